Source: an optimization exercise on an open RTL-to-GDS flow (aim: small area and a short achievable clock period). Production flows keep margins and buffers that such runs may drop.
At most, simulation tests tie the RTL to the original design; equivalence was not proved.
The runs stand in the order in which they began. Some may have run side by side, so a run need not build on the results above it, and the first need not be the original design.
The series may have gaps, and a smaller design here may also do less where the tests do not look.
No functional check of the RTL was part of runs 1 to 3.
Power is estimated from default activity; no workload was simulated.

**design/flow/design.v**
```verilog
parameter NBITS = 32;          
parameter BYTE = 8;
parameter WORDS = 1 << (NBITS-13);
parameter S_CONTROL = 2;       
parameter ALU_CONTROL = 6;     
parameter B = 4;
parameter C = 9;
parameter MEM = 3;
parameter DP_CTRL = S_CONTROL + ALU_CONTROL + B + C + MEM;
parameter CS_ADDR = 9;
parameter MICROINSTS = 1 << CS_ADDR;
parameter CS_CTRL = DP_CTRL + CS_ADDR;
module datapath (
   input logic clk,
   input logic reset,
   input logic [DP_CTRL-1:0] microinst,
   output logic n,
   output logic z,
   input logic [BYTE-1:0] mem_in,
   output logic [NBITS-1:0] mem_addr,
   output logic [BYTE-1:0] mem_out,
   output logic we);
   logic [1:0] sh;
   logic [5:0] alu;
   logic [8:0] wc;
   logic [2:0] mem;
   logic [3:0] bs;
   assign {sh, alu, wc, mem, bs} = microinst;
   logic [1:0] f;
   logic ena, enb, inva, inc;
   assign {f, ena, enb, inva, inc} = alu;
   logic fetch, rd, wr;
   assign {wr, rd, fetch} = mem;
   logic [31:0] mar, mdr, pc, sp, lv, cpp, tos, opc, h;
   logic [7:0]  mbr;
   logic s_mdr, s_pc, s_mbru, s_mbrs, s_sp, s_lv, s_cpp, s_tos, s_opc;
   assign s_mdr  = enb & (bs == 4'd0);
   assign s_pc   = enb & (bs == 4'd1);
   assign s_mbru = enb & (bs == 4'd2);
   assign s_mbrs = enb & (bs == 4'd3);
   assign s_sp   = enb & (bs == 4'd4);
   assign s_lv   = enb & (bs == 4'd5);
   assign s_cpp  = enb & (bs == 4'd6);
   assign s_tos  = enb & (bs == 4'd7);
   assign s_opc  = enb & (bs == 4'd8);
   logic [31:0] bb, aa;
   assign bb = ({32{s_mdr}} & mdr) | ({32{s_pc}} & pc) | ({32{s_sp}} & sp) |
               ({32{s_lv}} & lv) | ({32{s_cpp}} & cpp) | ({32{s_tos}} & tos) |
               ({32{s_opc}} & opc) |
               {{24{s_mbrs & mbr[7]}}, {8{s_mbru | s_mbrs}} & mbr};
   assign aa = ({32{ena}} & h) ^ {32{inva}};
   logic [31:0] g, p, sum, y;
   assign g = aa & bb;
   assign p = aa ^ bb;
   assign sum = aa + bb + {31'd0, inc};
   always_comb
      case (f)
         2'b00: y = g;
         2'b01: y = aa | bb;
         2'b10: y = ~bb;
         default: y = sum;
      endcase
   assign n = y[31];
   logic [31:0] kin;
   assign kin = {aa[30:0] | bb[30:0], inc};
   logic z_sum, z_log;
   assign z_sum = &(~(p ^ kin));
   assign z_log = ~|y;
   assign z = (f == 2'b11) ? z_sum : z_log;
   logic [31:0] cb;
   assign cb = (sh == 2'b10) ? {y[23:0], 8'd0} :
               (sh == 2'b01) ? {y[31], y[31:1]} : y;
   logic [31:0] cz;
   logic [7:0] mz;
   assign cz = cb & {32{~reset}};
   assign mz = mem_in & {8{~reset}};
   always_ff @(posedge clk) begin
      if (wc[0] | reset) h   <= cz;
      if (wc[1] | reset) opc <= cz;
      if (wc[2] | reset) tos <= cz;
      if (wc[3] | reset) cpp <= cz;
      if (wc[4] | reset) lv  <= cz;
      if (wc[5] | reset) sp  <= cz;
      if (wc[6] | reset) pc  <= cz;
      if (wc[8] | reset) mar <= cz;
      if (fetch | reset) mbr <= mz;
      if ((wc[7] & ~rd) | reset) mdr[31:8] <= cz[31:8];
      if ((wc[7] & ~rd) | reset) mdr[7:0] <= cz[7:0];
      else if (~wc[7] & rd) mdr[7:0] <= mz;
   end
   assign mem_addr = {mar[29:0], 2'b00};
   assign mem_out = mdr[7:0];
   assign we = wr & ~rd;
endmodule
```
**design/flow/run.sh**
```bash
#!/bin/bash
# synth_recipe.tcl (not shown) runs the flow's synth.tcl, then flattens the netlist and writes it again
# the make line also repeats each setting of config.mk as NAME=value (left out here)
make -C /OpenROAD-flow-scripts/flow DESIGN_CONFIG=/design/flow/config.mk WORK_HOME=/design/flow/orfs CLKGATE_MAP_FILE= SYNTH_SCRIPT=/design/flow/synth_recipe.tcl finish
```
**design/flow/config.mk**
```make
export PLATFORM = sky130hd
export DESIGN_NAME = datapath
export DESIGN_NICKNAME = datapath
export VERILOG_FILES = /design/flow/design.v
export SDC_FILE = /design/flow/constraint.sdc
export NUM_CORES = 4
export LEC_CHECK = 0
export CAP_MARGIN = 20
export CORE_MARGIN = 2
export CORE_UTILIZATION = 40
export SLEW_MARGIN = 20
```
**design/flow/constraint.sdc**
```tcl
create_clock -name core_clock -period 9.0 [get_ports {clk}]
set_input_delay 1.8000 -clock core_clock [delete_from_list [all_inputs] [get_ports {clk}]]
set_output_delay 1.8000 -clock core_clock [all_outputs]
set_load 0.01 [all_outputs]
```
==> impl_metrics.py, run 1 <==
metrics = {
    "outcome": {
        "status": "finished clean",
    },
    "setup_path": {
        "cpMostUsedCell": "buf_4",
        "arrival_ns": 7.02,
        "r2r_start": "mbr[7]",
        "ff2ff_setup_slack_ns": 3.90,
        "rr_worst_depth": 21,
        "endpoint_kind": "primary output",
        "critPathBufInv": 6,
        "startpoint_type": "input port",
        "reg2reg_to": "cpp[29]",
        "cp_slowest_cell": "mux4_2",
        "crit_family": "simple AND/OR/NAND/NOR gates",
        "crit_fanout": 13,
        "slowest_delay_ns": 0.51,
        "cp_cell_sequence": "dlygate4sd2_1 -> or3b_4 -> nor3_4 -> buf_12 -> buf_8 -> a22oi_1 -> nand3_1 -> ha_1 -> a21oi_1 -> buf_4 -> o221ai_2 -> buf_4 -> nor2_1 -> a21oi_2 -> xor2_1 -> mux4_2 -> nand4bb_1 -> or4_4 -> nor4b_2 -> or4b_4 -> nand2_2 -> clkdlybuf4s15_2",
        "worstSetupPathType": "input port to primary output",
        "crit_required_ns": 7.20,
    },
    "worst_hold_path": {
        "hold_path.class": "flop to flop",
        "min_from": "cpp[3]",
        "hold_depth": 6,
        "whs_endpoint": "mdr[2]",
    },
    "logic_synthesis": {
        "synth_area_leaders": "edfxtp_1 55%, ha_1 4.9%, nand2_1 2.8%",
        "yosys_most_used_dff": "edfxtp_1",
        "syn_avg_cell_area_um2": 11.30,
        "ys_seq_area_share_pct": 55.20,
        "synth_top_area_share_pct": 55.20,
        "ys_types": 79,
        "syn_area_mm2": 0.01599,
        "yosysTopAreaCell": "edfxtp_1",
        "synth-edff-count": 294,
        "synth.most_common_cell": "edfxtp_1",
        "yosysWarnings": 1,
        "synth_common_cells": "294 x edfxtp_1, 121 x nand2_1, 97 x nor2_1, 84 x inv_1, 76 x a21oi_1",
        "syn-instance-count": 1415,
        "ys_async_sr_fraction_pct": 0,
        "synth-seq-cells": 294,
    },
    "sta": {
        "fmax_ghz": 0.1134,
        "period_needed_ns": 8.815,
        "drv_slew": 0,
        "setup_viol_count_final": 0,
        "hold_ws_ns": 1.506,
        "skew_ns": 0.01242,
        "fin_crit_sh_pct": 97.95,
        "max-slew-margin-rel_pct": 29.02,
        "tightestPinTransition_ns": 1.065,
        "finalHoldViolCount": 0,
    },
    "placement": {
        "gp_congestion": 0.9378,
        "placed_area_mm2": 0.01902,
        "place_hpwl_um": 37420,
        "portBuffers": 74,
    },
    "pwr": {
        "power.density_mw_per_mm2": 185.3,
        "ir_drop_v": 0.0001369,
        "leakage_uw": 0.008333,
    },
    "detailed_routing": {
        "drcViolationCount": 0,
        "viasPerCell": 5.698,
        "wl_per_cell_um": 23.06,
        "vias": 12746,
        "ant_nets": 0,
        "routed_wl_um": 51590,
        "first_pass_iters": 5,
        "first_iter_violations": 1107,
    },
    "global_routing": {
        "first_global_vias": 12448,
        "antenna_found_initial": 0,
        "grt_overflow": 0,
        "grt_pass1_wl_um": 77070,
        "grt_max_degree": 57,
        "grt_usage_pct": 24.60,
    },
    "final_layout": {
        "area_growth_pct": 28.25,
        "fin_nets": 1794,
        "drive_gt1_share_pct": 25.76,
        "antenna_cells": 0,
        "stdcell_area_mm2": 0.02051,
    },
    "cts": {
        "clockBufferDepth": 3,
        "clk_pin_slew_ns": 0.06,
        "clock-sinks": 294,
        "htreeDepth": 1,
        "cts_buffers": 27,
        "clk_latency_ns": 0.54,
        "cts_tree": "yes",
        "cts_root_buffer": "clkbuf_16",
    },
    "floorplan": {
        "ioPinCount": 77,
        "start_util_pct": 40.34,
        "dieArea_mm2": 0.04160,
        "die_w_um": 204.0,
        "num_rows": 73,
        "core_mm2": 0.03964,
        "die_y_um": 204.0,
    },
    "job": {
        "cap_viol_max_count": 0,
    },
}
-- worst register-to-register path, cell delays in order (launching register included) --
cell	delay [ns]
edfxtp_1	0.41
nand3_1	0.15
nor2_4	0.08
buf_6	0.16
buf_6	0.18
a2111oi_1	0.43
buf_4	0.24
inv_1	0.06
ha_2	0.39
nand4_1	0.12
or2_2	0.33
o22ai_1	0.18
a21oi_2	0.08
nand2_1	0.11
buf_4	0.13
mux2i_1	0.17
a2bb2oi_1	0.45
buf_4	0.20
nand2_1	0.06
nor2_1	0.11
a221oi_1	0.06
nor2_1	0.68
-- metrics by stage --
| stage | setup WS (ns) | total power [uW] | util (%) | std cells | setup TNS [ns] |
|---|---|---|---|---|---|
| detailed placement | -0.7867 | 2686 | 47.99 | 2181 | -0.9115 |
| global placement | -0.7785 | 2676 | 47.95 | 2180 | -0.9163 |
| CTS | 0.0008225 | 3789 | 50.86 | 2233 | 0 |
| finish | 0.1848 | 3800 | 51.74 | 2237 | 0 |
| global route | -0.04044 | 3958 | 51.74 | 2237 | -0.04044 |
| floorplan | 0.3837 | 2234 | - | 1416 | 0 |
-- layer usage --
layer | global-route usage, % | share of wire (%) | vias to the layer above
li1 | - | - | 5878
met1 | 35.05 | 45 | 6314
met2 | 40.04 | 47 | 479
met3 | 2.599 | 6.0 | 75
met4 | 6.781 | 2.6 | 0
met5 | 0 | 0 | -
-- power breakdown --
group          total (uW)  internal, uW  switching (uW)
Sequential           1760          1710            52.4
Combinational         961           412             548
Clock                1080           606             474
Total                3800          2720            1080
-- registers in the layout (all words and copies together) (netlist names) --
signal,count
cpp,32
mbr,8
tos,32
sp,32
mdr,32
h,32
opc,32
mar,30
pc,32
lv,32
-- how the worst max path moves through the flow --
stage,from,to,cells past startpoint
5_1_grt,microinst[3],z,23
4_1_cts,microinst[2],z,24
3_3_place_gp,microinst[1],z,23
3_5_place_dp,microinst[3],z,22
2_1_floorplan,microinst[3],z,23
6_report,microinst[1],z,22
-- area by class of cell --
| cell class | count | area [um2] |
|---|---|---|
| clock buffers | 32 | 694.4 |
| well taps | 525 | 656.9 |
| inverters | 85 | 319.1 |
| clock inverters | 13 | 125.1 |
| multi-input cells | 930 | 6930 |
| repair buffers | 358 | 2957 |
| fillers | 3484 | 19130 |
| flip-flops and latches | 294 | 8828 |
-- layout by cell type (no fill, tap or decap), drive strengths merged, types with 10 or more instances in the layout --
cell           netlist  routed
edfxtp             294     294
buf                 38     286
nand2              121     121
nor2                97      97
inv                 84      84
a21oi               76      76
clkdlybuf4s50        0      65
ha                  63      63
a22oi               59      59
xnor2               49      49
a211oi              34      34
o21ai               33      33
clkbuf              69      32
nand3               29      29
a22o                28      28
a221oi              28      28
nand4               26      26
xor2                26      26
nor3                24      24
a2111oi             21      21
and3                20      20
nor2b               16      16
a21o                14      14
and2                13      13
clkinv               1      11
or2                 10      10
o31ai               10      10
-- timing repair --
item                                    in CTS  in global routing
endpoints found under the setup margin       2                  2
hold buffers                                 0                  0
gates resized for setup                     66                 67
setup buffers                                7                  4
pin swaps                                   14                 20
-- kinds of logic after synthesis --
group	synth area share (%)
mux	1.698
simple gates	12.67
other cells	0.02345
compound gates	16.27
fa+ha+maj	5.054
flops	55.20
xor+xnor	4.107
buf+inv	4.968
==> run 2, diff against run 1 <==
--- a/design/flow/design.v
+++ b/design/flow/design.v
@@ -54,11 +54,7 @@
    assign p = aa ^ bb;
    assign sum = aa + bb + {31'd0, inc};
-   always_comb
-      case (f)
-         2'b00: y = g;
-         2'b01: y = aa | bb;
-         2'b10: y = ~bb;
-         default: y = sum;
-      endcase
+   logic [31:0] ylog;
+   assign ylog = f[1] ? ~bb : (f[0] ? (aa | bb) : g);
+   assign y = (f == 2'b11) ? sum : ylog;
    assign n = y[31];
    logic [31:0] kin;
@@ -66,5 +62,5 @@
    logic z_sum, z_log;
    assign z_sum = &(~(p ^ kin));
-   assign z_log = ~|y;
+   assign z_log = ~|ylog;
    assign z = (f == 2'b11) ? z_sum : z_log;
    logic [31:0] cb;
--- a/design/flow/config.mk
+++ b/design/flow/config.mk
@@ -9,3 +9,5 @@
 export CORE_MARGIN = 2
 export CORE_UTILIZATION = 40
+export CTS_BUF_LIST = sky130_fd_sc_hd__clkbuf_4 sky130_fd_sc_hd__clkbuf_8
+export GPL_TIMING_DRIVEN = 0
 export SLEW_MARGIN = 20
==> run 2 against run 1 <==
- cell area down 7.8%
- clock power grew 8%
- global-route usage increased by 1.7 points
- critical endpoint is now n
- largest cell class unchanged
==> impl_metrics.py, run 2 <==
metrics = {
    "outcome": {
        "status": "finished clean",
    },
    "detailed_routing": {
        "ant_nets": 0,
        "vias": 12217,
        "viasPerCell": 5.910,
        "first_pass_iters": 6,
        "first_iter_violations": 1418,
        "wl_per_cell_um": 26.71,
        "drcViolationCount": 0,
        "top_layer_used": "met4",
        "wl_met2_um": 24440,
        "met3_length_um": 4067,
        "wl_met1_um": 24880,
        "routed_wl_um": 55200,
    },
    "logic_synthesis": {
        "yosys_most_used_dff": "edfxtp_1",
        "ys_types": 86,
        "synth_area_leaders": "edfxtp_1 55%, ha_1 4.9%, a22oi_1 3.2%",
        "synth-seq-cells": 294,
        "synth.area.mux_share_pct": 1.911,
        "synth_xor_area_share_pct": 4.969,
        "synth_compound_area_share_pct": 17.35,
        "synth_common_cells": "294 x edfxtp_1, 124 x nand2_1, 77 x inv_1, 76 x nor2_1, 68 x a22oi_1",
        "yosysTopAreaCell": "edfxtp_1",
        "synth-edff-count": 294,
        "synth_top_area_share_pct": 55.04,
        "ys_seq_area_share_pct": 55.04,
        "ys_async_sr_fraction_pct": 0,
        "synth-simple-area-share_pct": 10.70,
        "syn_avg_cell_area_um2": 11.53,
        "synth_top_family_by_area": "compound AO/OA/AOI/OAI gates",
        "yosysWarnings": 1,
        "syn_area_mm2": 0.01604,
        "synth_adder_area_share_pct": 5.039,
        "synth.most_common_cell": "edfxtp_1",
        "syn-instance-count": 1391,
    },
    "cts": {
        "cts_tree": "yes",
        "htreeDepth": 2,
        "cts_buffers": 44,
        "clk_pin_slew_ns": 0.07,
        "clock-sinks": 294,
        "postCtsHoldBufs": 0,
        "clockBufferDepth": 3,
        "clk_latency_ns": 0.60,
        "cts_root_buffer": "clkbuf_8",
    },
    "worst_hold_path": {
        "hold_depth": 6,
        "hold_path.class": "flop to flop",
    },
    "global_routing": {
        "antenna_found_initial": 0,
        "grt_pass1_wl_um": 79430,
        "grt_usage_pct": 26.29,
        "grt_overflow": 0,
        "grt_max_degree": 33,
        "first_global_vias": 11527,
    },
    "setup_path": {
        "worstSetupPathType": "input port to primary output",
        "arrival_ns": 7.04,
        "slowest_delay_ns": 0.67,
        "crit_fanout": 10,
        "startpoint_type": "input port",
        "crit_family": "buffers and inverters",
        "crit_required_ns": 7.20,
        "critPathBufInv": 6,
        "cp_cell_sequence": "clkdlybuf4s50_1 -> nand3b_1 -> nor3b_4 -> buf_4 -> buf_4 -> a22oi_1 -> and3_1 -> inv_1 -> ha_1 -> buf_2 -> a21oi_2 -> o21ai_0 -> a21oi_1 -> o21ba_2 -> o21a_1 -> nand2_2 -> a21oi_2 -> xor2_1 -> mux2i_2 -> clkdlybuf4s50_1",
        "cp_slowest_cell": "clkdlybuf4s50_1",
        "worst-path-stages": 20,
        "rr_worst_depth": 17,
        "endpoint_kind": "primary output",
    },
    "placement": {
        "placed_area_mm2": 0.01751,
        "gp_congestion": 0.9867,
        "portBuffers": 66,
        "place_hpwl_um": 40190,
    },
    "pwr": {
        "clkPwrFrac_pct": 31.1,
        "switchingPower_uw": 1138,
        "seqPwrFrac_pct": 46.8,
        "power.density_mw_per_mm2": 199.1,
        "switching_share_pct": 30.22,
        "intPower_uw": 2628,
        "leakage_uw": 0.007454,
        "combPwrFrac_pct": 22.1,
        "ir_drop_v": 0.0001330,
    },
    "sta": {
        "hold_ws_ns": 1.405,
        "fmax_ghz": 0.1131,
        "skew_ns": 0.03140,
        "setup_viol_count_final": 0,
        "tns_ns": 0,
        "max-slew-margin-rel_pct": 25.58,
        "fin_crit_sh_pct": 98.23,
        "period_needed_ns": 8.841,
        "drv_slew": 0,
        "tightestPinTransition_ns": 1.108,
        "finalHoldViolCount": 0,
    },
    "floorplan": {
        "dieArea_mm2": 0.04172,
        "start_util_pct": 40.46,
        "num_rows": 73,
        "ioPinCount": 77,
        "core_mm2": 0.03964,
        "die_y_um": 204.2,
        "die_w_um": 204.2,
    },
    "final_layout": {
        "layout_commonest_cell": "edfxtp_1",
        "antenna_cells": 0,
        "stdcell_area_mm2": 0.01891,
        "area_growth_pct": 17.91,
        "drive_gt1_share_pct": 14.33,
        "final_cell_mix": "294 x edfxtp_1, 122 x nand2_1, 76 x inv_1, 74 x nor2_1, 68 x a22oi_1",
        "fin_nets": 1604,
    },
    "job": {
        "cap_viol_max_count": 0,
    },
}
[run 2: changes by cell type after synthesis, sizes merged, moves of 11 or more]
cell	delta
xor2	+11
o21ai	+17
nand3	-16
nor2	-20
a221oi	-23
a21o	+15
a21oi	-17
[run 2: metal layers]
layer / vias to the layer above / track usage [%]
met5: - / 0
met4: 0 / 9.032
met3: 94 / 3.970
met2: 546 / 39.87
met1: 6117 / 38.36
li1: 5460 / -
[run 2: worst reg2reg max path, stage by stage, from the launching register on]
cell and delay (ns):
edfxtp_1 0.46, nand2_1 0.11, nor3_2 0.06, buf_4 0.21, clkbuf_2 0.37, a2111oi_4 0.64
inv_1 0.10, ha_2 0.45, nand4_1 0.22, or3_1 0.45, nor2_2 0.19, o2111ai_1 0.21
nand2_2 0.16, nand3_1 0.10, mux2i_1 0.26, nor4_1 0.48, nor2_1 0.10, nor3_1 0.89
[run 2: power groups by stage]
stage | Clock [uW] | Sequential (uW) | Combinational, uW
floorplan | 0 | 1780 | 465
global placement | 0 | 1780 | 778
detailed placement | 0 | 1790 | 784
CTS | 1180 | 1760 | 804
global route | 1240 | 1780 | 884
finish | 1170 | 1760 | 832
[run 2: final timing paths]
kind	startpoint	end	slack, ns
setup / recovery	microinst[2]	n	0.16
hold / removal	opc[18]	opc[17]	1.40
setup reg to reg	mbr[7]	lv[26]	3.16
hold reg to reg	opc[18]	opc[17]	1.40
[run 2: area by class of cell]
| type | instances | area (um2) |
|---|---|---|
| fillers | 3659 | 20730 |
| flip-flops and latches | 294 | 8828 |
| multi-input cells | 910 | 6894 |
| repair buffers | 81 | 785.8 |
| well taps | 525 | 656.9 |
| clock buffers | 49 | 643.1 |
| plain buffers | 97 | 506.7 |
| clock inverters | 33 | 304.0 |
| inverters | 78 | 292.8 |
[run 2: cell families (layout without fill, tap and decap cells)]
| kind of cell | count (synthesis) | in the layout |
|---|---|---|
| other cells | 1 | 2 |
| mux | 25 | 25 |
| compound gates | 378 | 378 |
| flops | 294 | 294 |
| xor+xnor | 91 | 91 |
| fa+ha+maj | 64 | 64 |
| simple gates | 350 | 350 |
| buf+inv | 188 | 338 |
[run 2: what timing repair did]
item                       in CTS  in global routing
setup buffers                   5                  6
gates resized for setup        56                 19
setup endpoints to repair       1                  1
cloned                          0                  0
pin swaps                       6                  4
[run 2: per-stage QoR]
step / power (uW) / setup WS [ns] / utilization [%] / instances
after global placement: 2560 / -1.260 / 43.79 / 1983
after global routing: 3901 / -0.02888 / 47.71 / 2067
after detailed placement: 2572 / -0.8188 / 44.18 / 1987
after floorplan: 2243 / 1.854 / - / 1392
after CTS: 3753 / 0.007654 / 47.38 / 2063
final: 3766 / 0.1591 / 47.71 / 2067
==> run 3, diff against run 2 <==
--- a/design/flow/config.mk
+++ b/design/flow/config.mk
@@ -6,8 +6,10 @@
 export NUM_CORES = 4
 export LEC_CHECK = 0
+export ABC_AREA = 1
 export CAP_MARGIN = 20
 export CORE_MARGIN = 2
-export CORE_UTILIZATION = 40
+export CORE_UTILIZATION = 60
 export CTS_BUF_LIST = sky130_fd_sc_hd__clkbuf_4 sky130_fd_sc_hd__clkbuf_8
 export GPL_TIMING_DRIVEN = 0
+export SETUP_SLACK_MARGIN = 3
 export SLEW_MARGIN = 20
==> run 3 against run 2 <==
- global-route usage rose by 8.5 points
- die area fell by 31%
- sequential share of layout area fell by 2.0 points
- non-clock buffer count rose by 29
- core utilization rose by 26 points
- clock power fell by 16%
- sequential cell count did not move
- still clean on timing, DRC and antenna
- clock skew fell by 0.0057 ns
- synthesized cell count rose by 18%
- largest cell class unchanged
- sequential power barely moved
- highest routed layer unchanged
- critical path depth fell by 3
- critical path type unchanged
==> impl_metrics.py, run 3 <==
metrics = {
    "outcome": {
        "status": "finished clean",
    },
    "floorplan": {
        "start_util_pct": 61.08,
        "die_w_um": 169.4,
        "ioPinCount": 77,
        "die_y_um": 169.4,
        "num_rows": 60,
        "core_mm2": 0.02688,
        "dieArea_mm2": 0.02870,
    },
    "cts": {
        "clock-sinks": 294,
        "cts_tree": "yes",
        "cts_root_buffer": "clkbuf_8",
        "cts_buffers": 42,
        "htreeDepth": 2,
        "clockBufferDepth": 3,
        "clk_pin_slew_ns": 0.06,
        "clk_latency_ns": 0.54,
    },
    "setup_path": {
        "arrival_ns": 4.56,
        "cp_slowest_cell": "o311ai_1",
        "slowest_delay_ns": 0.45,
        "crit_family": "compound AO/OA/AOI/OAI gates",
        "startpoint_type": "input port",
        "critPathBufInv": 5,
        "cp_cell_sequence": "buf_8 -> nand3_4 -> nor2_4 -> buf_12 -> buf_12 -> a22o_1 -> a221oi_2 -> nand4_1 -> buf_6 -> ha_4 -> a21oi_1 -> o311ai_1 -> a21oi_2 -> nand3_1 -> nand3_2 -> nand2_4 -> buf_6",
        "crit_fanout": 10,
        "endpoint_kind": "primary output",
        "worstSetupPathType": "input port to primary output",
        "crit_required_ns": 7.20,
    },
    "logic_synthesis": {
        "yosys_most_used_dff": "edfxtp_1",
        "yosysTopAreaCell": "edfxtp_1",
        "syn_avg_cell_area_um2": 9.997,
        "synth.most_common_cell": "nand2_1",
        "ys_types": 62,
        "ys_async_sr_fraction_pct": 0,
        "synth-seq-cells": 294,
        "yosysWarnings": 1,
        "syn-instance-count": 1642,
        "synth_top_area_share_pct": 53.78,
        "synth_area_leaders": "edfxtp_1 54%, nand2_1 8.9%, ha_1 4.8%",
        "ys_seq_area_share_pct": 53.78,
        "synth-edff-count": 294,
        "syn_area_mm2": 0.01642,
        "synth_common_cells": "388 x nand2_1, 294 x edfxtp_1, 141 x inv_1, 101 x nor2_1, 93 x nand3_1",
    },
    "detailed_routing": {
        "drcViolationCount": 0,
        "first_iter_violations": 1358,
        "vias": 13173,
        "routed_wl_um": 50440,
        "viasPerCell": 6.012,
        "wl_per_cell_um": 23.02,
        "first_pass_iters": 5,
        "ant_nets": 0,
    },
    "sta": {
        "max-slew-margin-rel_pct": 26.72,
        "rsz0062_at_grt": "true",
        "setup_viol_count_final": 0,
        "tns_ns": 0,
        "drv_slew": 0,
        "period_needed_ns": 6.356,
        "fmax_ghz": 0.1573,
        "fin_crit_sh_pct": 70.62,
        "finalHoldViolCount": 0,
        "tightestPinTransition_ns": 1.099,
        "skew_ns": 0.02574,
    },
    "final_layout": {
        "multi_input_area_mm2": 0.007249,
        "final_cell_mix": "372 x nand2_1, 294 x edfxtp_1, 132 x inv_1, 93 x nor2_1, 88 x nand3_1",
        "area_growth_pct": 20.38,
        "layout_commonest_cell": "nand2_1",
        "drive_gt1_share_pct": 21.14,
        "fin_nets": 1924,
        "fin_cells": 2191,
        "antenna_cells": 0,
        "seq_area_mm2": 0.008828,
        "n_fill_cell": 1934,
    },
    "global_routing": {
        "grt_usage_pct": 34.75,
        "grt_pass1_wl_um": 73270,
        "first_global_vias": 12437,
        "grt_max_degree": 34,
        "antenna_found_initial": 1,
        "grt_overflow": 0,
    },
    "pwr": {
        "ir_drop_v": 0.0001904,
        "power.density_mw_per_mm2": 182.3,
        "leakage_uw": 0.008124,
    },
    "worst_hold_path": {
        "hold_path.class": "flop to flop",
    },
    "placement": {
        "gp_congestion": 0.9751,
        "portBuffers": 71,
        "post-place-cells": 2055,
        "place_hpwl_um": 35250,
    },
    "job": {
        "cap_viol_max_count": 0,
    },
}
==> run 3: timing repair <==
action	CTS	global route
resized for setup	152	86
cloned	0	2
endpoints found under the setup margin	56	2
pin swaps	39	45
setup buffers	50	16
hold buffers	0	0
==> run 3: cell type report <==
class                           count  area share, %
Clock buffer                       54          3.381
Inverter                          156          3.039
Clock inverter                     14         0.4622
Multi-Input combinational cell   1125          36.68
Sequential cell                   294          44.68
Timing Repair Buffer              139          6.635
Buffer                             68          2.963
Tap cell                          341          2.159
==> run 3: power breakdown <==
group | total, uW | switching, uW | internal [uW]
combinational | 855 | 536 | 319
sequential | 1770 | 50.9 | 1720
clock | 980 | 469 | 511
total | 3600 | 1060 | 2550
==> run 3: path summary, 6_finish.rpt <==
path	slack (ns)	end	cells past startpoint	start
setup / recovery	2.64	n	17	microinst[2]
hold / removal	1.23	sp[13]	7	pc[13]
setup reg to reg	4.65	h[27]	18	mbr[7]
hold reg to reg	1.23	sp[13]	7	pc[13]
==> run 3: logic make-up (layout without fill, tap and decap cells) <==
family / count (synthesis) / count (layout) / synth area share (%)
and+or+nand+nor: 738 / 738 / 21.33
DFF: 294 / 294 / 53.78
AOI/OAI and AO/OA: 251 / 251 / 9.886
buffers and inverters: 224 / 431 / 6.319
xor gates and xnor gates: 70 / 70 / 3.735
adders and majority gates: 64 / 64 / 4.924
other: 1 / 2 / 0.02284
==> run 3: worst reg2reg max path, stage by stage, from the launching register on <==
cell	delay (ns)
edfxtp_1	0.42
nand2_4	0.13
nor2_8	0.06
inv_4	0.13
buf_8	0.18
nand4_1	0.25
ha_4	0.31
buf_4	0.14
buf_4	0.14
a21oi_1	0.24
o21ai_0	0.19
a21oi_1	0.40
o221a_2	0.29
nand2_1	0.05
nand2_1	0.05
nand3_1	0.17
nand3_1	0.13
o21ai_1	0.07
nor2_1	0.70
==> run 3: through the flow <==
step / total power, uW / area, um2 / hold slack, ns / util [%] / worst slack, ns
final: 3603 / 19760 / 1.227 / 73.53 / 2.644
after global routing: 3737 / 19760 / 1.285 / 73.53 / 2.566
after CTS: 3532 / 19240 / 1.169 / 71.60 / 2.600
after detailed placement: 2502 / 17560 / 1.166 / 65.33 / 1.122
after global placement: 2486 / 17560 / 1.125 / 65.33 / 1.104
after floorplan: 2242 / 16420 / 0.9620 / - / 3.018
==> run 3: routing by layer <==
layer	vias up	routed length (um)	track usage [%]	part of all wire (%)
met4	0	1892	12.97	3.8
met2	698	24270	58.67	48
met1	6306	19940	46.51	40
met3	127	4324	4.314	8.6
met5	-	0	0	0
li1	6042	-	-	-
==> run 4, diff against run 3 <==
--- a/design/flow/design.v
+++ b/design/flow/design.v
@@ -53,5 +53,32 @@
    assign g = aa & bb;
    assign p = aa ^ bb;
-   assign sum = aa + bb + {31'd0, inc};
+   logic [31:0] G [0:5];
+   logic [31:0] P [0:5];
+   logic [31:0] D [0:4];
+   assign G[0] = {g[30:0], inc};
+   assign P[0] = {p[30:0], 1'b0};
+   genvar l, i;
+   generate for (l = 1; l <= 5; l++) begin : up
+      for (i = 0; i < 32; i++) begin : b
+         if ((i % (1 << l)) == (1 << l) - 1) begin : node
+            assign G[l][i] = G[l-1][i] | (P[l-1][i] & G[l-1][i - (1 << (l-1))]);
+            assign P[l][i] = P[l-1][i] & P[l-1][i - (1 << (l-1))];
+         end else begin : pass
+            assign G[l][i] = G[l-1][i];
+            assign P[l][i] = P[l-1][i];
+         end
+      end
+   end endgenerate
+   assign D[4] = G[5];
+   generate for (l = 4; l >= 1; l--) begin : dn
+      for (i = 0; i < 32; i++) begin : b
+         if (((i % (1 << l)) == (1 << (l-1)) - 1) && i >= (1 << l)) begin : node
+            assign D[l-1][i] = G[l-1][i] | (P[l-1][i] & D[l][i - (1 << (l-1))]);
+         end else begin : pass
+            assign D[l-1][i] = D[l][i];
+         end
+      end
+   end endgenerate
+   assign sum = p ^ D[0];
    logic [31:0] ylog;
    assign ylog = f[1] ? ~bb : (f[0] ? (aa | bb) : g);
==> design/flow/flow/run.sh (new file) <==
#!/bin/bash
# Layout flow: the standard ORFS flow with a synthesis script that maps the
# logic with its own ABC script (same flip-flops and names as the standard
# synthesis) and small port buffers. Each tool's output goes to a log here.
set -euo pipefail
here=$(pwd)
{
  echo 'proc synth {args} { yosys synth -nofsm -noshare {*}$args }'
  echo "proc abc {args} {"
  echo '  set i [lsearch -exact $args -script]'
  echo "  if {\$i >= 0} { set args [lreplace \$args \$i [expr {\$i+1}] -script $here/flow/abc.script] }"
  echo '  yosys abc {*}$args'
  echo '}'
  tail -n +2 synth_recipe.tcl
} > flow_synth.tcl
sed "s#SYNTH_SCRIPT=[^ ]*#SYNTH_SCRIPT=$here/flow_synth.tcl#" standard.sh > flow_standard.sh
export BUFFER_PORTS_ARGS="-buffer_cell sky130_fd_sc_hd__buf_1"
bash flow_standard.sh > flow_make.log 2>&1
==> design/flow/flow/abc.script (new file) <==
strash
dch
map -a
topo
buffer -c
upsize -c
dnsize -c
stime -c
==> design/flow/standard.sh (new file) <==
#!/bin/bash
# synth_recipe.tcl (not shown) runs the flow's synth.tcl, then flattens the netlist and writes it again
# the make line also repeats each setting of config.mk as NAME=value (left out here)
make -C /OpenROAD-flow-scripts/flow DESIGN_CONFIG=/design/flow/config.mk WORK_HOME=/design/flow/orfs CLKGATE_MAP_FILE= SYNTH_SCRIPT=/design/flow/synth_recipe.tcl "${@:-finish}"
--- a/design/flow/config.mk
+++ b/design/flow/config.mk
@@ -6,9 +6,9 @@
 export NUM_CORES = 4
 export LEC_CHECK = 0
-export ABC_AREA = 1
 export CAP_MARGIN = 20
 export CORE_MARGIN = 2
 export CORE_UTILIZATION = 60
-export CTS_BUF_LIST = sky130_fd_sc_hd__clkbuf_4 sky130_fd_sc_hd__clkbuf_8
+export CTS_BUF_LIST = sky130_fd_sc_hd__clkbuf_8
+export CTS_CLUSTER_SIZE = 30
 export GPL_TIMING_DRIVEN = 0
 export SETUP_SLACK_MARGIN = 3
removed: design/flow/run.sh
==> run 4 against run 3 <==
- global-route usage is 2.1 points lower
- hold slack improved by 0.11 ns
- non-clock buffer count grew 25
- sequential power barely moved
==> impl_metrics.py, run 4 <==
metrics = {
    "outcome": {
        "status": "finished clean",
    },
    "setup_path": {
        "arrival_ns": 5.15,
        "r2r_start": "mbr[7]",
        "crit_end": "n",
        "crit_required_ns": 7.20,
        "rr_worst_depth": 24,
        "endpoint_kind": "primary output",
        "crit_fanout": 5,
        "startpoint_type": "input port",
        "worstSetupPathType": "input port to primary output",
        "startpoint": "microinst[0]",
        "reg2reg_to": "pc[22]",
        "ff2ff_setup_slack_ns": 4.11,
    },
    "cts": {
        "clk_pin_slew_ns": 0.06,
        "clk_latency_ns": 0.56,
        "cts_root_buffer": "clkbuf_8",
        "clockBufferDepth": 3,
        "htreeDepth": 2,
        "cts_tree": "yes",
        "postCtsHoldBufs": 0,
        "cts_buffers": 43,
        "clock-sinks": 294,
    },
    "detailed_routing": {
        "routed_wl_um": 43860,
        "wl_per_cell_um": 23.02,
        "first_iter_violations": 1112,
        "first_pass_iters": 7,
        "drcViolationCount": 0,
        "ant_nets": 0,
        "vias": 11363,
        "viasPerCell": 5.965,
    },
    "floorplan": {
        "ioPinCount": 77,
        "die_w_um": 162.5,
        "core_mm2": 0.02489,
        "start_util_pct": 60.56,
        "dieArea_mm2": 0.02641,
        "die_y_um": 162.5,
        "num_rows": 58,
    },
    "final_layout": {
        "fin_nets": 1658,
        "area_growth_pct": 23.77,
        "antenna_cells": 0,
        "final_cell_mix": "294 x edfxtp_1, 212 x nand2_1, 124 x inv_1, 80 x buf_4, 69 x buf_1",
        "drive_gt1_share_pct": 24.38,
        "layout_commonest_cell": "edfxtp_1",
    },
    "pwr": {
        "leakage_uw": 0.007646,
        "ir_drop_v": 0.0001905,
        "power.density_mw_per_mm2": 189.2,
    },
    "logic_synthesis": {
        "yosysWarnings": 4,
        "synth.most_common_cell": "edfxtp_1",
        "ys_seq_area_share_pct": 58.57,
        "syn_area_mm2": 0.01507,
        "ys_async_sr_fraction_pct": 0,
        "synth_common_cells": "294 x edfxtp_1, 220 x nand2_1, 118 x inv_1, 81 x nor2_1, 76 x a22oi_1",
        "synth_top_area_share_pct": 58.57,
        "ys_types": 51,
        "yosysTopAreaCell": "edfxtp_1",
        "synth-edff-count": 294,
        "yosys_most_used_dff": "edfxtp_1",
        "syn_avg_cell_area_um2": 11.31,
        "synth_area_leaders": "edfxtp_1 59%, nand2_1 5.5%, ha_1 5.3%",
        "synth-seq-cells": 294,
        "syn-instance-count": 1333,
    },
    "placement": {
        "gp_congestion": 0.9065,
        "place_hpwl_um": 28610,
        "portBuffers": 71,
    },
    "sta": {
        "drv_slew": 0,
        "fmax_ghz": 0.1440,
        "finalHoldViolCount": 0,
        "hold_ws_ns": 1.335,
        "skew_ns": 0.02600,
        "period_needed_ns": 6.945,
        "setup_viol_count_final": 0,
        "rsz0062_at_grt": "true",
        "tns_ns": 0,
        "fin_crit_sh_pct": 77.17,
        "tightestPinTransition_ns": 1.029,
        "max-slew-margin-rel_pct": 30.89,
    },
    "global_routing": {
        "grt_overflow": 0,
        "grt_max_degree": 33,
        "first_global_vias": 10712,
        "antenna_found_initial": 0,
        "grt_usage_pct": 32.63,
        "grt_pass1_wl_um": 63340,
    },
    "worst_hold_path": {
        "hold_path.class": "flop to flop",
    },
    "job": {
        "cap_viol_max_count": 0,
    },
}
## run 4: how the worst min path moves through the flow
stage                     slack (ns)  cells after the start    start       to
after floorplan                 1.04                      7  opc[31]  cpp[31]
after global placement          1.18                      7  mdr[31]    h[31]
after detailed placement        1.19                      7  mdr[31]    h[30]
after CTS                       1.29                      8  mdr[31]  opc[31]
after global routing            1.41                      7   opc[6]    pc[5]
final                           1.34                      8  mdr[29]   lv[29]
## run 4: stage by stage
stage	total power [uW]	area [um2]	worst slack (ns)	util, %	std cells
6_report	3529	18660	2.055	74.96	1905
5_1_grt	3660	18660	1.961	74.96	1905
4_1_cts	3455	18020	2.097	72.38	1878
3_5_place_dp	2375	15880	1.267	63.79	1741
3_3_place_gp	2352	15790	1.090	63.42	1735
2_1_floorplan	2173	15110	2.661	-	1334
## run 4: kinds of logic (layout without fill, tap and decap cells)
group	after synthesis	in the layout	share of synthesized area [%]
DFF	294	294	58.57
xor gates and xnor gates	67	67	3.893
AOI/OAI and AO/OA	258	258	11.30
muxes	6	6	0.3984
adders and majority gates	80	80	7.437
buffers and inverters	203	442	5.652
and+or+nand+nor	424	426	12.72
other	1	2	0.02488
## run 4: layout make-up
cell class / count / area, um2
timing repair buffer: 163 / 1240
clock buffer: 44 / 605.6
clock inverter: 32 / 190.2
buffer: 69 / 479.2
inverter: 134 / 524.3
multi-input combinational: 839 / 6377
fill: 1636 / 6233
tap: 330 / 412.9
sequential: 294 / 8828
## run 4: repair_timing
action | 4_1_cts | 5_1_grt
resized for setup | 184 | 79
setup buffers | 60 | 23
hold endpoints to repair | 0 | 0
gates cloned | 1 | 3
endpoints found under the setup margin | 180 | 171
pin swaps | 56 | 46
## run 4: report_power, final
part           internal [uW]  leakage [uW]  switching [uW]
clock network            514      0.000458             491
registers               1720       0.00316            47.2
logic                    281       0.00403             478
total                   2510       0.00765            1020
## run 4: routing by layer
layer,up-vias,global-route usage [%],wire length (um)
met5,-,0,0
met1,5501,45.04,17500
li1,5149,-,-
met2,595,53.09,20600
met3,118,5.551,4100
met4,0,11.14,1659
## run 4: critical path, stage by stage
cell and delay, ns:
buf_2 0.17, inv_4 0.08, nor4_4 0.47, buf_6 0.20, a22oi_2 0.09, nand2_2 0.09
nor2_4 0.07, fa_2 0.40, o21a_1 0.20, o21a_1 0.21, o21ai_2 0.19, inv_2 0.08
nor2_4 0.12, nor3_4 0.05, a31oi_4 0.23, nand3_2 0.11, nand2_2 0.09, xor2_1 0.16
nand2_1 0.11, o21ai_4 0.11, buf_6 0.12
==> run 5, diff against run 4 <==
==> design/flow/flow/run.sh (replaced) <==
#!/bin/bash
# Layout flow: the standard ORFS flow, with a synthesis script that maps the
# logic with its own ABC script (flow/abc.script) and without Yosys's full-adder
# extraction (flow/synth_pre.tcl), keeping the standard flip-flops and names,
# and with small port buffers. Each tool's output goes to a log here.
set -euo pipefail
here=$(pwd)
{
  echo 'proc synth {args} { yosys synth -nofsm -noshare {*}$args }'
  echo 'proc abc {args} {'
  echo '  set i [lsearch -exact $args -script]'
  echo "  if {\$i >= 0} { set args [lreplace \$args \$i [expr {\$i+1}] -script $here/flow/abc.script] }"
  echo '  yosys abc {*}$args'
  echo '}'
  if [[ -f flow/synth_pre.tcl ]]; then echo "source $here/flow/synth_pre.tcl"; fi
  tail -n +2 synth_recipe.tcl
} > flow_synth.tcl
sed "s#SYNTH_SCRIPT=[^ ]*#SYNTH_SCRIPT=$here/flow_synth.tcl#" standard.sh > flow_standard.sh
export BUFFER_PORTS_ARGS="-buffer_cell sky130_fd_sc_hd__buf_1"
bash flow_standard.sh > flow_make.log 2>&1
==> design/flow/flow/abc.script (replaced) <==
strash
dch
map -a
topo
stime -c
==> design/flow/flow/synth_pre.tcl (new file) <==
set ::env(ADDER_MAP_FILE) {}
--- a/design/flow/config.mk
+++ b/design/flow/config.mk
@@ -8,5 +8,5 @@
 export CAP_MARGIN = 20
 export CORE_MARGIN = 2
-export CORE_UTILIZATION = 60
+export CORE_UTILIZATION = 50
 export CTS_BUF_LIST = sky130_fd_sc_hd__clkbuf_8
 export CTS_CLUSTER_SIZE = 30
==> run 5 against run 4 <==
- setup slack got worse by 0.29 ns
- register-to-register slack got worse by 0.40 ns
- power increased by 1.7%
- hold slack got worse by 0.12 ns
- highest routed layer unchanged
- largest cell class unchanged
- global-route usage about the same
- combinational power increased by 0.5%
==> impl_metrics.py, run 5 <==
metrics = {
    "outcome": {
        "status": "finished clean",
    },
    "placement": {
        "place_hpwl_um": 27550,
        "gp_congestion": 0.9736,
        "portBuffers": 74,
    },
    "setup_path": {
        "crit_required_ns": 7.20,
        "endpoint_kind": "primary output",
        "crit_fanout": 6,
        "ff2ff_setup_slack_ns": 3.71,
        "startpoint_type": "input port",
        "worstSetupPathType": "input port to primary output",
        "arrival_ns": 5.44,
    },
    "cts": {
        "clk_pin_slew_ns": 0.06,
        "cts_root_buffer": "clkbuf_8",
        "cts_buffers": 49,
        "clock-sinks": 294,
        "htreeDepth": 2,
        "cts_tree": "yes",
        "clockBufferDepth": 3,
        "clk_latency_ns": 0.57,
    },
    "detailed_routing": {
        "top_layer_used": "met4",
        "wl_met1_um": 20080,
        "first_iter_violations": 1339,
        "wl_per_cell_um": 24.22,
        "wl_met2_um": 23430,
        "drcViolationCount": 0,
        "first_pass_iters": 5,
        "routed_wl_um": 50100,
        "vias": 12137,
        "viasPerCell": 5.866,
        "met3_length_um": 4653,
        "ant_nets": 0,
    },
    "final_layout": {
        "antenna_cells": 0,
        "drive_gt1_share_pct": 31.70,
        "area_growth_pct": 36.01,
        "fin_nets": 1688,
        "final_cell_mix": "294 x edfxtp_1, 174 x nand2_1, 164 x buf_4, 128 x nor2_1, 114 x clkinv_1",
        "layout_commonest_cell": "edfxtp_1",
    },
    "sta": {
        "skew_ns": 0.02940,
        "setup_viol_count_final": 0,
        "drv_slew": 0,
        "fmax_ghz": 0.1381,
        "tns_ns": 0,
        "fin_crit_sh_pct": 80.44,
        "tightestPinTransition_ns": 1.337,
        "period_needed_ns": 7.240,
        "finalHoldViolCount": 0,
        "rsz0062_at_grt": "true",
        "hold_ws_ns": 1.218,
        "max-slew-margin-rel_pct": 10.75,
    },
    "worst_hold_path": {
        "hold_path.class": "flop to flop",
    },
    "floorplan": {
        "core_mm2": 0.02763,
        "die_w_um": 171.1,
        "dieArea_mm2": 0.02929,
        "start_util_pct": 50.56,
        "num_rows": 61,
        "die_y_um": 171.1,
        "ioPinCount": 77,
    },
    "logic_synthesis": {
        "yosys_most_used_dff": "edfxtp_1",
        "synth-seq-cells": 294,
        "syn_avg_cell_area_um2": 10.57,
        "ys_seq_area_share_pct": 63.20,
        "synth.most_common_cell": "edfxtp_1",
        "syn-instance-count": 1322,
        "synth-edff-count": 294,
        "synth_common_cells": "294 x edfxtp_1, 216 x nor2_1, 190 x nand2_1, 140 x clkinv_1, 103 x a22oi_1",
        "yosysTopAreaCell": "edfxtp_1",
        "yosysWarnings": 4,
        "synth_top_area_share_pct": 63.20,
        "ys_types": 32,
        "syn_area_mm2": 0.01397,
        "synth_area_leaders": "edfxtp_1 63%, nor2_1 5.8%, a22oi_1 5.5%",
        "ys_async_sr_fraction_pct": 0,
    },
    "global_routing": {
        "grt_pass1_wl_um": 69230,
        "first_global_vias": 11353,
        "grt_usage_pct": 32.67,
        "grt_overflow": 0,
        "grt_max_degree": 33,
        "antenna_found_initial": 0,
    },
    "pwr": {
        "leakage_uw": 0.007352,
        "p_total_uw": 3588,
        "ir_drop_v": 0.0001441,
        "power.density_mw_per_mm2": 188.9,
    },
    "job": {
        "cap_viol_max_count": 0,
    },
}
-- run 5: cell types whose count changed after synthesis, sizes merged, moves of 16 or more --
| cell | change |
|---|---|
| clkinv | +139 |
| a22oi | +27 |
| nor2 | +129 |
| xnor2 | -18 |
| nand2 | -33 |
| fa | -16 |
| buf | -29 |
| a21oi | +34 |
| inv | -133 |
| clkbuf | -30 |
| o211ai | -25 |
| nor3 | +21 |
| ha | -64 |
-- run 5: critical path, cell delays in order --
cell and delay, ns:
buf_12 0.12, clkinv_8 0.05, nor2_2 0.04, nand4_1 0.19, buf_6 0.19, clkinv_8 0.09
a22oi_1 0.19, nand3_1 0.19, nor2_4 0.21, nor2_4 0.08, nor2_2 0.14, clkinv_2 0.11
nor2_4 0.14, nand2_2 0.07, o211ai_1 0.21, nor2_2 0.11, clkinv_2 0.06, nand4_1 0.09
nand2_2 0.12, nand3_2 0.09, o2111ai_4 0.09, clkinv_2 0.11, nor3_4 0.21, a21oi_2 0.09
xor2_1 0.15, mux2i_2 0.28, buf_2 0.20
-- run 5: path summary, 6_finish.rpt --
kind,startpoint,endpoint,depth (start not counted)
hold reg to reg,pc[24],h[24],5
setup reg to reg,mdr[2],mdr[14],40
setup / recovery,microinst[18],n,27
hold / removal,pc[24],h[24],5
-- run 5: through the flow --
step           setup slack [ns]  utilization [%]  std cells  instance area [um2]
6_report                  1.760            68.76       2069                19000
5_1_grt                   1.619            68.76       2069                19000
3_5_place_dp           -0.04890            55.02       1789                15200
2_1_floorplan             2.067                -       1323                14150
4_1_cts                   1.935            65.92       2026                18210
3_3_place_gp             -1.182            53.94       1775                14900
-- run 5: metal layers --
layer / GRT usage (%) / up-vias
li1: - / 5497
met5: 0 / -
met1: 42.74 / 5895
met3: 7.217 / 147
met4: 13.15 / 0
met2: 53.09 / 598
-- run 5: repair_timing --
action,4_1_cts,5_1_grt
pin swaps,80,64
buffers inserted,142,38
endpoints found under the setup margin,270,160
hold buffers,0,0
gates cloned,7,3
resized for setup,239,113
-- run 5: cell type report --
cell class / instances / area [um2]
repair buffers: 272 / 2276
flip-flops and latches: 294 / 8828
multi-input cells: 885 / 5801
clock buffers: 49 / 674.4
inverters: 140 / 655.6
clock inverters: 39 / 187.7
fillers: 2070 / 8631
well taps: 378 / 473.0
repair inverters: 2 / 27.53
plain buffers: 10 / 75.07
-- run 5: cells by family (layout without fill, tap and decap cells) --
family                 count (synthesis)  after routing  share of synthesized area [%]
multiplexers                           1              1                        0.07166
AO/OA/AOI/OAI                        305            306                          13.95
AND/OR/NAND/NOR                      525            530                          15.57
buffers and inverters                150            512                          4.299
other                                  1              2                        0.02685
flip-flops                           294            294                          63.20
XOR/XNOR                              46             46                          2.884
-- run 5: power breakdown --
| group | internal (uW) | switching, uW | total (uW) |
|---|---|---|---|
| combinational | 271 | 491 | 763 |
| clock | 536 | 533 | 1070 |
| sequential | 1710 | 48.1 | 1760 |
| total | 2520 | 1070 | 3590 |
==> run 6, diff against run 5 <==
==> design/flow/flow/abc.script (replaced) <==
strash
dch
map -a
topo
buffer -c
upsize -c
dnsize -c
stime -c
==> run 6 against run 5 <==
- power shrank 1.5%
- register-to-register slack better by 0.92 ns
- via count is 6.8% lower
- first-iteration DRC count shrank 15%
- cell area shrank 7.3%
- die area grew 4.0%
- area after synthesis increased by 4.1%
- highest routed layer unchanged
- clock power is 6% higher
- sequential power hardly changed
- final cell count down 4.5%
- synthesized cell count rose by 4.3%
==> impl_metrics.py, run 6 <==
metrics = {
    "cts": {
        "clockBufferDepth": 3,
        "htreeDepth": 2,
        "cts_root_buffer": "clkbuf_8",
        "cts_tree": "yes",
        "postCtsHoldBufs": 0,
        "clk_pin_slew_ns": 0.06,
        "clk_latency_ns": 0.58,
        "clock-sinks": 294,
        "cts_buffers": 46,
    },
    "final_layout": {
        "antenna_cells": 0,
        "final_util_pct": 61.37,
        "fin_nets": 1587,
        "multi_input_area_mm2": 0.005615,
        "layout_commonest_cell": "edfxtp_1",
        "seq_area_mm2": 0.008828,
        "n_fill_cell": 2388,
        "fin_cells": 1975,
        "area_growth_pct": 21.17,
        "final_cell_mix": "294 x edfxtp_1, 179 x nand2_1, 144 x nor2_1, 121 x inv_1, 87 x a22oi_1",
        "drive_gt1_share_pct": 23.07,
    },
    "global_routing": {
        "antenna_found_initial": 0,
        "grt_pass1_wl_um": 66520,
        "grt_max_degree": 33,
        "first_global_vias": 10589,
        "grt_overflow": 0,
        "grt_usage_pct": 29.75,
    },
    "setup_path": {
        "reg2reg_to": "mdr[22]",
        "endpoint_kind": "primary output",
        "crit_required_ns": 7.20,
        "cp_slowest_cell": "a2111oi_4",
        "crit_fanout": 10,
        "cpMostUsedCell": "inv_2",
        "slowest_delay_ns": 0.34,
        "r2r_start": "mdr[2]",
        "worstSetupPathType": "input port to primary output",
        "rr_worst_depth": 21,
        "startpoint_type": "input port",
        "arrival_ns": 5.29,
        "ff2ff_setup_slack_ns": 4.63,
    },
    "detailed_routing": {
        "wl_per_cell_um": 23.09,
        "first_iter_violations": 1136,
        "routed_wl_um": 45610,
        "ant_nets": 0,
        "first_pass_iters": 5,
        "drcViolationCount": 0,
        "vias": 11315,
        "viasPerCell": 5.729,
    },
    "placement": {
        "place_hpwl_um": 30820,
        "post-place-cells": 1841,
        "pre_cts_slack_ns": 1.258,
        "gp_congestion": 0.9727,
        "portBuffers": 71,
    },
    "sta": {
        "worst_slack_ns": 1.907,
        "rsz0062_at_grt": "true",
        "finalHoldViolCount": 0,
        "tightestPinTransition_ns": 1.137,
        "max-slew-margin-rel_pct": 24.21,
        "fin_crit_sh_pct": 78.81,
        "fmax_ghz": 0.1410,
        "tns_ns": 0,
        "setup_viol_count_final": 0,
        "skew_ns": 0.02386,
        "period_needed_ns": 7.093,
        "drv_slew": 0,
    },
    "logic_synthesis": {
        "ys_async_sr_fraction_pct": 0,
        "ys_types": 58,
        "yosys_most_used_dff": "edfxtp_1",
        "synth_common_cells": "294 x edfxtp_1, 198 x nor2_1, 186 x nand2_1, 114 x inv_1, 99 x a22oi_1",
        "synth_top_area_share_pct": 60.73,
        "yosysWarnings": 4,
        "synth_area_leaders": "edfxtp_1 61%, a22oi_1 5.1%, nor2_1 5.1%",
        "syn_avg_cell_area_um2": 10.54,
        "ys_seq_area_share_pct": 60.73,
        "syn-instance-count": 1379,
        "synth-edff-count": 294,
        "syn_area_mm2": 0.01454,
        "synth-seq-cells": 294,
        "yosysTopAreaCell": "edfxtp_1",
        "synth.most_common_cell": "edfxtp_1",
    },
    "floorplan": {
        "num_rows": 62,
        "die_w_um": 174.5,
        "dieArea_mm2": 0.03045,
        "ioPinCount": 77,
        "die_y_um": 174.5,
        "core_mm2": 0.02870,
        "start_util_pct": 50.65,
    },
    "pwr": {
        "leakage_uw": 0.007016,
        "power.density_mw_per_mm2": 200.6,
        "ir_drop_v": 0.0001569,
        "p_total_uw": 3533,
    },
    "worst_hold_path": {
        "min_from": "pc[24]",
        "whs_endpoint": "h[24]",
        "hold_depth": 5,
        "hold_path.class": "flop to flop",
    },
    "job": {
        "cap_viol_max_count": 0,
    },
    "outcome": {
        "status": "finished clean",
    },
}
[run 6: logic make-up (layout without fill, tap and decap cells)]
kind of cell	after synthesis	in the layout	synth area share, %
simple gates	525	525	16.35
mux	1	1	0.1549
compound gates	305	305	13.77
other cells	1	2	0.02580
buf+inv	207	418	6.137
xor+xnor	46	46	2.823
flops	294	294	60.73
[run 6: area by class of cell]
class / instances / share of cell area [%]
Sequential cell: 294 / 50.12
Multi-Input combinational cell: 879 / 31.88
Timing Repair Buffer: 125 / 4.361
Clock buffer: 46 / 3.594
Inverter: 140 / 3.019
Tap cell: 384 / 2.728
Buffer: 67 / 2.699
Clock inverter: 40 / 1.598
[run 6: how the worst max path moves through the flow]
| stage | startpoint | cells past startpoint | to | slack [ns] |
|---|---|---|---|---|
| 2_1_floorplan | microinst[3] | 23 | n | 2.73 |
| 3_3_place_gp | microinst[18] | 26 | n | 1.24 |
| 3_5_place_dp | microinst[0] | 25 | n | 1.26 |
| 4_1_cts | microinst[3] | 26 | n | 1.90 |
| 5_1_grt | microinst[1] | 29 | n | 1.73 |
| 6_report | microinst[1] | 28 | n | 1.91 |
[run 6: timing repair]
item                       4_1_cts  5_1_grt
gates resized for setup        129       94
pin swaps                       43       45
setup endpoints to repair       56       73
cloned                           2        0
buffers inserted                26       19
[run 6: through the flow]
step / cell area [um2] / hold slack [ns]
2_1_floorplan: 14550 / 0.9976
3_3_place_gp: 15300 / 1.277
3_5_place_dp: 15380 / 1.138
4_1_cts: 17050 / 1.130
5_1_grt: 17610 / 1.213
6_report: 17610 / 1.140
[run 6: per-layer routing]
layer	vias up	global-route usage [%]	routed length, um
met5	-	0	0
met4	0	8.576	1109
met3	84	4.549	3184
met2	466	45.39	20480
met1	5496	44.44	20840
li1	5269	-	-
[run 6: report_power, final]
part	switching [uW]	internal [uW]	leakage, uW
Combinational	451	201	0.00334
Clock	525	600	0.000512
Sequential	47.0	1710	0.00316
Total	1020	2510	0.00702
[run 6: critical path, delay by kind of cell]
| kind | cells | cell delay [ns] |
|---|---|---|
| compound gates | 6 | 1.18 |
| xor+xnor | 1 | 0.20 |
| buf+inv | 9 | 1.00 |
| mux | 1 | 0.10 |
| simple gates | 11 | 1.02 |
==> run 7, diff against run 6 <==
==> design/flow/flow/run.sh (replaced) <==
#!/bin/bash
# Layout flow: the standard ORFS flow (standard.sh, unchanged synthesis),
# with plain buf_2 cells as the port buffers instead of the delay cells
# buffer_ports picks by default. make's full output goes to flow_make.log here.
set -euo pipefail
export BUFFER_PORTS_ARGS="-buffer_cell sky130_fd_sc_hd__buf_2"
bash standard.sh "$@" > flow_make.log 2>&1
--- a/design/flow/config.mk
+++ b/design/flow/config.mk
@@ -6,10 +6,13 @@
 export NUM_CORES = 4
 export LEC_CHECK = 0
+export ABC_AREA = 1
 export CAP_MARGIN = 20
 export CORE_MARGIN = 2
 export CORE_UTILIZATION = 50
 export CTS_BUF_LIST = sky130_fd_sc_hd__clkbuf_8
-export CTS_CLUSTER_SIZE = 30
+export CTS_CLUSTER_DIAMETER = 60
+export CTS_CLUSTER_SIZE = 12
 export GPL_TIMING_DRIVEN = 0
-export SETUP_SLACK_MARGIN = 3
+export SETUP_SLACK_MARGIN = 4
 export SLEW_MARGIN = 20
+export TNS_END_PERCENT = 0
removed: design/flow/flow/abc.script
removed: design/flow/flow/synth_pre.tcl
==> run 7 against run 6 <==
- global-route usage rose by 4.0 points
- sequential power barely moved
- combinational power rose by 21%
- still clean on timing, DRC and antenna
- critical path depth down 4
==> impl_metrics.py, run 7 <==
metrics = {
    "outcome": {
        "status": "finished clean",
    },
    "final_layout": {
        "fin_cells": 2254,
        "fin_nets": 1961,
        "drive_gt1_share_pct": 22.08,
        "area_growth_pct": 19.20,
        "stdcell_area_mm2": 0.01911,
        "layout_commonest_cell": "nand2_1",
        "antenna_cells": 0,
        "final_cell_mix": "519 x nand2_1, 294 x edfxtp_1, 105 x inv_1, 101 x nor2_1, 93 x nand3_1",
    },
    "pwr": {
        "p_total_uw": 3308,
        "switchingPower_uw": 1013,
        "clkPwrFrac_pct": 23.0,
        "seqPwrFrac_pct": 53.2,
        "switching_share_pct": 30.61,
        "power.density_mw_per_mm2": 173.1,
        "combPwrFrac_pct": 23.9,
        "intPower_uw": 2295,
        "ir_drop_v": 0.0001391,
        "leakage_uw": 0.008314,
    },
    "setup_path": {
        "rr_worst_depth": 21,
        "crit_required_ns": 7.20,
        "cp_cell_sequence": "buf_12 -> clkinv_8 -> nand2_8 -> nor2_4 -> buf_12 -> buf_8 -> buf_6 -> nand2_2 -> nand2_2 -> nor2_2 -> nand2_2 -> ha_4 -> inv_2 -> o211ai_1 -> nand2_1 -> nand2_2 -> nand2_2 -> nand2_4 -> nand2_4 -> nand2_2 -> nand2_2 -> nand3_2 -> nand2_2 -> buf_6",
        "endpoint_kind": "primary output",
        "crit_fanout": 6,
        "worstSetupPathType": "input port to primary output",
        "cpMostUsedCell": "nand2_2",
        "arrival_ns": 4.42,
        "startpoint_type": "input port",
        "cp_slowest_cell": "ha_4",
        "slowest_delay_ns": 0.31,
    },
    "sta": {
        "tns_ns": 0,
        "drv_slew": 0,
        "rsz0062_at_grt": "true",
        "skew_ns": 0.02015,
        "finalHoldViolCount": 0,
        "period_needed_ns": 6.217,
        "max-slew-margin-rel_pct": 22.38,
        "fmax_ghz": 0.1609,
        "tightestPinTransition_ns": 1.160,
        "setup_viol_count_final": 0,
        "fin_crit_sh_pct": 69.07,
    },
    "placement": {
        "place_hpwl_um": 38330,
        "portBuffers": 71,
        "placed_area_mm2": 0.01700,
        "gp_congestion": 0.9899,
        "post-place-cells": 2142,
    },
    "logic_synthesis": {
        "ys_seq_area_share_pct": 55.07,
        "synth.most_common_cell": "nand2_1",
        "syn-instance-count": 1667,
        "syn_area_mm2": 0.01603,
        "synth-simple-area-share_pct": 24.45,
        "synth_adder_area_share_pct": 6.993,
        "synth_top_family_by_area": "simple AND/OR/NAND/NOR gates",
        "synth-edff-count": 294,
        "yosysTopAreaCell": "edfxtp_1",
        "syn_avg_cell_area_um2": 9.617,
        "ys_async_sr_fraction_pct": 0,
        "synth_xor_area_share_pct": 3.879,
        "ys_types": 43,
        "synth.area.mux_share_pct": 0.06244,
        "yosys_most_used_dff": "edfxtp_1",
        "yosysWarnings": 4,
        "synth_area_leaders": "edfxtp_1 55%, nand2_1 13%, ha_1 5.0%",
        "synth-seq-cells": 294,
        "synth_common_cells": "557 x nand2_1, 294 x edfxtp_1, 130 x nor2_1, 112 x inv_1, 98 x nand3_1",
        "synth_compound_area_share_pct": 4.012,
        "synth_top_area_share_pct": 55.07,
    },
    "detailed_routing": {
        "vias": 13051,
        "ant_nets": 0,
        "first_pass_iters": 6,
        "viasPerCell": 5.790,
        "wl_per_cell_um": 25.22,
        "routed_wl_um": 56850,
        "drcViolationCount": 0,
        "first_iter_violations": 1429,
    },
    "cts": {
        "cts_tree": "yes",
        "clock-sinks": 294,
        "clk_pin_slew_ns": 0.08,
        "clockBufferDepth": 3,
        "clk_latency_ns": 0.60,
        "cts_buffers": 30,
        "htreeDepth": 1,
        "cts_root_buffer": "clkbuf_8",
    },
    "global_routing": {
        "antenna_found_initial": 2,
        "first_global_vias": 12245,
        "grt_max_degree": 33,
        "grt_usage_pct": 33.70,
        "grt_pass1_wl_um": 80430,
        "grt_overflow": 0,
    },
    "worst_hold_path": {
        "hold_path.class": "flop to flop",
        "hold_depth": 9,
    },
    "floorplan": {
        "core_mm2": 0.03156,
        "die_y_um": 183.1,
        "num_rows": 65,
        "start_util_pct": 50.80,
        "die_w_um": 183.1,
        "dieArea_mm2": 0.03351,
        "ioPinCount": 77,
    },
    "job": {
        "cap_viol_max_count": 0,
    },
}
==> run 7: changes by cell type in the layout (fill, tap and decap cells not counted), sizes merged, moves of 33 or more <==
cell	before	now
nand4	19	71
xor2	18	52
o21ai	78	44
a21oi	60	15
nor2	216	136
a22oi	103	0
o211ai	2	35
inv	153	115
nand2	190	569
nand3	50	101
ha	0	64
==> run 7: what timing repair did <==
| action | CTS | global route |
|---|---|---|
| pin swaps | 51 | 51 |
| gates resized for setup | 168 | 79 |
| cloned | 2 | 0 |
| setup buffers | 57 | 16 |
| setup endpoints to repair | 267 | 249 |
| hold buffers | 0 | 0 |
==> run 7: critical path, delay by kind of cell <==
| family | cells | cell delay (ns) |
|---|---|---|
| AO/OA/AOI/OAI | 1 | 0.29 |
| AND/OR/NAND/NOR | 15 | 1.27 |
| adder cells (fa/ha/maj) | 1 | 0.31 |
| buffers and inverters | 7 | 0.72 |
==> run 7: cells by family (layout without fill, tap and decap cells) <==
family,count (synthesis),count (layout)
compound gates,105,105
xor+xnor,71,71
fa+ha+maj,80,80
buf+inv,199,383
flops,294,294
mux,1,1
other cells,1,2
simple gates,916,916
==> run 7: power groups by stage <==
| stage | registers [uW] | clock network [uW] | logic, uW |
|---|---|---|---|
| 2_1_floorplan | 1780 | 0 | 407 |
| 3_3_place_gp | 1780 | 0 | 660 |
| 3_5_place_dp | 1790 | 0 | 664 |
| 4_1_cts | 1760 | 768 | 735 |
| 5_1_grt | 1770 | 814 | 845 |
| 6_report | 1760 | 761 | 789 |
==> run 7: worst paths after layout <==
| path | from | endpoint | slack [ns] |
|---|---|---|---|
| setup / recovery | microinst[3] | n | 2.78 |
| hold / removal | mdr[31] | h[30] | 1.29 |
| setup reg to reg | mbr[7] | mdr[24] | 4.14 |
| hold reg to reg | mdr[31] | h[30] | 1.29 |
==> run 7: area by class of cell <==
class	instances	area (um2)
buffer	83	680.7
tap	402	503.0
clock buffer	31	426.7
sequential	294	8828
timing repair buffer	147	1121
fill	2702	12450
multi-input combinational	1175	7042
clock inverter	6	42.54
inverter	116	465.4
==> run 7: metrics by stage <==
stage / worst slack, ns / hold slack [ns] / util, %
final: 2.783 / 1.290 / 60.56
after global routing: 2.694 / 1.355 / 60.56
after CTS: 2.860 / 1.226 / 59.04
after detailed placement: 1.696 / 1.212 / 53.87
after global placement: 1.748 / 1.224 / 53.80
after floorplan: 3.343 / 0.9983 / -
==> run 7: layer usage <==
metal / share of wire, % / wire length [um] / global-route usage [%]
met1: 40 / 22870 / 43.88
met2: 48 / 27030 / 56.21
met3: 7.6 / 4341 / 5.540
met4: 4.6 / 2610 / 14.30
met5: 0 / 0 / 0
==> run 8, diff against run 7 <==
==> design/flow/flow/run.sh (replaced) <==
#!/bin/bash
# Layout flow: the standard ORFS flow (standard.sh, unchanged synthesis),
# with plain buf_2 cells as the port buffers instead of the delay cells
# buffer_ports picks by default, and with ORFS power recovery (downsizing of
# gates off the critical paths) after global routing. make's full output goes
# to flow_make.log here.
set -euo pipefail
export RECOVER_POWER=50
export BUFFER_PORTS_ARGS="-buffer_cell sky130_fd_sc_hd__buf_2"
bash standard.sh "$@" > flow_make.log 2>&1
==> run 8 against run 7 <==
- now fails the layout checks on capacitance limit, slew limit
- core utilization decreased by 0.17 points
- synthesized cell count unchanged
- combinational power fell by 1%
- area after synthesis unchanged
- fmax about the same
- clock power about the same
- hold slack lost 0.014 ns
- sequential share of layout area rose by 0.13 points
- largest cell class unchanged
- largest power group unchanged
==> impl_metrics.py, run 8 <==
metrics = {
    "global_routing": {
        "grt_pass1_wl_um": 80430,
        "grt_overflow": 0,
        "grt_usage_pct": 33.70,
        "first_global_vias": 12245,
        "antenna_found_initial": 2,
        "grt_max_degree": 33,
    },
    "logic_synthesis": {
        "synth_common_cells": "557 x nand2_1, 294 x edfxtp_1, 130 x nor2_1, 112 x inv_1, 98 x nand3_1",
        "syn-instance-count": 1667,
        "ys_types": 43,
        "synth_top_area_share_pct": 55.07,
        "synth_area_leaders": "edfxtp_1 55%, nand2_1 13%, ha_1 5.0%",
        "syn_avg_cell_area_um2": 9.617,
        "ys_seq_area_share_pct": 55.07,
        "synth.most_common_cell": "nand2_1",
        "yosys_most_used_dff": "edfxtp_1",
        "syn_area_mm2": 0.01603,
        "yosysTopAreaCell": "edfxtp_1",
        "synth-seq-cells": 294,
        "synth-edff-count": 294,
        "ys_async_sr_fraction_pct": 0,
        "yosysWarnings": 4,
    },
    "setup_path": {
        "startpoint": "microinst[3]",
        "startpoint_type": "input port",
        "crit_fanout": 6,
        "worstSetupPathType": "input port to primary output",
        "crit_required_ns": 7.20,
        "arrival_ns": 4.42,
        "r2r_start": "mbr[7]",
        "endpoint_kind": "primary output",
    },
    "sta": {
        "setup_viol_count_final": 0,
        "hold_ws_ns": 1.276,
        "rsz0062_at_grt": "true",
        "skew_ns": 0.01853,
        "period_needed_ns": 6.216,
        "drv_slew": 283,
        "max-slew-margin-rel_pct": -105.4,
        "finalHoldViolCount": 0,
        "tightestPinTransition_ns": 3.081,
        "fin_crit_sh_pct": 69.06,
        "worst_slack_ns": 2.784,
        "fmax_ghz": 0.1609,
        "tns_ns": 0,
    },
    "cts": {
        "clock-sinks": 294,
        "htreeDepth": 1,
        "cts_root_buffer": "clkbuf_8",
        "cts_tree": "yes",
        "clk_pin_slew_ns": 0.08,
        "clk_latency_ns": 0.60,
        "cts_buffers": 30,
        "clockBufferDepth": 3,
    },
    "detailed_routing": {
        "first_iter_violations": 1290,
        "ant_nets": 0,
        "vias": 13036,
        "viasPerCell": 5.781,
        "first_pass_iters": 5,
        "routed_wl_um": 56880,
        "drcViolationCount": 0,
        "wl_per_cell_um": 25.22,
    },
    "outcome": {
        "so_faults": "capacitance limit, slew limit",
        "status": "complete, but fails checks",
    },
    "final_layout": {
        "final_cell_mix": "519 x nand2_1, 294 x edfxtp_1, 105 x inv_1, 101 x nor2_1, 93 x nand3_1",
        "stdcell_area_mm2": 0.01906,
        "fin_nets": 1961,
        "layout_commonest_cell": "nand2_1",
        "area_growth_pct": 18.86,
        "drive_gt1_share_pct": 19.82,
        "n_fill_cell": 2721,
    },
    "placement": {
        "place_hpwl_um": 38330,
        "placed_area_mm2": 0.01700,
        "portBuffers": 71,
        "pre_cts_slack_ns": 1.696,
        "gp_congestion": 0.9899,
    },
    "pwr": {
        "ir_drop_v": 0.0001380,
        "leakage_uw": 0.008189,
        "power.density_mw_per_mm2": 173.4,
    },
    "worst_hold_path": {
        "min_from": "mdr[31]",
        "hold_path.class": "flop to flop",
    },
    "floorplan": {
        "ioPinCount": 77,
        "start_util_pct": 50.80,
        "dieArea_mm2": 0.03351,
        "num_rows": 65,
        "die_w_um": 183.1,
        "die_y_um": 183.1,
        "core_mm2": 0.03156,
    },
    "job": {
        "cap_viol_max_count": 9,
    },
}
[run 8: cell counts after synthesis]
Identical to the previous run, type by type.
[run 8: per-stage QoR]
| step | util, % | instances | power, uW |
|---|---|---|---|
| 2_1_floorplan | - | 1668 | 2190 |
| 3_3_place_gp | 53.80 | 2141 | 2443 |
| 3_5_place_dp | 53.87 | 2142 | 2451 |
| 4_1_cts | 59.04 | 2238 | 3260 |
| 5_1_grt | 60.38 | 2254 | 3428 |
| 6_report | 60.39 | 2255 | 3305 |
[run 8: final cells by class]
cell class              instances  area [um2]  area share (%)
clock buffers                  31       426.7           2.239
multi-input cells            1175        7042           36.95
flip-flops and latches        294        8828           46.33
diodes                          1       2.502         0.01313
repair buffers                147        1066           5.594
inverters                     116       465.4           2.443
clock inverters                 6       42.54          0.2232
plain buffers                  83       679.4           3.565
well taps                     402       503.0           2.640
[run 8: per-layer routing]
layer  share of wire (%)  up-vias  GRT usage, %
met2                  48      639         56.21
met4                 4.7        0         14.30
li1                    -     5941             -
met1                  39     6309         43.88
met5                   0        -             0
met3                 8.4      147         5.540
[run 8: cell families (layout without fill, tap and decap cells)]
logic type,Yosys count,after routing,share of synthesized area (%)
xor+xnor,71,71,3.879
compound gates,105,105,4.012
fa+ha+maj,80,80,6.993
simple gates,916,916,24.45
mux,1,1,0.06244
other cells,1,3,0.02339
flops,294,294,55.07
buf+inv,199,383,5.510
[run 8: repair_timing]
item | in CTS | in global routing
setup endpoints to repair | 267 | 249
pin swaps | 51 | 51
hold buffers | 0 | 0
gates resized for setup | 168 | 79
gates cloned | 2 | 0
buffers inserted | 57 | 16
[run 8: power breakdown]
| group | switching (uW) | internal (uW) |
|---|---|---|
| Sequential | 45.2 | 1720 |
| Clock | 448 | 314 |
| Combinational | 519 | 261 |
| Total | 1010 | 2290 |
[run 8: path summary, 6_finish.rpt]
path,depth (start not counted),end,slack (ns)
worst min register to register,9,h[31],1.28
worst min-delay path,9,h[31],1.28
worst max register to register,21,mdr[24],4.16
worst max-delay path,24,n,2.78
[run 8: worst max-delay path: stages]
cell      delay, ns
buf_12         0.10
clkinv_8       0.06
nand2_8        0.10
nor2_4         0.05
buf_12         0.14
buf_8          0.14
buf_6          0.13
nand2_2        0.05
nand2_2        0.05
nor2_2         0.11
nand2_2        0.12
ha_4           0.31
inv_2          0.03
o211ai_1       0.29
nand2_1        0.11
nand2_2        0.13
nand2_2        0.08
nand2_4        0.09
nand2_4        0.07
nand2_2        0.06
nand2_2        0.05
nand3_2        0.09
nand2_2        0.10
buf_6          0.13
==> run 9, diff against run 8 <==
==> design/flow/flow/run.sh (replaced) <==
#!/bin/bash
# Layout flow: the standard ORFS flow, with a synthesis script that maps the
# logic with its own ABC script (flow/abc.script) and without Yosys's full-adder
# extraction (flow/synth_pre.tcl), keeping the standard flip-flops and names,
# with plain buf_2 port buffers, and with ORFS power recovery (downsizing of
# gates off the critical paths) after global routing. Each tool's output goes
# to a log here.
set -euo pipefail
here=$(pwd)
{
  echo 'proc synth {args} { yosys synth -nofsm -noshare {*}$args }'
  echo 'proc abc {args} {'
  echo '  set i [lsearch -exact $args -script]'
  echo "  if {\$i >= 0} { set args [lreplace \$args \$i [expr {\$i+1}] -script $here/flow/abc.script] }"
  echo '  yosys abc {*}$args'
  echo '}'
  if [[ -f flow/synth_pre.tcl ]]; then echo "source $here/flow/synth_pre.tcl"; fi
  tail -n +2 synth_recipe.tcl
} > flow_synth.tcl
sed "s#SYNTH_SCRIPT=[^ ]*#SYNTH_SCRIPT=$here/flow_synth.tcl#" standard.sh > flow_standard.sh
export RECOVER_POWER=50
export BUFFER_PORTS_ARGS="-buffer_cell sky130_fd_sc_hd__buf_2"
bash flow_standard.sh "$@" > flow_make.log 2>&1
==> design/flow/flow/abc.script (new file) <==
strash
dch
map -B 0.9
topo
stime -c
buffer -c
upsize -c
dnsize -c
==> design/flow/flow/synth_pre.tcl (new file) <==
set ::env(ADDER_MAP_FILE) {}
--- a/design/flow/config.mk
+++ b/design/flow/config.mk
@@ -6,5 +6,4 @@
 export NUM_CORES = 4
 export LEC_CHECK = 0
-export ABC_AREA = 1
 export CAP_MARGIN = 20
 export CORE_MARGIN = 2
==> run 9 against run 8 <==
- the layout still fails its checks (capacitance limit, slew limit)
- critical path type unchanged
- die area is 4.5% lower
- cell area shrank 4.0%
- first-iteration DRC count decreased by 7.4%
- non-clock buffer count shrank 31
- register-to-register slack better by 1.0 ns
- final cell count decreased by 3.9%
- routed wire length fell by 13%
- sequential cell count did not move
- fmax shrank 0.12%
==> impl_metrics.py, run 9 <==
metrics = {
    "logic_synthesis": {
        "ys_async_sr_fraction_pct": 0,
        "synth_top_area_share_pct": 57.75,
        "yosysWarnings": 4,
        "synth.most_common_cell": "nand2_1",
        "syn_area_mm2": 0.01529,
        "synth_area_leaders": "edfxtp_1 58%, nand2_1 12%, nand3_1 3.8%",
        "syn_avg_cell_area_um2": 9.566,
        "synth-seq-cells": 294,
        "synth_common_cells": "495 x nand2_1, 294 x edfxtp_1, 126 x inv_1, 117 x nand3_1, 113 x nor2_1",
        "ys_seq_area_share_pct": 57.75,
        "syn-instance-count": 1598,
        "yosysTopAreaCell": "edfxtp_1",
        "ys_types": 56,
        "yosys_most_used_dff": "edfxtp_1",
        "synth-edff-count": 294,
    },
    "sta": {
        "period_needed_ns": 6.223,
        "skew_ns": 0.01543,
        "drv_slew": 247,
        "fin_crit_sh_pct": 69.15,
        "tns_ns": 0,
        "max-slew-margin-rel_pct": -136.7,
        "fmax_ghz": 0.1607,
        "setup_viol_count_final": 0,
        "rsz0062_at_grt": "true",
        "finalHoldViolCount": 0,
        "tightestPinTransition_ns": 3.550,
    },
    "detailed_routing": {
        "vias": 12166,
        "ant_nets": 0,
        "first_iter_violations": 1194,
        "routed_wl_um": 49500,
        "first_pass_iters": 6,
        "wl_per_cell_um": 22.84,
        "drcViolationCount": 0,
        "viasPerCell": 5.614,
    },
    "setup_path": {
        "endpoint_kind": "primary output",
        "slowest_delay_ns": 0.35,
        "worstSetupPathType": "input port to primary output",
        "crit_fanout": 7,
        "cp_slowest_cell": "o41ai_4",
        "startpoint_type": "input port",
        "critPathBufInv": 5,
        "ff2ff_setup_slack_ns": 5.17,
        "crit_required_ns": 7.20,
        "rr_worst_depth": 17,
        "crit_family": "buffers and inverters",
        "r2r_start": "mbr[7]",
        "arrival_ns": 4.42,
        "cp_cell_sequence": "buf_8 -> nand3_2 -> nor2_4 -> buf_12 -> bufbuf_16 -> nand2_1 -> nand2_1 -> a221oi_4 -> nand3_2 -> buf_4 -> xnor2_1 -> a211oi_2 -> nand4_1 -> o41ai_4 -> buf_2",
        "reg2reg_to": "cpp[16]",
    },
    "global_routing": {
        "grt_overflow": 0,
        "grt_max_degree": 33,
        "grt_usage_pct": 30.25,
        "grt_pass1_wl_um": 69770,
        "first_global_vias": 11094,
        "antenna_found_initial": 0,
    },
    "worst_hold_path": {
        "whs_endpoint": "mdr[27]",
        "hold_path.class": "flop to flop",
        "hold_depth": 5,
        "min_from": "tos[28]",
    },
    "final_layout": {
        "fin_cells": 2167,
        "drive_gt1_share_pct": 25.52,
        "stdcell_area_mm2": 0.01830,
        "final_cell_mix": "444 x nand2_1, 294 x edfxtp_1, 125 x inv_1, 91 x nand3_1, 83 x nor2_1",
        "fin_nets": 1797,
        "area_growth_pct": 19.73,
        "antenna_cells": 0,
        "layout_commonest_cell": "nand2_1",
    },
    "cts": {
        "cts_root_buffer": "clkbuf_8",
        "clk_pin_slew_ns": 0.08,
        "cts_tree": "yes",
        "htreeDepth": 1,
        "clk_latency_ns": 0.62,
        "cts_buffers": 30,
        "clockBufferDepth": 3,
        "clock-sinks": 294,
    },
    "floorplan": {
        "num_rows": 64,
        "die_y_um": 178.9,
        "die_w_um": 178.9,
        "ioPinCount": 77,
        "dieArea_mm2": 0.03199,
        "core_mm2": 0.03035,
        "start_util_pct": 50.37,
    },
    "pwr": {
        "leakage_uw": 0.008021,
        "power.density_mw_per_mm2": 175.6,
        "ir_drop_v": 0.0001285,
        "p_total_uw": 3214,
    },
    "placement": {
        "gp_congestion": 0.9878,
        "post-place-cells": 2067,
        "portBuffers": 71,
        "place_hpwl_um": 32960,
        "placed_area_mm2": 0.01631,
    },
    "outcome": {
        "status": "complete, but fails checks",
        "so_faults": "capacitance limit, slew limit",
    },
    "job": {
        "cap_viol_max_count": 8,
    },
}
==> run 9: power by group <==
| part | switching, uW | leakage [uW] | internal [uW] |
|---|---|---|---|
| Combinational | 474 | 0.00460 | 213 |
| Clock | 455 | 0.000257 | 314 |
| Sequential | 46.1 | 0.00316 | 1710 |
==> run 9: worst reg2reg max path, stage by stage (launching register included) <==
cell and delay, ns:
edfxtp_1 0.45, nand3_4 0.14, buf_12 0.15, buf_6 0.13
buf_4 0.12, nand2_2 0.05, nor2_4 0.15, nand3_4 0.12
inv_1 0.12, o21a_1 0.13, nand2_2 0.08, a21oi_4 0.24
nand2_8 0.09, a21oi_1 0.22, nand3_1 0.11, o21ai_0 0.23
o211ai_1 0.15, a31oi_1 0.78
==> run 9: timing repair <==
item                                    in CTS  in global routing
hold buffers                                 0                  0
cloned                                       1                  1
endpoints found under the setup margin      42                159
gates resized for setup                     79                196
setup buffers                               22                 35
pin swaps                                   21                 77
==> run 9: logic make-up (layout without fill, tap and decap cells) <==
family / after synthesis / count (layout) / synth area share [%]
muxes: 2 / 2 / 0.1310
xor gates and xnor gates: 50 / 50 / 2.865
and+or+nand+nor: 855 / 855 / 24.71
AOI/OAI and AO/OA: 194 / 194 / 8.242
DFF: 294 / 294 / 57.75
buffers and inverters: 202 / 374 / 6.278
other: 1 / 2 / 0.02453
==> run 9: final cells by class <==
type | instances | area (um2)
clock buffer | 31 | 426.7
inverter | 135 | 520.5
fill | 2625 | 12050
timing repair buffer | 132 | 934.6
sequential | 294 | 8828
clock inverter | 9 | 50.05
buffer | 67 | 628.1
tap | 396 | 495.5
multi-input combinational | 1103 | 6419
==> run 9: per-stage QoR <==
stage	util, %	setup WS [ns]	hold slack (ns)
floorplan	-	3.412	0.9552
global placement	53.60	1.922	1.197
detailed placement	53.76	1.952	1.205
CTS	57.10	2.671	1.208
global route	60.31	2.671	1.185
finish	60.31	2.777	1.131
==> run 9: how the worst max path moves through the flow <==
stage                  startpoint  endpoint  slack [ns]  cells after the start
finish              microinst[18]         z        2.78                     15
floorplan           microinst[18]         n        3.41                     20
CTS                  microinst[1]         z        2.67                     16
global route         microinst[3]         n        2.67                     22
detailed placement   microinst[2]         z        1.95                     14
global placement     microinst[3]         z        1.92                     15
==> run 9: routing by layer <==
metal,routed length (um),vias up,GRT usage [%]
met5,0,-,0
met4,1434,0,9.112
met3,3607,89,5.937
met2,22420,422,46.99
met1,22040,5895,43.05
li1,-,5760,-

[port drivers added, routing unchanged]
No port has a modelled driver above. Below, the same layouts with a new extraction and two added sets of constraints. Step 1 assumes that a clkbuf_16 drives the clock port and a buf_2 every other input. Step 2 adds t to the input delays and takes it off the output delays; t is the mean of the earliest and latest rising clock arrival at the registers after step 1. Input paths then give back, and output paths get back, about the clock's delay inside the block. a / b / c = no drivers / after step 1 / after step 2; a / b = the first two.
run | t, ns | setup slack, ns | latest minus earliest clock arrival (ns) | slew at the worst register clock pin (ns)
run 1 | 0.584 | 0.185 / 0.156 / 0.156 | 0.013 / 0.012 | 0.07 / 0.07
run 2 | 0.630 | 0.159 / 0.121 / 0.121 | 0.032 / 0.032 | 0.08 / 0.08
run 3 | 0.571 | 2.644 / 2.596 / 2.596 | 0.026 / 0.026 | 0.07 / 0.07
run 4 | 0.590 | 2.055 / 2.034 / 2.034 | 0.026 / 0.026 | 0.07 / 0.07
run 5 | 0.607 | 1.760 / 1.701 / 1.642 | 0.029 / 0.029 | 0.07 / 0.07
run 6 | 0.609 | 1.907 / 1.884 / 1.884 | 0.024 / 0.024 | 0.07 / 0.07
run 7 | 0.633 | 2.783 / 2.718 / 2.328 | 0.021 / 0.020 | 0.09 / 0.09
run 8 | 0.634 | 2.784 / 2.720 / 2.349 | 0.018 / 0.018 | 0.09 / 0.09
run 9 | 0.655 | 2.777 / 2.727 / 2.727 | 0.016 / 0.015 | 0.09 / 0.09
The setup slack of run 7, which loses most, moves by -0.065 ns with the drivers and by -0.455 ns with both steps.
